Background: an optimization exercise with open tools, aiming at small area. Do not read the settings as production practice. Function was checked by simulation only, so behaviour that the tests miss may differ from the original. Runs are listed by start time; runs that overlapped did not see each other's results, and the first one shown may already differ from the original design. Some runs may be left out. An edit can pass the tests and still lose a function that they never use. The clock port is modelled as an ideal driver; clocking choices that lean on that would not hold on a real chip. No activity file was given, so power comes from the tool's default toggle rates.

<file path="flow/constraint.sdc">
create_clock -name core_clock -period 10.0 [get_ports {clk}]
set_input_delay 2.0000 -clock core_clock [delete_from_list [all_inputs] [get_ports {clk}]]
set_output_delay 2.0000 -clock core_clock [all_outputs]
set_load 0.01 [all_outputs]
</file>
<file path="flow/design.v">
module ClockModule(clk,rst_n,clk_m,ce_m); 
    input clk,rst_n;
    output reg clk_m;
    output ce_m; 
    reg [2:0]count,Y;
    reg clk_Y;
    assign ce_m=clk_m&(count==3'b100);
    always@(posedge clk or negedge rst_n)
        if(!rst_n)
          begin
            count<=3'b000;
            clk_m<=1'b0;
          end
        else
          begin
            count<=Y;
            clk_m<=clk_Y;
          end
    always@(count or clk_m)
      begin
        if(count==3'b100)
          begin
            Y=3'b000;
            clk_Y=~clk_m;
          end
        else
          begin
            Y=count+3'b1;
            clk_Y=clk_m;
          end
      end
    endmodule
module KeyboardClockModule(clk_modified,clk,rst_n,ce_kp,ce_kn);
    input clk;
    input rst_n;
    output reg clk_modified;
    output ce_kp,ce_kn; 
    reg [8:0]Q;
    assign ce_kp=(&Q)&~clk_modified;
    assign ce_kn=(&Q)&clk_modified;
    always@(posedge clk or negedge rst_n)
      begin
        if(!rst_n){clk_modified,Q}<=10'b0;
        else {clk_modified,Q}<={clk_modified,Q}+10'b1;
      end
    endmodule
module InputToASCII(keyboard,ascii,e);
    input [15:0]keyboard;
    output reg [7:0]ascii;
    output e;
    wire [3:0]num;
    wire [15:0]keyboard_n;
    assign keyboard_n=~keyboard;
    PriorityEncoder pe(keyboard_n,num,e);
    always@(num)
      case(num)
        4'hf:ascii=8'd55;
        4'he:ascii=8'd52;
        4'hd:ascii=8'd49;
        4'hc:ascii=8'd0;
        4'hb:ascii=8'd56;
        4'ha:ascii=8'd53;
        4'h9:ascii=8'd50;
        4'h8:ascii=8'd48;
        4'h7:ascii=8'd57;
        4'h6:ascii=8'd54;
        4'h5:ascii=8'd51;
        4'h4:ascii=8'd61;
        4'h3:ascii=8'd43;
        4'h2:ascii=8'd45;
        4'h1:ascii=8'd42;
        4'h0:ascii=8'd47;
      endcase
    endmodule
module EightSegDisplayment(segmentSelect,bitSelect_m,data,clk,ce,rst_n);
    input clk,ce,rst_n;
    input [15:0]data;
    output [6:0]segmentSelect;
    output [3:0]bitSelect_m;
    reg [3:0]numSelected;
    wire [6:0]segmentSelect_n;
    wire [1:0]num;
    wire [3:0]coverCode;
    wire [3:0]bitSelect;
    assign segmentSelect=~segmentSelect_n;
    assign coverCode=~{|data[15:12],|data[15:8],|data[15:4],1'b1};
    assign bitSelect_m=coverCode|bitSelect;
    always@(num or data)
      begin
        case(num)
          2'b00:numSelected=data[15:12];
          2'b01:numSelected=data[11:8];
          2'b10:numSelected=data[7:4];
          2'b11:numSelected=data[3:0];
        endcase
      end
    SequenceSingalGenerator ssg(clk,ce,rst_n,num,bitSelect);
    ToDisplay bcdtd(numSelected,segmentSelect_n);
    endmodule
module ToDisplay(i,o);
    input [3:0]i;
    output reg [6:0]o;
    always@(i)
    begin
        case(i)
            4'h0:o=7'b1111110;
            4'h1:o=7'b0110000;
            4'h2:o=7'b1101101;
            4'h3:o=7'b1111001;
            4'h4:o=7'b0110011;
            4'h5:o=7'b1011011;
            4'h6:o=7'b1011111;
            4'h7:o=7'b1110000;
            4'h8:o=7'b1111111;
            4'h9:o=7'b1111011;
            4'ha:o=7'b1110111;
            4'hb:o=7'b0011111;
            4'hc:o=7'b1001110;
            4'hd:o=7'b0111101;
            4'he:o=7'b1001111;
            4'hf:o=7'b1000111;
        endcase
    end
    endmodule
module KeyboardScaner(Yin,clk,ce_p,ce_n,rst_n,Xout,data);
    input [3:0]Yin;
    input clk,ce_p,ce_n,rst_n;
    output [3:0]Xout;
    output reg[15:0]data;
    wire [1:0]num;
    reg [15:0]cacheA,cacheB,cacheC,cacheD,cacheE,dataOriginal;
    SequenceSingalGenerator ssg(clk,ce_n,rst_n,num,Xout);
    always@(posedge clk or negedge rst_n)
      if(!rst_n)
        begin
          dataOriginal<=16'hffff;
          {cacheA,cacheB,cacheC,cacheD,cacheE}<={5{16'hffff}};
          data<=16'hffff;
        end
      else if(ce_p)
      begin
        case(num)
          2'b00:
            begin
            dataOriginal[15:12]<=Yin;
            {cacheA,cacheB,cacheC,cacheD,cacheE}<={cacheB,cacheC,cacheD,cacheE,dataOriginal};
            data<=cacheA | cacheB | cacheC | cacheD | cacheE;
            end
          2'b01:dataOriginal[11:8]<=Yin;
          2'b10:dataOriginal[7:4]<=Yin;
          2'b11:dataOriginal[3:0]<=Yin;
        endcase
      end
    endmodule
module SerialClockModule(e,clk,ce,rst_n,out,half);
    input e,clk,ce,rst_n;
    output reg out,half;
    reg [13:0]Q;
    reg [13:0]Y;
    always@(posedge clk or negedge rst_n)
        if(!rst_n)Q<=14'd0;
        else if(ce)Q<=Y;
    always@(Q or e)
      if(!e)
        begin
          Y=14'd0;
          out=1'b0;
          half=1'b0;
        end
      else
        begin
          if(Q==14'd520) 
            begin
              out=1'b1;
              Y=14'd0;
            end
          else
            begin
              out=1'b0;
              Y=14'd1+Q;
              end
          if(Q==14'd260) 
              half=1'b1;
          else
              half=1'b0;
        end
    endmodule
module ShiftReg(Di,D,e,set,clk,ce,rst_n,Q,none);
    input Di,set,clk,ce,rst_n,e;
    input [12:0]none;
    input [12:0]D;
    output reg [12:0]Q;
    reg [12:0]Y;
    always@(posedge clk or negedge rst_n)
      begin
        if(!rst_n) Q<=none;
        else if(ce) Q<=Y;
      end
    always@(Di or Q or set or e or D)
        if(set)Y=D;
        else if(!e) Y=Q;
        else Y={Di,Q[12:1]};
    endmodule
module NegedgeDetector(i,clk,ce,rst_n,neg);
    input i,clk,ce,rst_n;
    output reg neg;
    wire [12:0]antiVibrationQ;
    reg [1:0]negCache,Y;
    always@(posedge clk or negedge rst_n)
        if(!rst_n) negCache<=2'd0;
        else if(ce) negCache<=Y;
    always@(*)
      begin
        neg=negCache[1]&(~negCache[0]);
        Y={negCache[0],|antiVibrationQ};
      end
    ShiftReg antiVibration(i,13'h1fff,1'b1,1'b0,clk,ce,rst_n,antiVibrationQ,13'h1fff);
    endmodule
module PriorityEightToThree(i,o,ex);
    input [7:0]i;
    output [2:0]o;
    output ex;
    assign o[2]=(|i[7:4]);
    assign o[1]=(i[7]|i[6]|(~i[5]&~i[4]&(i[3]|i[2])));
    assign o[0]=(i[7]|(~i[6]&(i[5]|(~i[4]&(i[3]|(~i[2]&i[1]))))));
    assign ex=|i;
    endmodule
module PriorityEncoder(i,o,ex);
    input [15:0]i;
    output reg [3:0]o;
    output ex;
    wire ex1,ex2;
    wire [2:0]o1,o2;
    assign ex=ex1|ex2;
    always@(*)
        if(ex1)o={1'b1,o1};
        else o={1'b0,o2};
    PriorityEightToThree pett1(i[15:8],o1,ex1);
    PriorityEightToThree pett2(i[7:0],o2,ex2);
    endmodule
module JK_FF(J,K,clk,ce,rst_n,Q);
    input J,K,clk,ce,rst_n;
    output Q;
    reg Y,Q;
    always@(posedge clk or negedge rst_n)
        if(!rst_n)Q<=1'b0;
        else if(ce)Q<=Y;
    always@(J or K or Q)
    begin
        case(Q)
          1'b0:if(J)Y=1'b1;
               else Y=1'b0;
          1'b1:if(K)Y=1'b0;
               else Y=1'b1;
        endcase
    end
    endmodule
module SequenceSingalGenerator(clk,ce,rst_n,num,out);
    input clk,ce,rst_n;
    output reg [3:0]out;
    output reg [1:0]num;
    reg [1:0]y;
    always@(posedge clk or negedge rst_n)
      begin
        if(!rst_n)num<=2'b00;
        else if(ce)num<=y;
      end
    always@(num)
      begin
        y=num+2'b01;
        case(num)
          2'b00:out=4'b0111;
          2'b01:out=4'b1011;
          2'b10:out=4'b1101;
          2'b11:out=4'b1110;
        endcase
      end
    endmodule
module SerialSender(data,e,clk,ce,rst_n,out,aviliable);
    input [7:0]data;
    input e,clk,ce,rst_n;
    output aviliable;
    output out;
    wire next;
    wire [12:0]frames;
    wire over,E;
    wire [12:0]Q;
    assign frames={2'b11,^data,data,2'b01};
    assign over=!Q[12:1];
    assign out=Q[0];
    assign aviliable=!E;
    JK_FF jk(e,over,clk,ce,rst_n,E);
    SerialClockModule scm(.e(E),.clk(clk),.ce(ce),.rst_n(rst_n),.out(next),.half());
    ShiftReg sr(1'b0,frames,next,aviliable,clk,ce,rst_n,Q,13'h1);
    endmodule
module SerialReceiver(in,rst,clk,ce,rst_n,data,inputValid,receiving_n);
    input in,rst,clk,ce,rst_n;
    output inputValid;
    output reg [7:0]data;
    output reg receiving_n;
    wire half;
    wire [12:0]Q;
    wire receiving;
    wire neg;
    reg reliableInput;
    reg [7:0]Y;
    reg received,aviRst;
    always@(posedge clk or negedge rst_n)
      begin
        if(!rst_n) data<=8'd0;
        else if(ce) data<=Y;
      end
    always@(*)
      begin
        received=~Q[1];
        reliableInput=received & (Q[10]==(^Q[9:2]));
        aviRst=receiving|rst;
        receiving_n=~receiving;
        if(reliableInput)Y=Q[9:2];
        else Y=data;
      end
    NegedgeDetector nd(in,clk,ce,rst_n,neg);
    JK_FF jk(reliableInput,aviRst,clk,ce,rst_n,inputValid);
    JK_FF jk2(neg,received,clk,ce,rst_n,receiving);
    ShiftReg sr(in,13'h1fff,half,receiving_n,clk,ce,rst_n,Q,13'h1fff);
    SerialClockModule scm(.e(receiving),.clk(clk),.ce(ce),.rst_n(rst_n),.out(),.half(half));
    endmodule
module Main(clk,rst_n,i,o,Yin,Xout,segmentSelect,bitSelect_m);
    input clk,rst_n,i;
    input [3:0]Yin;
    output o;
    output [3:0]Xout;
    output [6:0]segmentSelect;
    output [3:0]bitSelect_m;
    wire clk_m,clk_k;
    wire ce_m,ce_kp,ce_kn;
    wire e,ex,e_n;
    wire [7:0]ascii;
    wire [15:0]keyboard;
    wire [7:0]receivedData;
    wire inputValid,inputValid_n,REV;
    reg [15:0]displaycode,displaycodeCache,Ydis,Ydisc;
    assign e_n=~e;
    assign inputValid_n=~inputValid;
    always@(posedge clk or negedge rst_n)
        if(!rst_n){displaycode,displaycodeCache}<=32'd0;
        else if(ce_m){displaycode,displaycodeCache}<={Ydis,Ydisc};
    always@(*)
        if(REV)
          begin
            if(&receivedData)
              begin
                Ydis=displaycodeCache;
                Ydisc=displaycodeCache;
              end
            else
              begin
                Ydis=displaycode;
                Ydisc={displaycodeCache[7:0],receivedData};
              end
          end
        else
          begin
            Ydis=displaycode;
            Ydisc=displaycodeCache;
          end
    KeyboardClockModule kcm(clk_k,clk,rst_n,ce_kp,ce_kn);
    ClockModule cm(clk,rst_n,clk_m,ce_m);
    NegedgeDetector nd1(inputValid_n,clk,ce_m,rst_n,REV);
    NegedgeDetector nd2(e_n,clk,ce_m,rst_n,ex);
    KeyboardScaner ks(Yin,clk,ce_kp,ce_kn,rst_n,Xout,keyboard);
    InputToASCII ita(keyboard,ascii,e);
    SerialSender ss(.data(ascii),.e(ex),.clk(clk),.ce(ce_m),.rst_n(rst_n),.out(o),.aviliable());
    SerialReceiver sr(.in(i),.rst(1'b0),.clk(clk),.ce(ce_m),.rst_n(rst_n),.data(receivedData),.inputValid(inputValid),.receiving_n());
    EightSegDisplayment esd(segmentSelect,bitSelect_m,displaycode,clk,ce_kn,rst_n);
    endmodule
</file>
<file path="flow/run.sh">
#!/bin/bash
# synth_recipe.tcl (not shown) runs the flow's synth.tcl, then flattens the netlist and writes it again
# the make line also repeats each setting of config.mk as NAME=value (left out here)
make -C /OpenROAD-flow-scripts/flow DESIGN_CONFIG=/design/flow/config.mk WORK_HOME=/design/flow/orfs CLKGATE_MAP_FILE= SYNTH_SCRIPT=/design/flow/synth_recipe.tcl finish
</file>
<file path="flow/config.mk">
export PLATFORM = sky130hd
export DESIGN_NAME = Main
export DESIGN_NICKNAME = Main
export VERILOG_FILES = /design/flow/design.v
export SDC_FILE = /design/flow/constraint.sdc
export NUM_CORES = 4
export LEC_CHECK = 0
export CAP_MARGIN = 20
export CORE_MARGIN = 2
export CORE_UTILIZATION = 40
export SLEW_MARGIN = 20
</file>
==> run_results.csv, run 1 <==
group,metric,value,unit
run_status,status,"timing/DRC/antenna clean",
floorplan,die_h,178,um
pwr,power_frac_comb,1.3,%
sta,whs,449,ps
drt,postRouteWirelength,20300,um
place,place_hpwl,12500,um
drt,drt_iter0_drc,388,
sta,fmax,194,MHz
global_route,grt_pass1_vias,7395,
critical_path,cp_max_fo,7,
critical_path,critical_path.max_stage_delay,520,ps
clock_network,postCtsSetupBuffers,0,
drt,drcViolationCount,0,
clock_network,htree_levels,1,
job,max_cap_violations,0,
floorplan,row_count,63,
pwr,switching_share,20.8,%
pwr,cell_internal_pwr,0.00171,W
pwr,power_density,159,nW/um^2
pwr,pwr-share-seq,51.4,%
drt,antenna_left,0,
sta,worst_pin_slew,1020,ps
global_route,grt_use_total,13.5,%
floorplan,die_w,178,um
clock_network,cts_buffers,29,
synthesis,syn_area_per_cell,11.5,sq um
floorplan,initial_core_util,40.7,%
sta,setup_tns,0,ps
global_route,overflow,0,
sta,slew_viol_final,0,
global_route,grt_max_degree,166,
pwr,clkPwrFrac,47.2,%
clock_network,clk_path_buf_depth,3,
synthesis,synthArstFlopShare,100,%
place,placed_cell_area,12700,sq um
sta,slew_headroom,32.2,%
synthesis,syn-cell-area,12100,sq um
critical_path,required,8000,ps
synthesis,synth_seq_area_share,57.9,%
synthesis,yosys.area.top_type,"dfstp_2",
layout,area_growth,12.7,%
synthesis,ys_ff_latch,271,
drt,avgViaCountPerCell,5.02,
pwr,p_sw,0.000449,W
critical_path,worst-path-buf-inv,3,
synthesis,yosys_most_used_dff,"dfstp_2",
critical_path,critical_path.startpoint_type,"flip-flop",
layout,stdcell_area,13600,sq um
synthesis,synth_top_area_share,35.7,%
drt,num_vias,7447,
clock_network,clk_latency,540,ps
layout,layout-drive-gt1-share,33.1,%
place,dp_cells,1430,
global_route,antenna_found_initial,0,
sta,fin_crit_sh,51.6,%
clock_network,postCtsHoldBufs,0,
clock_network,cts-root-buf,"clkbuf_16",
layout,ff_latch_area,6990,sq um
sta,hold_viol,0,
synthesis,synthTopCellsByArea,"dfstp_2, dfrtp_1, mux2_2",
sta,skew,7.18,ps
synthesis,synth_edf_count,0,
pwr,ir_drop,0.131,mV
synthesis,yosys_warnings,15,
pwr,p_leak,5.85,nW
sta,setup_viol,0,
layout,insertedDiodeCount,0,
clock_network,clock_sinks,271,
layout,layout.nets,1106,
layout,multi_input_area,4810,sq um
global_route,grt_pass1_wl,36000,um
critical_path,cp_top_family,"buffers and inverters",
critical_path,slowest_stage,"clkdlybuf4s50_1",
clock_network,cts_resized,0,
critical_path,crit_chain,"inv_1 -> ha_1 -> mux2i_1 -> inv_1 -> ha_1 -> a211oi_1 -> a21o_1 -> clkdlybuf4s50_1",
clock_network,clk_pin_slew,60,ps
synthesis,synth_cells,1052,
critical_path,end_kind,"output port",
drt,first_pass_iters,4,
critical_path,path_class,"flip-flop to output port",
sta,finalCriticalPeriod,5160,ps
clock_network,cts_tree,"built",
floorplan,die_area,31600,sq um
critical_path,arrival,3160,ps
sta,rsz0062_at_grt,"false",
layout,fill_cells,2809,
synthesis,syn_nets,1087,
worst_hold_path,hp-class,"flip-flop to flip-flop",
place,place.gp.congestion,0.821,
layout,layout.cells.non_filler,1484,
floorplan,num_io_pins,23,
synthesis,yosysUniqueCellTypes,60,
place,port_buffers,22,
drt,avgRoutedWirePerCell,13.7,um
floorplan,core,29600,sq um
layout,fin_util,45.9,%
-- logic make-up after synthesis --
logic type,count (synthesis),synth area share (%)
AND/OR/NAND/NOR,374,14.4
flip-flops,271,57.9
multiplexers,142,13.2
AO/OA/AOI/OAI,139,7.33
buffers and inverters,71,2.35
adder cells (fa/ha/maj),28,2.90
XOR/XNOR,27,1.96
-- worst paths after layout --
check                                            from                             endpoint  slack, ps  cells after the start
max                        esd.ssg.num[0]$_DFFE_PN0P_                     segmentSelect[2]       4840                      8
min                               sr.jk.Q$_DFFE_PN0P_  nd1.antiVibration.Q[12]$_DFFE_PN1P_        450                      1
max reg2reg                   ks.data[10]$_DFFE_PN1P_              ss.sr.Q[10]$_DFFE_PN0P_       7010                      9
min reg2reg                       sr.jk.Q$_DFFE_PN0P_  nd1.antiVibration.Q[12]$_DFFE_PN1P_        450                      1
max in group asynchronous                       rst_n            ks.ssg.num[0]$_DFFE_PN0P_       7140                      2
min in group asynchronous                       rst_n             ss.scm.Q[12]$_DFFE_PN0P_       1520                      1
-- layout make-up --
cell class,count,share of cell area (%)
clock inverter,12,0.487
multi-input combinational,710,35.4
inverter,32,0.883
clock buffer,42,6.30
timing repair buffer,27,2.02
tap,390,3.59
sequential,271,51.4
-- power groups by stage --
| stage | sequential [W] | combinational (W) | clock [W] |
|---|---|---|---|
| floorplan | 0.00113 | 0.00000394 | 0 |
| global placement | 0.00113 | 0.0000308 | 0 |
| detailed placement | 0.00113 | 0.0000310 | 0 |
| CTS | 0.00111 | 0.0000311 | 0.00106 |
| global route | 0.00111 | 0.0000347 | 0.00110 |
| finish | 0.00111 | 0.0000288 | 0.00102 |
-- metal layers --
layer	vias up	global-route usage, %	routed length [um]
met3	37	2.14	559
met4	0	3.83	474
met5	-	0	0
met1	3625	19.8	10400
li1	3712	-	-
met2	73	20.6	8870
-- through the flow --
step                      setup WS (ps)  total power (W)
after floorplan                    6010          0.00113
after global placement             5470          0.00116
after detailed placement           5350          0.00116
after CTS                          4770          0.00220
after global routing               4540          0.00225
final                              4840          0.00216
-- state kept, by name, indices dropped and copies added, names as in the netlist, 3 cells and up --
| signal | cells |
|---|---|
| displaycodeCache | 16 |
| displaycode | 16 |
| ks.cacheA | 16 |
| ks.cacheB | 16 |
| ks.cacheC | 16 |
| ks.cacheD | 16 |
| ks.cacheE | 16 |
| ks.dataOriginal | 16 |
| ks.data | 16 |
| sr.scm.Q | 14 |
| ss.scm.Q | 14 |
| nd1.antiVibration.Q | 13 |
| nd2.antiVibration.Q | 13 |
| sr.nd.antiVibration.Q | 13 |
| ss.sr.Q | 13 |
| sr.sr.Q | 12 |
| kcm.Q | 9 |
| sr.data | 8 |
| cm.count | 3 |
-- cell usage in the layout (no fill, tap or decap), types with 13 or more instances in the layout --
cell type / count
inv_1: 32
a21oi_1: 20
dfrtp_1: 107
nor2_1: 50
o21ai_0: 59
nand3_1: 22
mux2_2: 137
dfstp_2: 164
nand4_1: 13
xnor2_1: 16
clkdlybuf4s50_1: 21
nand2_1: 202
or4_1: 21
ha_1: 28
clkbuf_16: 31
-- cells in the mapped netlist, drive strengths merged (2+ instances only) --
master / count
a21oi: 20
and4b: 2
and3: 9
o22ai: 6
nor2b: 4
nor4: 12
nor2: 50
and2: 2
or4: 21
and4: 2
o211ai: 3
or2: 2
o311ai: 2
clkbuf: 29
xnor2: 16
nand3: 23
or3: 2
a211oi: 2
nand4: 13
ha: 28
a22oi: 2
nor3: 11
o31ai: 7
nand2: 203
xor2: 11
o21ai: 59
a222oi: 2
dfrtp: 107
mux2i: 5
a31oi: 9
o22a: 12
a22o: 2
inv: 32
nand2b: 10
buf: 10
mux2: 137
o41ai: 4
dfstp: 164
nand3b: 2
==> run 2: changes to the inputs <==
==> flow/design.v (replaced) <==
module Main(clk,rst_n,i,o,Yin,Xout,segmentSelect,bitSelect_m);
    input clk,rst_n,i;
    input [3:0]Yin;
    output o;
    output [3:0]Xout;
    output [6:0]segmentSelect;
    output [3:0]bitSelect_m;
    reg [3:0]c10;
    wire tick=c10[3]&c10[0];                  
    always@(posedge clk or negedge rst_n)
        if(!rst_n)c10<=4'd0;
        else c10<=tick?4'd0:c10+4'd1;
    reg [11:0]sc;
    always@(posedge clk or negedge rst_n)
        if(!rst_n)sc<=12'd0;
        else sc<=sc+12'd1;
    wire [1:0]num=sc[11:10];
    wire ce_kp=(&sc[8:0])&~sc[9];             
    wire upd=ce_kp&(num==2'b00);              
    assign Xout=~(4'b1000>>num);
    localparam [2:0] Z0=3'd0,P1=3'd1,P2=3'd2,P3=3'd3,P4=3'd4,P5=3'd5,P6=3'd6,Z1=3'd7;
    function [2:0]knext;
        input [2:0]s;
        input x;
        case(s)
          Z0,Z1:knext=x?P1:Z0;
          P1:knext=x?P2:Z0;
          P2:knext=x?P3:Z0;
          P3:knext=x?P4:Z0;
          P4:knext=x?P5:Z0;
          P5:knext=x?P6:Z1;
          default:knext=x?P6:Z1;
        endcase
    endfunction
    reg [2:0]ks[0:15];
    wire [15:0]kp;
    genvar g;
    generate for(g=0;g<16;g=g+1)begin:key
        wire sel=ce_kp&(num==2'd3-g/4);
        assign kp[g]=(ks[g]==P6)|(ks[g]==Z1);
        always@(posedge clk or negedge rst_n)
            if(!rst_n)ks[g]<=Z0;
            else if(sel)ks[g]<=knext(ks[g],~Yin[g%4]);
    end endgenerate
    reg ke;
    reg [3:0]kn;
    reg [3:0]kn_Y;
    integer j;
    always@(*)begin
        kn_Y=4'd0;
        for(j=0;j<16;j=j+1)if(kp[j])kn_Y=j;
    end
    always@(posedge clk or negedge rst_n)
        if(!rst_n)begin ke<=1'b0;kn<=4'd0;end
        else if(upd)begin ke<=|kp;kn<=kn_Y;end
    reg [3:0]c2;
    wire ex=(c2==4'd14);
    always@(posedge clk or negedge rst_n)
        if(!rst_n)c2<=4'd0;
        else if(tick)c2<=ke?(c2+{3'd0,~&c2}):4'd0;
    reg [3:0]ss;
    reg [9:0]ts;
    reg [3:0]L;
    wire s_idle=(ss==4'd0);
    wire s_next=ts[9]&ts[3];                  
    always@(posedge clk)
        if(tick)ts<=(s_idle|s_next)?10'd0:ts+10'd1;
    always@(posedge clk)
        if(tick&s_idle)L<=kn;
    always@(posedge clk or negedge rst_n)
        if(!rst_n)ss<=4'd0;
        else if(tick)begin
            if(s_idle)ss<={3'd0,ex};
            else if(ss==4'd13)ss<=4'd0;
            else if(s_next)ss<=ss+4'd1;
        end
    reg [7:0]ascii;
    always@(*)
      case(L)
        4'hf:ascii=8'd55;
        4'he:ascii=8'd52;
        4'hd:ascii=8'd49;
        4'hc:ascii=8'd0;
        4'hb:ascii=8'd56;
        4'ha:ascii=8'd53;
        4'h9:ascii=8'd50;
        4'h8:ascii=8'd48;
        4'h7:ascii=8'd57;
        4'h6:ascii=8'd54;
        4'h5:ascii=8'd51;
        4'h4:ascii=8'd61;
        4'h3:ascii=8'd43;
        4'h2:ascii=8'd45;
        4'h1:ascii=8'd42;
        4'h0:ascii=8'd47;
      endcase
    wire [12:0]frame={2'b11,^ascii,ascii,2'b01};
    reg ob;
    always@(*)
      case(ss)
        4'd1:ob=frame[0];
        4'd2:ob=frame[1];
        4'd3:ob=frame[2];
        4'd4:ob=frame[3];
        4'd5:ob=frame[4];
        4'd6:ob=frame[5];
        4'd7:ob=frame[6];
        4'd8:ob=frame[7];
        4'd9:ob=frame[8];
        4'd10:ob=frame[9];
        4'd11:ob=frame[10];
        default:ob=1'b1;
      endcase
    assign o=ob;
    reg si;
    reg [3:0]ci;
    wire neg_i=(ci==4'd13);
    always@(posedge clk or negedge rst_n)
        if(!rst_n)begin si<=1'b1;ci<=4'd0;end
        else if(tick)begin
            si<=i;
            ci<=si?4'd0:(ci+{3'd0,ci!=4'd14});
        end
    reg [3:0]rs;
    reg [9:0]tr;
    reg [7:0]D;
    reg P;
    wire r_idle=(rs==4'd0);
    wire half=tr[9]&tr[3];                    
    wire r_done=(rs==4'd13);
    wire reliable=r_done&~P;
    always@(posedge clk)
        if(tick)tr<=r_idle?10'd260:half?10'd0:tr+10'd1;
    always@(posedge clk or negedge rst_n)
        if(!rst_n)rs<=4'd0;
        else if(tick)begin
            if(r_idle)rs<={3'd0,neg_i};
            else if(r_done)rs<=4'd0;
            else if(half&((rs!=4'd1)|~i))rs<=rs+4'd1;
        end
    always@(posedge clk)
        if(tick&half)begin
            if(rs==4'd1)P<=1'b0;
            else if(rs<=4'd10)P<=P^i;
            if(rs>=4'd2&&rs<=4'd9)D<={i,D[7:1]};
        end
    reg [3:0]pc;
    wire REV=(pc==4'd15);
    always@(posedge clk or negedge rst_n)
        if(!rst_n)pc<=4'd0;
        else if(tick)begin
            if(pc==4'd0)pc<={3'd0,reliable};
            else if(pc<=4'd12&&!r_idle)pc<=4'd0;
            else pc<=pc+4'd1;
        end
    reg [15:0]dc,dcc;
    always@(posedge clk or negedge rst_n)
        if(!rst_n)begin dc<=16'd0;dcc<=16'd0;end
        else if(tick&REV)begin
            if(&D)dc<=dcc;
            else dcc<={dcc[7:0],D};
        end
    reg [3:0]digit;
    always@(*)
      case(num)
        2'b00:digit=dc[15:12];
        2'b01:digit=dc[11:8];
        2'b10:digit=dc[7:4];
        2'b11:digit=dc[3:0];
      endcase
    reg [6:0]seg;
    always@(*)
      case(digit)
        4'h0:seg=7'b1111110;
        4'h1:seg=7'b0110000;
        4'h2:seg=7'b1101101;
        4'h3:seg=7'b1111001;
        4'h4:seg=7'b0110011;
        4'h5:seg=7'b1011011;
        4'h6:seg=7'b1011111;
        4'h7:seg=7'b1110000;
        4'h8:seg=7'b1111111;
        4'h9:seg=7'b1111011;
        4'ha:seg=7'b1110111;
        4'hb:seg=7'b0011111;
        4'hc:seg=7'b1001110;
        4'hd:seg=7'b0111101;
        4'he:seg=7'b1001111;
        4'hf:seg=7'b1000111;
      endcase
    assign segmentSelect=~seg;
    assign bitSelect_m=Xout|~{|dc[15:12],|dc[15:8],|dc[15:4],1'b1};
endmodule
==> run_results.csv, run 2 <==
group,metric,value,unit
sta,setup_tns,0,ps
synthesis,synth_seq_area_share,48.0,%
synthesis,synthTopCellsByArea,"dfrtp_1, edfxtp_1, mux2_2",
critical_path,slowest_stage,"dfrtp_1",
place,place.gp.congestion,0.816,
critical_path,path_common_cell,"inv_1",
pwr,switching_share,21.5,%
synthesis,ys_ff_latch,161,
critical_path,worstReg2RegStart,"c10[0]$_DFF_PN0_",
global_route,overflow,0,
synthesis,syn-cell-area,8680,sq um
pwr,power_density,139,nW/um^2
critical_path,end_kind,"output port",
pwr,clkPwrFrac,46.7,%
critical_path,cp_max_fo,11,
layout,top_register,"ks",
sta,fmax,201,MHz
layout,reg_top3,"ks (48), dc (16), dcc (16)",
pwr,p_leak,3.85,nW
drt,antenna_left,0,
synthesis,synthArstFlopShare,75.8,%
synthesis,synth_common_cells,"dfrtp_1, nand2_1, o21ai_0",
layout,layout-drive-gt1-share,12.1,%
synthesis,syn_nets,884,
global_route,grt_use_total,15.7,%
sta,rsz0062_at_grt,"false",
synthesis,yosysUniqueCellTypes,71,
worst_hold_path,hold_path_startpoint,"sc[4]$_DFF_PN0_",
pwr,pwr-share-seq,50.6,%
synthesis,yosys.area.top_type,"dfrtp_1",
clock_network,cts_buffers,17,
clock_network,postCtsHoldBufs,0,
floorplan,num_io_pins,23,
drt,avgRoutedWirePerCell,14.6,um
layout,area_growth,11.1,%
global_route,grt_pass1_vias,5809,
floorplan,initial_core_util,41.0,%
floorplan,die_area,22900,sq um
clock_network,cts-root-buf,"clkbuf_16",
pwr,power_frac_comb,2.7,%
sta,slew_headroom,44.4,%
drt,postRouteWirelength,16700,um
clock_network,cts_tree,"built",
clock_network,clk_path_buf_depth,2,
synthesis,yosys_warnings,2,
layout,final_cell_mix,"dfrtp_1, nand2_1, o21ai_0, a21oi_1, mux2_2",
place,place_hpwl,11000,um
clock_network,postCtsSetupBuffers,0,
sta,whs,471,ps
sta,fin_crit_sh,49.6,%
sta,finalCriticalPeriod,4960,ps
clock_network,clk_pin_slew,60,ps
layout,layout.nets,888,
critical_path,critical_path.max_stage_delay,640,ps
sta,hold_viol,0,
sta,slew_viol_final,0,
pwr,cell_internal_pwr,0.00105,W
clock_network,htree_levels,4,
sta,skew,6.75,ps
critical_path,path_class,"flip-flop to output port",
synthesis,synth_cells,852,
critical_path,required,8000,ps
drt,drt_iter0_drc,393,
run_status,status,"timing/DRC/antenna clean",
clock_network,cts_resized,0,
critical_path,crit_start,"sc[11]$_DFF_PN0_",
place,port_buffers,22,
clock_network,clock_sinks,161,
global_route,antenna_found_initial,0,
floorplan,die_h,151,um
critical_path,crit_chain,"mux4_2 -> inv_1 -> ha_1 -> inv_1 -> nor2_1 -> a211oi_1 -> a31oi_1 -> clkdlybuf4s50_1",
pwr,ir_drop,0.120,mV
job,max_cap_violations,0,
drt,drcViolationCount,0,
floorplan,core,21200,sq um
sta,worst_pin_slew,833,ps
sta,setup_viol,0,
drt,num_vias,6275,
drt,first_pass_iters,5,
place,place_ws,5480,ps
sta,setup_ws,5040,ps
worst_hold_path,hp-class,"flip-flop to flip-flop",
floorplan,die_w,151,um
global_route,grt_pass1_wl,28800,um
layout,layout_commonest_cell,"dfrtp_1",
floorplan,row_count,53,
layout,fill_cells,1964,
synthesis,synth_edf_count,33,
synthesis,yosys_most_used_dff,"dfrtp_1",
drt,avgViaCountPerCell,5.49,
clock_network,clk_latency,430,ps
pwr,p_sw,0.000289,W
layout,insertedDiodeCount,0,
synthesis,syn_area_per_cell,10.2,sq um
synthesis,yosysMostFrequentCell,"dfrtp_1",
layout,largest_reg_flops,48,
synthesis,synth_top_area_share,34.9,%
critical_path,arrival,2960,ps
global_route,grt_max_degree,63,
critical_path,critical_path.startpoint_type,"flip-flop",
[run 2: critical path: cells and delay by family, from the launching register on]
family	cells	cell delay, ps
fa+ha+maj	1	180
buf+inv	3	770
simple gates	1	110
flops	1	640
mux	1	640
compound gates	2	210
[run 2: cell families after synthesis]
kind of cell	Yosys count	share of synthesized area (%)
AOI/OAI and AO/OA	226	16.4
DFF	161	48.0
buffers and inverters	69	3.40
and+or+nand+nor	281	17.0
xor gates and xnor gates	30	3.03
muxes	60	8.58
adders and majority gates	25	3.60
[run 2: path summary, 6_finish.rpt]
kind	to	slack [ps]	cells after the start
setup / recovery	segmentSelect[3]	5040	8
hold / removal	sc[4]$_DFF_PN0_	470	1
setup reg to reg	dc[10]$_DFFE_PN0P_	7000	5
hold reg to reg	sc[4]$_DFF_PN0_	470	1
max in group asynchronous	pc[2]$_DFFE_PN0P_	7050	2
min in group asynchronous	ks[11][2]$_DFFE_PN0P_	1660	1
[run 2: cell type report]
type	instances	area, sq um	share of cell area (%)
Clock buffer	23	489	5.07
Clock inverter	9	80.1	0.830
Inverter	30	113	1.17
Multi-Input combinational cell	622	4220	43.8
Sequential cell	161	4170	43.2
Tap cell	275	344	3.57
Timing Repair Buffer	24	233	2.41
[run 2: power groups by stage]
stage | sequential, W | combinational, W | clock (W)
floorplan | 0.000689 | 0.0000214 | 0
global placement | 0.000692 | 0.0000373 | 0
detailed placement | 0.000692 | 0.0000379 | 0
CTS | 0.000679 | 0.0000381 | 0.000645
global route | 0.000680 | 0.0000432 | 0.000682
finish | 0.000679 | 0.0000367 | 0.000627
[run 2: layer usage]
metal	share of wire (%)	up-vias	global-route usage (%)
met5	0	-	0
met3	3.0	15	4.07
met4	0.94	0	3.79
met2	46	74	24.8
li1	-	3127	-
met1	50	3059	21.8
[run 2: through the flow]
stage	std cells	instance area (sq um)	utilization, %	total power [W]
after floorplan	852	8680	-	0.000710
after global placement	1112	9070	42.9	0.000729
after detailed placement	1112	9070	42.9	0.000730
after CTS	1144	9640	45.6	0.00136
after global routing	1144	9640	45.6	0.00141
final	1144	9640	45.6	0.00134
==> run 3: changes to the inputs <==
--- a/flow/design.v
+++ b/flow/design.v
@@ -7,4 +7,19 @@
     output [3:0]bitSelect_m;
+    wire tick,ce_kp,upd,ex,REV;
+    wire [1:0]num;
+    wire [3:0]kn;
+    wire [7:0]D;
+    TimeBase tb0(clk,rst_n,tick,num,ce_kp,upd);
+    assign Xout=~(4'b1000>>num);
+    Keys k0(clk,rst_n,tick,ce_kp,upd,Yin,ex,kn);
+    Sender s0(clk,rst_n,tick,ex,kn,o);
+    Receiver r0(clk,rst_n,tick,i,REV,D);
+    Display d0(clk,rst_n,tick,REV,D,num,segmentSelect,bitSelect_m);
+endmodule
+module TimeBase(clk,rst_n,tick,num,ce_kp,upd);
+    input clk,rst_n;
+    output tick,ce_kp,upd;
+    output [1:0]num;
     reg [3:0]c10;
-    wire tick=c10[3]&c10[0];                  
+    assign tick=c10[3]&c10[0];                  
     always@(posedge clk or negedge rst_n)
@@ -16,6 +31,11 @@
         else sc<=sc+12'd1;
-    wire [1:0]num=sc[11:10];
-    wire ce_kp=(&sc[8:0])&~sc[9];             
-    wire upd=ce_kp&(num==2'b00);              
-    assign Xout=~(4'b1000>>num);
+    assign num=sc[11:10];
+    assign ce_kp=(&sc[8:0])&~sc[9];             
+    assign upd=ce_kp&(num==2'b00);              
+endmodule
+module Keys(clk,rst_n,tick,ce_kp,upd,Yin,ex,kn);
+    input clk,rst_n,tick,ce_kp,upd;
+    input [3:0]Yin;
+    output ex;
+    output reg [3:0]kn;
     localparam [2:0] Z0=3'd0,P1=3'd1,P2=3'd2,P3=3'd3,P4=3'd4,P5=3'd5,P6=3'd6,Z1=3'd7;
@@ -34,14 +54,21 @@
     endfunction
-    reg [2:0]ks[0:15];
+    function kpr;
+        input [2:0]s;
+        kpr=(s==P6)|(s==Z1);
+    endfunction
+    reg [11:0]h,r1,r2,r3;
+    wire [11:0]hn;
+    genvar g;
+    generate for(g=0;g<4;g=g+1)begin:col
+        assign hn[3*g+2:3*g]=knext(h[3*g+2:3*g],~Yin[g]);
+    end endgenerate
+    always@(posedge clk or negedge rst_n)
+        if(!rst_n)begin h<=12'd0;r1<=12'd0;r2<=12'd0;r3<=12'd0;end
+        else if(ce_kp)begin h<=r1;r1<=r2;r2<=r3;r3<=hn;end
+    wire [47:0]all={h,r1,r2,r3};
     wire [15:0]kp;
-    genvar g;
-    generate for(g=0;g<16;g=g+1)begin:key
-        wire sel=ce_kp&(num==2'd3-g/4);
-        assign kp[g]=(ks[g]==P6)|(ks[g]==Z1);
-        always@(posedge clk or negedge rst_n)
-            if(!rst_n)ks[g]<=Z0;
-            else if(sel)ks[g]<=knext(ks[g],~Yin[g%4]);
+    generate for(g=0;g<16;g=g+1)begin:pr
+        assign kp[g]=kpr(all[3*g+2:3*g]);
     end endgenerate
     reg ke;
-    reg [3:0]kn;
     reg [3:0]kn_Y;
@@ -56,3 +83,3 @@
     reg [3:0]c2;
-    wire ex=(c2==4'd14);
+    assign ex=(c2==4'd14);
     always@(posedge clk or negedge rst_n)
@@ -60,2 +87,7 @@
         else if(tick)c2<=ke?(c2+{3'd0,~&c2}):4'd0;
+endmodule
+module Sender(clk,rst_n,tick,ex,kn,o);
+    input clk,rst_n,tick,ex;
+    input [3:0]kn;
+    output o;
     reg [3:0]ss;
@@ -76,23 +108,6 @@
         end
-    reg [7:0]ascii;
-    always@(*)
-      case(L)
-        4'hf:ascii=8'd55;
-        4'he:ascii=8'd52;
-        4'hd:ascii=8'd49;
-        4'hc:ascii=8'd0;
-        4'hb:ascii=8'd56;
-        4'ha:ascii=8'd53;
-        4'h9:ascii=8'd50;
-        4'h8:ascii=8'd48;
-        4'h7:ascii=8'd57;
-        4'h6:ascii=8'd54;
-        4'h5:ascii=8'd51;
-        4'h4:ascii=8'd61;
-        4'h3:ascii=8'd43;
-        4'h2:ascii=8'd45;
-        4'h1:ascii=8'd42;
-        4'h0:ascii=8'd47;
-      endcase
-    wire [12:0]frame={2'b11,^ascii,ascii,2'b01};
+    wire [15:0]A0=16'b1010010010111101,A1=16'b1000001001101011,
+               A2=16'b1100010001010101,A3=16'b0000100010011111,
+               A4=16'b1110111111110000,A5=16'b1110111111111111,
+               AP=16'b1110101000010011;
     reg ob;
@@ -100,13 +115,12 @@
       case(ss)
-        4'd1:ob=frame[0];
-        4'd2:ob=frame[1];
-        4'd3:ob=frame[2];
-        4'd4:ob=frame[3];
-        4'd5:ob=frame[4];
-        4'd6:ob=frame[5];
-        4'd7:ob=frame[6];
-        4'd8:ob=frame[7];
-        4'd9:ob=frame[8];
-        4'd10:ob=frame[9];
-        4'd11:ob=frame[10];
+        4'd2:ob=1'b0;
+        4'd3:ob=A0[L];
+        4'd4:ob=A1[L];
+        4'd5:ob=A2[L];
+        4'd6:ob=A3[L];
+        4'd7:ob=A4[L];
+        4'd8:ob=A5[L];
+        4'd9:ob=1'b0;
+        4'd10:ob=1'b0;
+        4'd11:ob=AP[L];
         default:ob=1'b1;
@@ -114,2 +128,7 @@
     assign o=ob;
+endmodule
+module Receiver(clk,rst_n,tick,i,REV,D);
+    input clk,rst_n,tick,i;
+    output REV;
+    output reg [7:0]D;
     reg si;
@@ -125,3 +144,2 @@
     reg [9:0]tr;
-    reg [7:0]D;
     reg P;
@@ -147,3 +165,3 @@
     reg [3:0]pc;
-    wire REV=(pc==4'd15);
+    assign REV=(pc==4'd15);
     always@(posedge clk or negedge rst_n)
@@ -155,2 +173,9 @@
         end
+endmodule
+module Display(clk,rst_n,tick,REV,D,num,segmentSelect,bitSelect_m);
+    input clk,rst_n,tick,REV;
+    input [7:0]D;
+    input [1:0]num;
+    output [6:0]segmentSelect;
+    output [3:0]bitSelect_m;
     reg [15:0]dc,dcc;
@@ -162,10 +187,3 @@
         end
-    reg [3:0]digit;
-    always@(*)
-      case(num)
-        2'b00:digit=dc[15:12];
-        2'b01:digit=dc[11:8];
-        2'b10:digit=dc[7:4];
-        2'b11:digit=dc[3:0];
-      endcase
+    wire [3:0]digit=dc[15-4*num-:4];
     reg [6:0]seg;
@@ -191,3 +209,3 @@
     assign segmentSelect=~seg;
-    assign bitSelect_m=Xout|~{|dc[15:12],|dc[15:8],|dc[15:4],1'b1};
-endmodule
+    assign bitSelect_m=~(4'b1000>>num)|~{|dc[15:12],|dc[15:8],|dc[15:4],1'b1};
+endmodule
==> run_results.csv, run 3 <==
group,metric,value,unit
critical_path,critical_path.max_stage_delay,750,ps
drt,postRouteWirelength,14200,um
clock_network,postCtsHoldBufs,0,
sta,whs,476,ps
synthesis,yosys_most_used_dff,"dfrtp_1",
critical_path,cp_top_family,"compound AO/OA/AOI/OAI gates",
clock_network,clk_pin_slew,60,ps
sta,setup_viol,0,
floorplan,die_w,143,um
global_route,overflow,0,
pwr,power_density,148,nW/um^2
sta,skew,13.1,ps
synthesis,synth_cells,696,
global_route,gr-usage-met1,20.4,%
layout,insertedDiodeCount,0,
clock_network,cts_tree,"built",
synthesis,syn_nets,721,
layout,stdcell_area,8730,sq um
layout,ff_latch_area,4050,sq um
layout,layout-drive-gt1-share,17.9,%
clock_network,postCtsSetupBuffers,0,
critical_path,arrival,3060,ps
floorplan,core,19300,sq um
critical_path,critical_path.startpoint_type,"flip-flop",
clock_network,cts-root-buf,"clkbuf_16",
synthesis,synth_common_cells,"dfrtp_1, mux2_2, nand2_1",
synthesis,yosys_warnings,5,
critical_path,end_kind,"output port",
critical_path,cp_num_cells,8,
drt,first_pass_iters,6,
sta,setup_ws,4940,ps
sta,rsz0062_at_grt,"false",
critical_path,crit_chain,"nand2b_1 -> o22a_1 -> o211ai_1 -> o31ai_1 -> a21oi_1 -> nor2_1 -> o311ai_2 -> clkdlybuf4s50_1",
clock_network,htree_levels,4,
synthesis,syn_area_per_cell,11.2,sq um
place,placed_cell_area,8150,sq um
run_status,status,"timing/DRC/antenna clean",
critical_path,required,8000,ps
synthesis,synthTopCellsByArea,"dfrtp_1, edfxtp_1, mux2_2",
critical_path,ff2ff_path_depth,5,
synthesis,yosys.area.top_type,"dfrtp_1",
critical_path,worst-path-buf-inv,1,
clock_network,cts_resized,0,
critical_path,slowest_stage,"dfrtp_1",
clock_network,clock_sinks,155,
place,place_ws,5420,ps
drt,drcViolationCount,0,
layout,fill_cells,1804,
layout,reg_top3,"d0.dc (16), d0.dcc (16)",
clock_network,cts_buffers,17,
sta,finalCriticalPeriod,5060,ps
floorplan,num_io_pins,23,
layout,multi_input_area,3450,sq um
synthesis,synth_seq_area_share,52.0,%
pwr,p_leak,3.83,nW
sta,setup_tns,0,ps
global_route,use_met3,3.37,%
worst_hold_path,hp-class,"flip-flop to flip-flop",
clock_network,clk_latency,420,ps
critical_path,cp_max_fo,21,
job,max_cap_violations,0,
drt,avgRoutedWirePerCell,14.5,um
layout,area_growth,12.2,%
global_route,top_usage_layer,"met2",
synthesis,syn-cell-area,7780,sq um
place,place_hpwl,9660,um
global_route,groute.layer.met2.usage,23.1,%
critical_path,rrSetupSlack,7350,ps
drt,drt_iter0_drc,310,
floorplan,die_h,143,um
synthesis,synthArstFlopShare,78.7,%
sta,hold_viol,0,
synthesis,ys_ff_latch,155,
layout,layout_commonest_cell,"dfrtp_1",
global_route,grt_use_total,14.9,%
sta,slew_viol_final,0,
synthesis,yosysMostFrequentCell,"dfrtp_1",
drt,num_vias,5189,
global_route,grt_max_degree,78,
place,port_buffers,22,
drt,avgViaCountPerCell,5.29,
floorplan,row_count,51,
global_route,antenna_found_initial,0,
synthesis,synth_edf_count,33,
sta,slew_headroom,26.8,%
worst_hold_path,holdPathStages,0,
critical_path,path_class,"flip-flop to output port",
synthesis,synth_top_area_share,38.9,%
layout,layout.nets,727,
floorplan,die_area,20600,sq um
global_route,grt_pass1_wl,24700,um
clock_network,clk_path_buf_depth,2,
global_route,grt_pass1_vias,5135,
pwr,ir_drop,0.129,mV
place,place.gp.congestion,0.798,
layout,final_cell_mix,"dfrtp_1, mux2_2, nand2_1, o21ai_0, nor2_1",
sta,fin_crit_sh,50.6,%
drt,antenna_left,0,
synthesis,yosysUniqueCellTypes,69,
floorplan,initial_core_util,40.4,%
sta,worst_pin_slew,1100,ps
sta,fmax,198,MHz
[run 3: cell types whose count changed in the layout (fill, tap and decap cells not counted), sizes merged, moves of 11 or more]
cell / previous run / this run
nand2: 80 / 69
mux2: 49 / 69
o21ai: 71 / 46
a221o: 14 / 0
a21oi: 62 / 20
o31ai: 14 / 3
nor2b: 39 / 2
[run 3: layout make-up]
cell class	instances	share of cell area [%]
Multi-Input combinational cell	481	39.5
Clock inverter	13	1.46
Tap cell	265	3.80
Inverter	23	1.00
Clock buffer	19	5.19
Timing Repair Buffer	24	2.67
Sequential cell	155	46.3
[run 3: cells by family after synthesis]
| kind of cell | Yosys count | share of synthesized area [%] |
|---|---|---|
| AND/OR/NAND/NOR | 212 | 14.0 |
| flip-flops | 155 | 52.0 |
| AO/OA/AOI/OAI | 141 | 11.9 |
| multiplexers | 80 | 12.0 |
| buffers and inverters | 60 | 3.78 |
| XOR/XNOR | 30 | 3.38 |
| adder cells (fa/ha/maj) | 18 | 2.89 |
[run 3: layer usage]
metal	wire length, um	part of all wire [%]
met3	410	2.9
met4	284	2.0
met1	6890	49
met5	0	0
met2	6620	47
[run 3: worst register-to-register path, cell delays in order (launching register included)]
cell and delay, ps:
dfrtp_1 410, nand2_2 260, clkinv_2 560, nand4_4 210, nor3_4 680, mux2_2 410
[run 3: metrics by stage]
stage	power (W)	util, %	cells
after global placement	0.000676	42.3	948
after floorplan	0.000662	-	696
after detailed placement	0.000677	42.3	948
after global routing	0.00134	45.3	980
final	0.00129	45.3	980
after CTS	0.00131	45.3	980
[run 3: path summary, 6_finish.rpt]
kind                                      start                    end
max in group asynchronous                 rst_n   k0.r1[4]$_DFFE_PN0P_
hold reg to reg            k0.kn[3]$_DFFE_PN0P_      s0.L[3]$_DFFE_PP_
min in group asynchronous                 rst_n  d0.dc[13]$_DFFE_PN0P_
setup reg to reg           tb0.c10[0]$_DFF_PN0_   d0.dc[7]$_DFFE_PN0P_
hold / removal             k0.kn[3]$_DFFE_PN0P_      s0.L[3]$_DFFE_PP_
setup / recovery           s0.ss[2]$_DFFE_PN0P_                      o
[run 3: power by group]
part           switching (W)  internal (W)
sequential        0.00000111      0.000644
combinational      0.0000137    0.00000470
clock               0.000267      0.000362
==> run 4: changes to the inputs <==
--- a/flow/design.v
+++ b/flow/design.v
@@ -7,3 +7,3 @@
     output [3:0]bitSelect_m;
-    wire tick,ce_kp,upd,ex,REV;
+    wire tick,ce_kp,upd,exw,ex,rose,REV;
     wire [1:0]num;
@@ -11,6 +11,7 @@
     wire [7:0]D;
-    TimeBase tb0(clk,rst_n,tick,num,ce_kp,upd);
+    TimeBase tb0(clk,rst_n,tick,num,ce_kp,upd,exw);
     assign Xout=~(4'b1000>>num);
-    Keys k0(clk,rst_n,tick,ce_kp,upd,Yin,ex,kn);
-    Sender s0(clk,rst_n,tick,ex,kn,o);
+    Keys k0(clk,rst_n,ce_kp,upd,num,Yin,rose,kn);
+    assign ex=rose&exw;
+    Sender s0(clk,rst_n,tick,upd,ex,kn,o);
     Receiver r0(clk,rst_n,tick,i,REV,D);
@@ -18,5 +19,5 @@
 endmodule
-module TimeBase(clk,rst_n,tick,num,ce_kp,upd);
+module TimeBase(clk,rst_n,tick,num,ce_kp,upd,exw);
     input clk,rst_n;
-    output tick,ce_kp,upd;
+    output tick,ce_kp,upd,exw;
     output [1:0]num;
@@ -34,9 +35,11 @@
     assign upd=ce_kp&(num==2'b00);              
-endmodule
-module Keys(clk,rst_n,tick,ce_kp,upd,Yin,ex,kn);
-    input clk,rst_n,tick,ce_kp,upd;
+    assign exw=(sc>=12'd652)&(sc<=12'd661);
+endmodule
+module Keys(clk,rst_n,ce_kp,upd,num,Yin,rose,kn);
+    input clk,rst_n,ce_kp,upd;
+    input [1:0]num;
     input [3:0]Yin;
-    output ex;
-    output reg [3:0]kn;
-    localparam [2:0] Z0=3'd0,P1=3'd1,P2=3'd2,P3=3'd3,P4=3'd4,P5=3'd5,P6=3'd6,Z1=3'd7;
+    output reg rose;         
+    output reg [3:0]kn;      
+    localparam [2:0] Z0=3'd0,Z1=3'd1,P1=3'd6,P2=3'd3,P3=3'd4,P4=3'd2,P5=3'd7,P6=3'd5;
     function [2:0]knext;
@@ -58,2 +61,3 @@
     endfunction
+    reg ok;
     reg [11:0]h,r1,r2,r3;
@@ -62,7 +66,9 @@
     generate for(g=0;g<4;g=g+1)begin:col
-        assign hn[3*g+2:3*g]=knext(h[3*g+2:3*g],~Yin[g]);
+        assign hn[3*g+2:3*g]=knext(ok?h[3*g+2:3*g]:Z0,~Yin[g]);
     end endgenerate
-    always@(posedge clk or negedge rst_n)
-        if(!rst_n)begin h<=12'd0;r1<=12'd0;r2<=12'd0;r3<=12'd0;end
-        else if(ce_kp)begin h<=r1;r1<=r2;r2<=r3;r3<=hn;end
+    always@(posedge clk)
+        if(ce_kp)begin h<=r1;r1<=r2;r2<=r3;r3<=hn;end
+    always@(posedge clk or negedge rst_n)
+        if(!rst_n)ok<=1'b0;
+        else if(ce_kp&(num==2'd3))ok<=1'b1;
     wire [47:0]all={h,r1,r2,r3};
@@ -73,19 +79,13 @@
     reg ke;
-    reg [3:0]kn_Y;
     integer j;
     always@(*)begin
-        kn_Y=4'd0;
-        for(j=0;j<16;j=j+1)if(kp[j])kn_Y=j;
+        kn=4'd0;
+        for(j=0;j<16;j=j+1)if(kp[j])kn=j;
     end
     always@(posedge clk or negedge rst_n)
-        if(!rst_n)begin ke<=1'b0;kn<=4'd0;end
-        else if(upd)begin ke<=|kp;kn<=kn_Y;end
-    reg [3:0]c2;
-    assign ex=(c2==4'd14);
-    always@(posedge clk or negedge rst_n)
-        if(!rst_n)c2<=4'd0;
-        else if(tick)c2<=ke?(c2+{3'd0,~&c2}):4'd0;
-endmodule
-module Sender(clk,rst_n,tick,ex,kn,o);
-    input clk,rst_n,tick,ex;
+        if(!rst_n)begin ke<=1'b0;rose<=1'b0;end
+        else if(upd)begin ke<=ok&(|kp);rose<=ok&(|kp)&~ke;end
+endmodule
+module Sender(clk,rst_n,tick,upd,ex,kn,o);
+    input clk,rst_n,tick,upd,ex;
     input [3:0]kn;
@@ -96,7 +96,7 @@
     wire s_idle=(ss==4'd0);
-    wire s_next=ts[9]&ts[3];                  
-    always@(posedge clk)
-        if(tick)ts<=(s_idle|s_next)?10'd0:ts+10'd1;
-    always@(posedge clk)
-        if(tick&s_idle)L<=kn;
+    wire s_next=~|{ts[9],ts[6],ts[5],ts[3],ts[2],ts[0]};
+    always@(posedge clk)
+        if(tick)ts<=(s_idle|s_next)?10'd117:{ts[8:0],ts[9]^ts[6]};
+    always@(posedge clk)
+        if(upd&(s_idle|ss[3]&ss[2]))L<=kn;
     always@(posedge clk or negedge rst_n)
@@ -146,3 +146,3 @@
     wire r_idle=(rs==4'd0);
-    wire half=tr[9]&tr[3];                    
+    wire half=~|{tr[9],tr[6],tr[5],tr[3],tr[2],tr[0]};
     wire r_done=(rs==4'd13);
@@ -150,3 +150,3 @@
     always@(posedge clk)
-        if(tick)tr<=r_idle?10'd260:half?10'd0:tr+10'd1;
+        if(tick)tr<=r_idle?10'd593:half?10'd117:{tr[8:0],tr[9]^tr[6]};
     always@(posedge clk or negedge rst_n)
--- a/flow/config.mk
+++ b/flow/config.mk
@@ -7,5 +7,7 @@
 export LEC_CHECK = 0
+export ABC_AREA = 1
 export CAP_MARGIN = 20
 export CORE_MARGIN = 2
-export CORE_UTILIZATION = 40
+export CORE_UTILIZATION = 60
+export CTS_BUF_LIST = sky130_fd_sc_hd__clkbuf_4
 export SLEW_MARGIN = 20
==> run_results.csv, run 4 <==
group,metric,value,unit
run_status,status,"timing/DRC/antenna clean",
synthesis,synth_top_family_by_area,"simple AND/OR/NAND/NOR gates",
synthesis,yosys.area.top_type,"edfxtp_1",
drt,postRouteWirelength,11800,um
synthesis,ys_ff_latch,149,
sta,skew,13.5,ps
synthesis,yosys_most_used_dff,"edfxtp_1",
layout,layout_commonest_cell,"nand2_1",
floorplan,die_h,111,um
floorplan,initial_core_util,62.3,%
synthesis,muxShareOfSynthArea,1.32,%
global_route,grt_pass1_vias,4455,
sta,slew_viol_final,0,
layout,layout.cells.non_filler,867,
clock_network,cts_resized,0,
drt,first_pass_iters,5,
clock_network,cts_buffers,17,
sta,setup_viol,0,
layout,layout.nets,739,
sta,rsz0062_at_grt,"false",
layout,area_growth,9.06,%
drt,drcViolationCount,0,
place,place_hpwl,8280,um
synthesis,synth_cells,681,
synthesis,syn_area_per_cell,10.0,sq um
critical_path,cp_max_fo,5,
synthesis,synth_common_cells,"nand2_1, inv_1, edfxtp_1",
floorplan,row_count,38,
sta,setup_tns,0,ps
clock_network,clk_pin_slew,120,ps
clock_network,postCtsHoldBufs,0,
sta,slew_headroom,42.1,%
synthesis,synth_xor_area_share,1.79,%
global_route,antenna_found_initial,0,
critical_path,critical_path.startpoint_type,"flip-flop",
place,place_ws,5660,ps
sta,worst_pin_slew,869,ps
drt,avgRoutedWirePerCell,13.6,um
layout,reg_top3,"d0.dc (16), d0.dcc (16)",
sta,fmax,203,MHz
synthesis,synth_compound_area_share,8.98,%
clock_network,cts_tree,"built",
synthesis,synth-simple-area-share,16.6,%
synthesis,synthAdderAreaFrac,3.29,%
clock_network,htree_levels,4,
global_route,grt_max_degree,69,
layout,insertedDiodeCount,0,
critical_path,path_class,"flip-flop to output port",
synthesis,synth_seq_area_share,60.5,%
synthesis,synthArstFlopShare,45.6,%
floorplan,num_io_pins,23,
clock_network,clock_sinks,149,
worst_hold_path,hp-class,"flip-flop to flip-flop",
clock_network,clk_latency,540,ps
synthesis,synth_top_area_share,35.6,%
sta,fin_crit_sh,49.3,%
global_route,grt_use_total,20.3,%
synthesis,yosysUniqueCellTypes,42,
layout,layout-drive-gt1-share,9.90,%
critical_path,end_kind,"output port",
clock_network,postCtsSetupBuffers,0,
global_route,overflow,0,
drt,num_vias,4598,
critical_path,arrival,2930,ps
drt,drt_iter0_drc,370,
sta,hold_viol,0,
synthesis,synthTopCellsByArea,"edfxtp_1, dfrtp_1, nand2_1",
job,max_cap_violations,0,
floorplan,die_w,111,um
synthesis,syn-cell-area,6840,sq um
synthesis,syn_nets,706,
place,place.gp.congestion,0.876,
clock_network,cts-root-buf,"clkbuf_4",
synthesis,yosys_warnings,5,
drt,antenna_left,0,
layout,fill_cells,863,
clock_network,clk_path_buf_depth,2,
sta,setup_ws,5070,ps
critical_path,required,8000,ps
synthesis,synth_edf_count,81,
place,dp_cells,835,
global_route,grt_pass1_wl,20100,um
layout,final_cell_mix,"nand2_1, inv_1, edfxtp_1, dfrtp_1, o21ai_0",
floorplan,die_area,12300,sq um
sta,finalCriticalPeriod,4930,ps
place,port_buffers,22,
floorplan,core,11000,sq um
synthesis,yosysMostFrequentCell,"nand2_1",
drt,avgViaCountPerCell,5.30,
[run 4: critical path, stage by stage (launching register included)]
cell and delay (ps):
dfrtp_1 390, inv_1 110, nand2_1 130, o22ai_1 200, a21oi_1 50, o21ai_0 190
inv_1 160, ha_1 300, nand2_1 80, nand2_1 50, inv_1 70, o21ai_0 70
nand2_1 70, clkdlybuf4s50_1 520
[run 4: cell families (layout without fill, tap and decap cells)]
group                      after synthesis  after routing
and+or+nand+nor                        252            252
adders and majority gates               18             18
muxes                                    8              8
xor gates and xnor gates                14             14
AOI/OAI and AO/OA                      108            108
buffers and inverters                  132            178
DFF                                    149            149
[run 4: layout make-up]
cell class	count	area, sq um	area share [%]
clock inverters	13	110	1.48
multi-input cells	400	2200	29.5
clock buffers	19	143	1.91
well taps	140	175	2.35
inverters	120	450	6.04
repair buffers	26	245	3.29
flip-flops and latches	149	4140	55.5
[run 4: stage by stage]
step	hold slack [ps]	util (%)	area, sq um
floorplan	400	-	6840
global placement	405	65.6	7200
detailed placement	408	65.6	7200
CTS	442	67.9	7450
global route	450	67.9	7460
finish	437	67.9	7460
[run 4: final timing paths]
check | start | endpoint | slack (ps) | cells after the start
worst min-delay path | k0.r2[5]$_DFFE_PP_ | k0.r1[5]$_DFFE_PP_ | 440 | 0
min in group asynchronous | rst_n | tb0.sc[2]$_DFF_PN0_ | 1630 | 2
max in group asynchronous | rst_n | r0.ci[1]$_DFFE_PN0P_ | 7790 | 2
worst max register to register | tb0.sc[0]$_DFF_PN0_ | s0.L[2]$_SDFFCE_PP1P_ | 7310 | 9
worst min register to register | k0.r2[5]$_DFFE_PP_ | k0.r1[5]$_DFFE_PP_ | 440 | 0
worst max-delay path | tb0.sc[11]$_DFF_PN0_ | segmentSelect[3] | 5070 | 13
[run 4: metal layers]
layer	global-route usage [%]	up-vias	share of wire (%)
li1	-	2322	-
met1	27.3	2176	48
met2	32.0	86	47
met3	5.85	14	3.9
met4	6.75	0	1.2
met5	0	-	0
Power of run 4 is not shown: the default activity estimate is doubtful for this run.
==> run 5: changes to the inputs <==
==> flow/flow/run.sh (new file) <==
#!/bin/bash
# The standard layout (bash standard.sh: the ORFS flow and synthesis,
# unchanged) with three changes to how the layout is made:
#  - port buffers are buf_1 cells (every input and output still gets one);
#  - clock tree synthesis uses clkbuf_4 and no dummy balancing loads;
#  - before detailed placement, lightly loaded logic cells (fanout <= 6) are
#    set to their smallest drive strength, and repair_design fixes any
#    slew or capacitance need that leaves (flow/down.tcl).
# Each step's full log is in orfs/logs/; make's output is in flow.log.
set -euo pipefail
here=$(pwd)
export BUFFER_PORTS_ARGS="-buffer_cell sky130_fd_sc_hd__buf_1"
export CTS_ARGS="-sink_clustering_enable -repair_clock_nets -buf_list sky130_fd_sc_hd__clkbuf_4 -dont_use_dummy_load"
export PRE_DETAIL_PLACE_TCL="$here/flow/down.tcl"
bash standard.sh > "$here/flow.log" 2>&1
test -s "$here/out/final.def"
==> flow/flow/down.tcl (new file) <==
# Downsize combinational cells to the smallest drive of their kind, then let
# repair_design fix any slew/cap/fanout need that creates.
set db [ord::get_db]
set lib_masters {}
foreach lib [$db getLibs] { foreach m [$lib getMasters] { dict set lib_masters [$m getName] $m } }
set dont [list]
if {[info exists ::env(DONT_USE_CELLS)]} { set dont $::env(DONT_USE_CELLS) }
set n 0
foreach inst [[ord::get_db_block] getInsts] {
  set m [$inst getMaster]
  set name [$m getName]
  if {![regexp {^(sky130_fd_sc_hd__[a-z0-9]+)_([0-9]+)$} $name -> base drv]} continue
  if {[regexp {__(df|edf|sdf|dl|clk|tap|fill|decap|conb|diode|lpflow|probe)} $name]} continue
  if {[$inst isFixed]} continue
  set fo 0
  foreach it [$inst getITerms] {
    if {[$it isOutputSignal] && [$it getNet] ne "NULL"} {
      set fo [expr {max($fo, [llength [[$it getNet] getITerms]] + [llength [[$it getNet] getBTerms]] - 1)}]
    }
  }
  if {$fo > 6} continue
  set best $name
  set barea [expr {[$m getWidth]*[$m getHeight]}]
  dict for {cand cm} $lib_masters {
    if {![regexp "^${base}_\[0-9\]+\$" $cand]} continue
    if {[lsearch -exact $dont $cand] >= 0} continue
    set a [expr {[$cm getWidth]*[$cm getHeight]}]
    if {$a < $barea} { set best $cand; set barea $a }
  }
  if {$best ne $name} {
    replace_cell [$inst getName] $best
    incr n
  }
}
puts "downsized $n cells"
estimate_parasitics -placement
repair_design
==> flow/standard.sh (new file) <==
#!/bin/bash
# synth_recipe.tcl (not shown) runs the flow's synth.tcl, then flattens the netlist and writes it again
# the make line also repeats each setting of config.mk as NAME=value (left out here)
make -C /OpenROAD-flow-scripts/flow DESIGN_CONFIG=/design/flow/config.mk WORK_HOME=/design/flow/orfs CLKGATE_MAP_FILE= SYNTH_SCRIPT=/design/flow/synth_recipe.tcl "${@:-finish}"
removed: flow/run.sh
==> run_results.csv, run 5 <==
group,metric,value,unit
critical_path,critical_path.startpoint_type,"flip-flop",
synthesis,synth_common_cells,"nand2_1, inv_1, edfxtp_1",
place,place_hpwl,8110,um
clock_network,cts-root-buf,"clkbuf_4",
clock_network,clk_latency,510,ps
layout,area_growth,4.28,%
critical_path,rrSetupSlack,7280,ps
sta,hold_viol,0,
place,place.gp.congestion,0.896,
critical_path,slowest_stage,"dfrtp_1",
floorplan,die_w,111,um
clock_network,clock_sinks,149,
place,port_buffers,22,
synthesis,ys_ff_latch,149,
layout,stdcell_area,7130,sq um
worst_hold_path,min_to,"k0.h[5]$_DFFE_PP_",
layout,final_cell_mix,"nand2_1, inv_1, edfxtp_1, dfrtp_1, o21ai_0",
sta,slew_viol_final,0,
global_route,grt_max_degree,69,
sta,finalCriticalPeriod,4570,ps
drt,avgRoutedWirePerCell,13.7,um
layout,insertedDiodeCount,0,
job,max_cap_violations,0,
synthesis,synthArstFlopShare,45.6,%
layout,reg_top3,"d0.dc (16), d0.dcc (16)",
sta,setup_viol,0,
clock_network,htree_levels,4,
worst_hold_path,holdPathStages,0,
drt,antenna_left,0,
critical_path,critical_path.max_stage_delay,390,ps
synthesis,yosys_warnings,5,
critical_path,crit_chain,"inv_1 -> nand2_1 -> o22ai_1 -> a21oi_1 -> o21ai_0 -> inv_1 -> ha_1 -> nand2_1 -> nand2_1 -> inv_1 -> o21ai_0 -> nand2_1 -> buf_1",
synthesis,yosys.area.top_type,"edfxtp_1",
critical_path,cp_max_fo,5,
drt,avgViaCountPerCell,5.40,
critical_path,end_kind,"output port",
layout,fill_cells,890,
global_route,grt_pass1_wl,19900,um
clock_network,clk_pin_slew,90,ps
global_route,grt_pass1_vias,4347,
global_route,grt_use_total,19.9,%
clock_network,postCtsHoldBufs,0,
sta,slew_headroom,37.5,%
layout,layout-drive-gt1-share,6.74,%
critical_path,path_common_cell,"nand2_1",
floorplan,core,11000,sq um
worst_hold_path,hp-class,"flip-flop to flip-flop",
synthesis,syn-cell-area,6840,sq um
critical_path,arrival,2570,ps
sta,fmax,219,MHz
drt,drcViolationCount,0,
synthesis,synthTopCellsByArea,"edfxtp_1, dfrtp_1, nand2_1",
layout,layout_commonest_cell,"nand2_1",
synthesis,yosysMostFrequentCell,"nand2_1",
synthesis,syn_area_per_cell,10.0,sq um
drt,first_pass_iters,6,
synthesis,synth_top_area_share,35.6,%
clock_network,postCtsSetupBuffers,0,
clock_network,cts_tree,"built",
sta,setup_tns,0,ps
critical_path,path_class,"flip-flop to output port",
clock_network,clk_path_buf_depth,2,
run_status,status,"timing/DRC/antenna clean",
floorplan,die_h,111,um
critical_path,required,8000,ps
global_route,antenna_found_initial,0,
drt,num_vias,4600,
layout,multi_input_area,2130,sq um
critical_path,worstReg2RegStart,"tb0.sc[0]$_DFF_PN0_",
sta,worst_pin_slew,927,ps
worst_hold_path,hold_path_startpoint,"k0.r1[5]$_DFFE_PP_",
sta,rsz0062_at_grt,"false",
critical_path,ff2ff_path_depth,9,
layout,fin_util,64.9,%
floorplan,initial_core_util,62.3,%
floorplan,row_count,38,
floorplan,die_area,12300,sq um
synthesis,yosysUniqueCellTypes,42,
layout,layout.nets,739,
global_route,overflow,0,
sta,fin_crit_sh,45.7,%
drt,drt_iter0_drc,394,
clock_network,cts_buffers,17,
clock_network,cts_resized,0,
synthesis,synth_cells,681,
place,placed_cell_area,7000,sq um
synthesis,yosys_most_used_dff,"edfxtp_1",
synthesis,synth_edf_count,81,
critical_path,crit_start,"tb0.sc[11]$_DFF_PN0_",
floorplan,num_io_pins,23,
critical_path,reg2reg_to,"s0.L[2]$_SDFFCE_PP1P_",
synthesis,synth_seq_area_share,60.5,%
layout,ff_latch_area,4140,sq um
drt,postRouteWirelength,11700,um
synthesis,syn_nets,706,
sta,skew,42.7,ps
## run 5: cell counts after synthesis
Identical to the previous run, type by type.
## run 5: worst max path at each step
| stage | cells after the start | to | slack [ps] |
|---|---|---|---|
| floorplan | 8 | s0.L[0]$_SDFFCE_PP1P_ | 5840 |
| global placement | 13 | segmentSelect[3] | 6110 |
| detailed placement | 13 | segmentSelect[3] | 5970 |
| CTS | 13 | segmentSelect[3] | 5410 |
| global route | 13 | segmentSelect[3] | 5210 |
| finish | 13 | segmentSelect[3] | 5430 |
## run 5: kinds of logic after synthesis
group | synth area share [%]
AO/OA/AOI/OAI | 8.98
adder cells (fa/ha/maj) | 3.29
flip-flops | 60.5
multiplexers | 1.32
buffers and inverters | 7.56
AND/OR/NAND/NOR | 16.6
XOR/XNOR | 1.79
## run 5: per-layer routing
layer	part of all wire (%)	global-route usage, %	up-vias
met5	0	0	-
met4	0.97	6.75	0
met3	4.4	5.30	12
met2	46	30.7	95
met1	49	27.9	2183
li1	-	-	2310
## run 5: cell type report
| type | count | area share [%] |
|---|---|---|
| sequential | 149 | 58.0 |
| multi-input combinational | 400 | 29.9 |
| inverter | 120 | 6.32 |
| tap | 140 | 2.46 |
| clock buffer | 17 | 1.79 |
| timing repair buffer | 26 | 1.58 |
## run 5: per-stage QoR
step | instances | hold WS (ps) | setup slack (ps)
after floorplan | 681 | 400 | 5840
after global placement | 835 | 405 | 6110
after detailed placement | 835 | 407 | 5970
after CTS | 852 | 425 | 5410
after global routing | 852 | 440 | 5210
final | 852 | 425 | 5430
## run 5: worst max-delay path: cells and delay by family, from the launching register on
| family | cells | cell delay [ps] |
|---|---|---|
| AND/OR/NAND/NOR | 4 | 340 |
| flip-flops | 1 | 390 |
| adder cells (fa/ha/maj) | 1 | 300 |
| buffers and inverters | 4 | 520 |
| AO/OA/AOI/OAI | 4 | 530 |
Power of run 5 is not shown: the default activity estimate is doubtful for this run.
==> run 6: changes to the inputs <==
==> flow/flow/run.sh (replaced) <==
#!/bin/bash
# The standard layout (standard.sh) with these changes to how the layout
# is made:
#  - synthesis is the standard one (standard.sh synth: same script, same
#    passes, same registers) but its ABC step uses flow/abc_area.script, a
#    stronger area recipe, through a copy of ORFS's scripts folder in which
#    only that file differs;
#  - port buffers are buf_1 cells (every input and output still gets one);
#  - clock tree synthesis uses clkbuf_4 and no dummy balancing loads;
#  - clock buffers whose flip-flop clock pins show a slew over 105 ps after
#    clock tree synthesis become clkbuf_8 (flow/clkfix.tcl);
#  - before detailed placement, lightly loaded logic cells (fanout <= 6) are
#    set to their smallest drive strength, and repair_design fixes any slew
#    or capacitance need that leaves (flow/down.tcl).
# Each step's full log is in orfs/logs/; make's output is in synth.log and
# flow.log.
set -euo pipefail
here=$(pwd)
rm -rf "$here/abc_scripts"
cp -r "$FLOW_HOME/scripts" "$here/abc_scripts"
cp "$here/flow/abc_area.script" "$here/abc_scripts/abc_area.script"
SCRIPTS_DIR="$here/abc_scripts" bash standard.sh synth > "$here/synth.log" 2>&1
export BUFFER_PORTS_ARGS="-buffer_cell sky130_fd_sc_hd__buf_1"
export CTS_ARGS="-sink_clustering_enable -repair_clock_nets -buf_list sky130_fd_sc_hd__clkbuf_4 -dont_use_dummy_load"
export PRE_DETAIL_PLACE_TCL="$here/flow/down.tcl"
export POST_CTS_TCL="$here/flow/clkfix.tcl"
bash standard.sh > "$here/flow.log" 2>&1
test -s "$here/out/final.def"
==> flow/flow/abc_area.script (new file) <==
strash
&get -n
&st
&deepsyn -T 40
&put
strash
&get -n
&st
&dch -f
&nf -R 1000 -a
&put
strash
dch -f
map -a
mfs2
strash
&get -n
&st
&deepsyn -T 20
&dch -f
&nf -R 1000 -a
&put
topo
dnsize -c
==> flow/flow/clkfix.tcl (new file) <==
estimate_parasitics -placement
set up 0
foreach inst [[ord::get_db_block] getInsts] {
  if {[[$inst getMaster] getName] ne "sky130_fd_sc_hd__clkbuf_4"} continue
  set net [[$inst findITerm X] getNet]
  if {$net eq "NULL"} continue
  set worst 0
  foreach it [$net getITerms] {
    if {[$it getInst] eq $inst} continue
    set pin [get_pins [$it getName]]
    foreach e {rise fall} {
      set s [get_property $pin slew_max_$e]
      if {[string is double -strict $s]} {
        set worst [expr {max($worst, [sta::time_ui_sta $s] * 1e12)}]
      }
    }
  }
  if {$worst > 105} {
    replace_cell [$inst getName] sky130_fd_sc_hd__clkbuf_8
    incr up
  }
}
puts "clock buffers upsized: $up"
if {$up} {
  detailed_placement
  check_placement -verbose
}
==> run_results.csv, run 6 <==
group,metric,value,unit
run_status,status,"timing/DRC/antenna clean",
global_route,grt_pass1_vias,4031,
global_route,grt_use_total,22.1,%
sta,fmax,202,MHz
clock_network,clk_pin_slew,80,ps
floorplan,die_area,11600,sq um
floorplan,core,10400,sq um
pwr,ir_drop,0.124,mV
drt,antenna_left,0,
critical_path,arrival,2940,ps
place,place.gp.congestion,0.833,
sta,slew_viol_final,0,
synthesis,syn_area_per_cell,12.5,sq um
critical_path,worstReg2RegStart,"tb0.sc[3]$_DFF_PN0_",
sta,whs,428,ps
drt,num_vias,4056,
synthesis,synth_cells,516,
synthesis,syn_nets,541,
layout,layout.nets,588,
synthesis,yosys.area.top_type,"edfxtp_1",
layout,reg_top3,"d0.dc (16), d0.dcc (16)",
drt,postRouteWirelength,11400,um
place,place_hpwl,7800,um
global_route,overflow,0,
clock_network,clock_sinks,149,
synthesis,synthArstFlopShare,45.6,%
drt,drcViolationCount,0,
clock_network,cts_tree,"built",
critical_path,cp_max_fo,5,
sta,fin_crit_sh,49.4,%
drt,avgRoutedWirePerCell,16.4,um
synthesis,synthTopCellsByArea,"edfxtp_1, dfrtp_1, mux2_1",
place,port_buffers,22,
synthesis,ys_ff_latch,149,
critical_path,ff2ff_path_depth,8,
synthesis,syn-cell-area,6440,sq um
floorplan,die_w,108,um
critical_path,required,8000,ps
worst_hold_path,hold_path_startpoint,"k0.r1[2]$_DFFE_PP_",
global_route,antenna_found_initial,0,
layout,layout-drive-gt1-share,4.63,%
critical_path,end_kind,"output port",
floorplan,initial_core_util,62.1,%
drt,first_pass_iters,5,
synthesis,yosysMostFrequentCell,"edfxtp_1",
layout,fin_util,66.7,%
critical_path,path_class,"flip-flop to output port",
global_route,grt_pass1_wl,19400,um
global_route,grt_max_degree,69,
pwr,power_density,136,nW/um^2
worst_hold_path,holdPathStages,0,
worst_hold_path,hp-class,"flip-flop to flip-flop",
synthesis,synth_seq_area_share,64.2,%
sta,setup_viol,0,
clock_network,clk_latency,420,ps
sta,worst_pin_slew,981,ps
pwr,p_leak,2.77,nW
place,dp_cells,680,
layout,area_growth,7.36,%
sta,hold_viol,0,
floorplan,row_count,37,
drt,drt_iter0_drc,272,
critical_path,rrSetupSlack,7120,ps
layout,ff_latch_area,4140,sq um
layout,layout.cells.non_filler,697,
floorplan,die_h,108,um
layout,stdcell_area,6910,sq um
drt,avgViaCountPerCell,5.82,
job,max_cap_violations,0,
synthesis,synth_edf_count,81,
layout,insertedDiodeCount,0,
sta,skew,28.3,ps
synthesis,yosysUniqueCellTypes,48,
sta,rsz0062_at_grt,"false",
synthesis,yosys_most_used_dff,"edfxtp_1",
place,placed_cell_area,6740,sq um
synthesis,synth_top_area_share,37.8,%
critical_path,critical_path.startpoint_type,"flip-flop",
layout,multi_input_area,2170,sq um
sta,setup_tns,0,ps
synthesis,synth_common_cells,"edfxtp_1, dfrtp_1, nand2_1, nor2_1, clkinv_1",
layout,layout_commonest_cell,"edfxtp_1",
synthesis,yosys_warnings,5,
sta,slew_headroom,33.9,%
sta,finalCriticalPeriod,4940,ps
worst_hold_path,min_to,"k0.h[2]$_DFFE_PP_",
floorplan,num_io_pins,23,
layout,final_cell_mix,"edfxtp_1, dfrtp_1, nor2_1, nand2_1, clkinv_1",
critical_path,reg2reg_to,"s0.L[0]$_SDFFCE_PP1P_",
layout,fill_cells,798,
## run 6: changes by cell type after synthesis, sizes merged, moves of 6 or more
| cell | previous run | this run |
|---|---|---|
| and2 | 0 | 9 |
| and3 | 0 | 7 |
| buf | 7 | 1 |
| clkinv | 0 | 34 |
| inv | 120 | 0 |
| mux2 | 8 | 30 |
| nand2 | 137 | 44 |
| nand2b | 0 | 9 |
| nand3 | 37 | 13 |
| nor2b | 0 | 8 |
| nor3 | 11 | 5 |
| o21ai | 53 | 23 |
| or3 | 0 | 6 |
## run 6: stage by stage
step | power (W) | setup WS (ps)
3_5_place_dp | 0.000669 | 5520
3_3_place_gp | 0.000668 | 5610
5_1_grt | 0.000973 | 4880
2_1_floorplan | 0.000661 | 5640
6_report | 0.000939 | 5060
## run 6: worst max-delay path, stage by stage (launching register included)
cell and delay [ps]:
dfrtp_1 410, and2_0 260, a222oi_1 290, a21boi_0 500, ha_1 320, or3_1 400, a32o_1 220, buf_1 130
## run 6: area by class of cell
type                    instances  share of cell area [%]
clock buffers                  17                    2.48
well taps                     136                    2.46
multi-input cells             332                    31.5
inverters                      34                    1.85
repair buffers                 29                    1.95
flip-flops and latches        149                    59.8
## run 6: per-layer routing
metal / share of wire (%) / vias to the layer above / global-route usage, %
li1: - / 1960 / -
met1: 47 / 1972 / 30.2
met2: 47 / 109 / 34.1
met3: 4.7 / 15 / 6.54
met4: 1.4 / 0 / 7.42
met5: 0 / - / 0
## run 6: logic make-up after synthesis
| kind of cell | count (synthesis) | share of synthesized area, % |
|---|---|---|
| adders and majority gates | 18 | 3.50 |
| buffers and inverters | 35 | 2.10 |
| muxes | 30 | 5.25 |
| DFF | 149 | 64.2 |
| and+or+nand+nor | 174 | 13.5 |
| xor gates and xnor gates | 18 | 2.45 |
| AOI/OAI and AO/OA | 92 | 8.96 |
## run 6: power breakdown
group          switching (W)  internal, W   total, W
clock               0.000175     0.000109   0.000284
combinational     0.00000800   0.00000260  0.0000106
sequential        0.00000105     0.000644   0.000645
## run 6: worst max path at each step
stage / start / end / slack, ps / cells past startpoint
5_1_grt: tb0.sc[11]$_DFF_PN0_ / segmentSelect[6] / 4880 / 8
6_report: tb0.sc[11]$_DFF_PN0_ / segmentSelect[5] / 5060 / 7
3_3_place_gp: tb0.sc[11]$_DFF_PN0_ / segmentSelect[5] / 5610 / 7
3_5_place_dp: tb0.sc[11]$_DFF_PN0_ / segmentSelect[5] / 5520 / 7
2_1_floorplan: tb0.sc[3]$_DFF_PN0_ / s0.L[0]$_SDFFCE_PP1P_ / 5640 / 7

[re-timing with driven ports]
Ports are ideal in the flow. The routed layouts listed here were re-timed in OpenROAD.
Step 1 (the two cells are an assumption about what drives the block):
set clk [get_ports {clk}]
set_driving_cell -lib_cell sky130_fd_sc_hd__clkbuf_16 $clk
set_driving_cell -lib_cell sky130_fd_sc_hd__buf_2 [delete_from_list [all_inputs] $clk]
Step 2 also shifts input and output timing later by t, the mid clock arrival at the registers, as if the neighbouring blocks saw the same clock.
a / b / c = ideal ports / drivers / drivers and shift; a / b = the first two.
run | t, ns | setup WS [ns] | hold WS [ns] | worst setup path after step 2 | clock arrival spread, ns
run 1 | 0.586 | 4.843 / 4.796 / 5.382 | 0.449 / 0.449 / 0.449 | register to output | 0.010 / 0.010
run 2 | 0.464 | 5.037 / 4.994 / 5.458 | 0.471 / 0.471 / 0.471 | register to output | 0.007 / 0.008
run 3 | 0.459 | 4.943 / 4.899 / 5.357 | 0.476 / 0.476 / 0.476 | register to output | 0.014 / 0.013
run 4 | 0.567 | 5.070 / 5.037 / 5.603 | 0.437 / 0.437 / 0.437 | register to output | 0.014 / 0.015
run 5 | 0.526 | 5.430 / 5.397 / 5.923 | 0.425 / 0.425 / 0.425 | register to output | 0.042 / 0.043
run 6 | 0.446 | 5.059 / 5.020 / 5.466 | 0.428 / 0.428 / 0.428 | register to output | 0.031 / 0.031
After both steps setup and hold are still met in every run listed.
